From an optimization exercise on the open Yosys and OpenROAD flow, aimed at small area; shortcuts taken in it are not production practice. Where RTL was checked, it was by simulation tests only, not by an equivalence proof against the original. Runs are listed by start time; runs that overlapped did not see each other's results, and the first one shown may already differ from the original design. The series may have gaps, and a smaller design here may also do less where the tests do not look. No functional check of the RTL was part of run 10. Power and IR drop assume default switching activity.

--- flow/design.v ---
module fifo(
    input rst, clk, clr, en,
    input push_in, pop_in,
    input [7:0] din,
    input [3:0] threshold,
    output [7:0] dout,
    output reg empty, full, overrun, underrun, threshold_trigger
);
    reg [7:0] mem [0:15];  
    reg [3:0] waddr;
    logic push, pop;  
    logic temp_full, temp_empty;
    assign temp_empty = ~|(waddr);  
    assign temp_full  = &(waddr);   
    assign push = push_in & ~temp_full  & ~pop_in & en;  
    assign pop  = pop_in  & ~temp_empty & ~push_in & en;  
    always@(posedge clk, posedge rst) begin
        if(rst) waddr <= 4'h0;
        else if(clr) waddr <= 4'h0;
        else begin
            case({push, pop})
                2'b10: waddr <= waddr + 1;
                2'b01: waddr <= waddr - 1;
                default: waddr <= waddr;
            endcase
        end
    end
    assign dout = mem[0];  
    always@(posedge clk, posedge rst) begin
        if(rst) for(int i=0; i<16; ++i) mem[i] <= 8'h00;
        else if(clr) for(int i=0; i<16; ++i) mem[i] <= 8'h00;
        else begin
            case({push, pop})
                2'b01: begin
                    for(int i=0; i<15; ++i) mem[i] <= mem[i+1];
                    mem[15] <= 8'h00;
                end
                2'b10: mem[waddr] <= din;
                default: ;
            endcase
        end
    end
    always@(posedge clk, posedge rst) begin
        if(rst) begin
            empty <= 1'b1;
            full <= 1'b0;
            underrun <= 1'b0;
            overrun <= 1'b0;
            threshold_trigger <= 1'b0;
        end
        else begin
            empty <= temp_empty;
            full <= temp_full;
            underrun <= pop_in & temp_empty;
            overrun <= push_in & temp_full;
            threshold_trigger <= (waddr >= threshold);
        end
    end
endmodule
module uart_tx_top(
    input clk, rst, baud_pulse, parity_enable, tx_hold_reg_empty, stop_bit, sticky_parity, even_parity_select, set_break,
    input [7:0] din,  
    input [1:0] wls,
    output reg pop, sreg_empty, tx
);
    typedef enum logic [1:0] { 
        idle,
        start,
        send,
        parity
    } state_type;
    state_type state;
    reg [7:0] shift_register;  
    reg tx_data;  
    reg d_parity;  
    reg [2:0] bit_count;  
    reg [4:0] count;  
    reg parity_out;  
    always@(posedge clk, posedge rst) begin
        if(rst) begin
            state <= idle;
            count <= 5'd15;
            bit_count <= 0;
            shift_register <= 8'h00;
            pop <= 1'b0;
            sreg_empty <= 1'b0;
            tx_data <= 1'b1;
            d_parity <= 1'b0;
            parity_out <= 1'b0;
        end
        else begin
            pop <= 1'b0;  
            if(baud_pulse) begin
            case(state)
                idle: begin
                    if(tx_hold_reg_empty == 1'b0) begin  
                        if(count != 0) begin  
                            count <= count - 1;
                            state <= idle;
                        end
                        else begin
                            count <= 5'd15;
                            state <= start;
                            bit_count <= {1'b1, wls};  
                            pop <= 1'b1;  
                            shift_register <= din;
                            sreg_empty <= 1'b0;
                            tx_data <= 1'b0;  
                        end
                    end
                end
                start: begin
                    case(wls)  
                        2'b00: d_parity <= ^shift_register[4:0];
                        2'b01: d_parity <= ^shift_register[5:0];
                        2'b10: d_parity <= ^shift_register[6:0];
                        2'b11: d_parity <= ^shift_register[7:0];
                    endcase
                    if(count !=0) begin  
                        count <= count -1;
                        state <= start;
                    end
                    else begin
                        count <= 5'd15;
                        state <= send;
                        tx_data <= shift_register[0];  
                        shift_register <= shift_register >> 1;  
                    end
                end
                send: begin
                    case({sticky_parity, even_parity_select})
                        2'b00: parity_out <= ~d_parity;  
                        2'b01: parity_out <= d_parity;  
                        2'b10: parity_out <= 1'b1;      
                        2'b11: parity_out <= 1'b0;      
                    endcase
                    if(bit_count != 0) begin
                        if(count != 0) begin
                            count <= count - 1;
                            state <= send;
                        end
                        else begin
                            count <= 5'd15;
                            bit_count <= bit_count - 1;
                            state <= send;
                            tx_data <= shift_register[0];  
                            shift_register <= shift_register >> 1;  
                        end
                    end
                    else begin
                        if(count != 0) begin 
                            count <= count -1;
                            state <= send;
                        end
                        else begin
                            count <= 5'd15;
                            sreg_empty <= 1'b1;
                            if(parity_enable == 1'b1) begin
                                state <= parity;
                                count <= 5'd15;
                                tx_data <= parity_out;
                            end
                            else begin
                                state <= idle;
                                tx_data <= 1'b1;
                                count <= (stop_bit == 1'b0) ? 5'd15 : (wls == 2'b00) ? 5'd23 : 5'd31;
                            end
                        end
                    end
                end
                parity: begin
                    if(count != 0) begin  
                        count <= count -1;
                        state <= parity;
                    end
                    else begin
                        state <= idle;
                        tx_data <= 1'b1;
                        count <= (stop_bit == 1'b0) ? 5'd15 : (wls == 2'b00) ? 5'd23 : 5'd31;
                    end
                end
                default: ;
            endcase
            end
        end
    end
    always@(posedge clk, posedge rst) begin 
        if(rst) tx <= 1'b1;
        else tx <= tx_data & ~set_break;
    end
endmodule
module uart_rx_top(
    input clk, rst, baud_pulse, rx, parity_enable, sticky_parity, even_parity_select,
    input [1:0] wls,
    output reg push, 
    output reg parity_error, frame_error, break_error,
    output reg [7:0] dout
);
    typedef enum logic [7:0] {
        idle,
        start,
        read,
        parity,
        stop
    } state_type;
    state_type state;
    reg rx_reg;  
    wire fall_edge;
    always@(posedge clk, posedge rst) begin
        if(rst) rx_reg <= 1'b1;
        else rx_reg <= rx;
    end
    assign fall_edge = rx_reg;
    reg [2:0] bit_count;  
    reg [3:0] count;  
    always@(posedge clk, posedge rst) begin
        if(rst) begin
            state <= idle;
            push <= 1'b0;
            parity_error <= 1'b0;
            frame_error <= 1'b0;
            break_error <= 1'b0;
            bit_count <= 3'h0;
            count <= 4'h0;
            dout <= 8'h00;
        end
        else begin
            push <= 1'b0;
            if (baud_pulse) begin
                case(state)
                    idle: begin
                        if(!fall_edge) begin
                            state <= start;
                            count <= 4'd15;
                        end
                        else state <= idle;
                    end
                    start: begin
                        count <= count -1;
                        if(count == 4'd7) begin  
                            if(rx==1'b1) begin  
                                state <= idle;
                                count <= 4'd15;
                            end
                            else state <= start;
                        end
                        else if(count == 0) begin
                            state <= read;
                            count <= 4'd15;
                            bit_count <= {1'b1, wls};  
                        end
                    end
                    read: begin
                        count <= count -1;
                        if(count == 4'd7) begin
                            case(wls)
                                2'b00: dout <= {3'b000, rx, dout[4:1]};  
                                2'b01: dout <= {2'b00 , rx, dout[5:1]};
                                2'b10: dout <= {1'b0  , rx, dout[6:1]};
                                2'b11: dout <= {        rx, dout[7:1]};
                            endcase
                            state <= read;
                        end
                        else if(count == 0) begin
                            if(bit_count == 0) begin
                                if(parity_enable == 1'b1) begin
                                    state <= parity;
                                    count <= 4'd15;
                                end
                                else begin
                                    state <= stop;
                                    count <= 4'd15;
                                end
                            end
                            else begin
                                bit_count <= bit_count -1;
                                state <= read;
                                count <= 4'd15;
                            end
                        end
                    end
                    parity: begin
                        count <= count -1;
                        if(count == 4'd7) begin
                            case({sticky_parity, even_parity_select})
                                2'b00: parity_error <= ~^{rx, dout};  
                                2'b01: parity_error <= ^{rx, dout};  
                                2'b10: parity_error <= ~rx;      
                                2'b11: parity_error <= rx;      
                            endcase
                            state <= parity;
                        end
                        else if(count == 0) begin
                            state <= stop;
                            count <= 4'd15;
                        end
                    end
                    stop: begin
                        count <= count -1;
                        if(count == 4'd7) begin
                            frame_error <= ~rx;  
                            push <= 1'b1;
                            state <= stop;
                        end
                        else if(count == 0) begin
                            state <= idle;
                            count <= 4'd15;
                        end
                    end
                    default: ;
                endcase
            end
        end
    end
endmodule
 module uart_registers(
    input clk, rst,
    input wr, rd,
    input rx_fifo_empty,
    input rx_output_error, rx_parity_error, rx_frame_error, rx_break_error,
    input [2:0] addr,   
    input [7:0] din,
    input [7:0] rx_fifo_in,
    output tx_push, rx_pop, tx_rst, rx_rst,
    output [3:0] rx_fifo_threshold,
    output reg [7:0] dout,
    output [7:0] fcr_out, lcr_out, lsr_out,
    output baud_out
 );
    reg [7:0] lcr;
    wire lcr_dlab = lcr[7];  
    reg [1:0] fcr_rx_trigger;  
    reg       fcr_dma_mode;    
    reg       fcr_tx_rst;      
    reg       fcr_rx_rst;      
    reg       fcr_fifo_ena;    
    reg [7:0] lsr;
    reg [7:0] scr;  
    wire [3:0] dlab_addr;
    assign dlab_addr = {lcr_dlab, addr};
    wire tx_fifo_wr;
    assign tx_fifo_wr = wr & (dlab_addr == 4'b0000);  
    assign tx_push = tx_fifo_wr;  
    wire rx_fifo_rd;
    assign rx_fifo_rd = rd & (dlab_addr == 4'b0000);
    assign rx_pop = rx_fifo_rd;
    reg [7:0] rx_data;  
    always@(posedge clk, posedge rst) begin
        if(rst) rx_data <= 8'h00;
        else if(rx_pop) rx_data <= rx_fifo_in;  
    end
    reg [7:0] dmsb;  
    reg [7:0] dlsb;  
    wire [15:0] divisor = {dmsb, dlsb};
    reg update_baud;
    reg baud_pulse;
    reg [15:0] baud_count;
    always@(posedge clk, posedge rst) begin
        if(rst) begin
            dlsb <= 8'h00;
            dmsb <= 8'h00;
            update_baud <= 1'b0;
        end
        else begin
            update_baud <= 1'b0;
            if(wr & (dlab_addr == 4'b1000)) begin
                dlsb <= din;  
                update_baud <= 1'b1;  
            end
            if(wr & (dlab_addr == 4'b1001)) begin
                dmsb <= din;  
                update_baud <= 1'b1;  
            end
        end
    end
    always @(posedge clk, posedge rst) begin
        if (rst) baud_count  <= 16'h0;
        else if (update_baud || baud_count == 16'h0000) baud_count <= divisor;  
        else baud_count <= baud_count -1;
    end
    always @(posedge clk, posedge rst) begin
        if(rst) baud_pulse <= 1'b0;
        else baud_pulse <= |divisor & ~|baud_count;  
    end
    assign baud_out = baud_pulse;  
    always @(posedge clk, posedge rst) begin
        if(rst) begin
            fcr_rx_trigger <= 2'b00;
            fcr_dma_mode   <= 1'b0;
            fcr_tx_rst     <= 1'b0;
            fcr_rx_rst     <= 1'b0;
            fcr_fifo_ena   <= 1'b0;
        end
        else if (wr == 1'b1 && addr == 3'b010) begin
            fcr_rx_trigger <= din[7:6];
            fcr_dma_mode   <= din[3];
            fcr_tx_rst     <= din[2];
            fcr_rx_rst     <= din[1];
            fcr_fifo_ena   <= din[0];
        end
        else begin
            fcr_tx_rst     <= 1'b0;
            fcr_rx_rst     <= 1'b0;
        end
    end
    assign tx_rst = fcr_tx_rst;   
    assign rx_rst = fcr_rx_rst;
    assign fcr_out = {fcr_rx_trigger, 2'b00, fcr_dma_mode, fcr_tx_rst, fcr_rx_rst, fcr_fifo_ena};
    reg [3:0] rx_fifo_th_count;
    always@(*) begin
        if(fcr_fifo_ena == 1'b0) rx_fifo_th_count = 0;
        else begin
            case(fcr_rx_trigger)
                2'b00: rx_fifo_th_count = 4'd1;
                2'b01: rx_fifo_th_count = 4'd4;
                2'b10: rx_fifo_th_count = 4'd8;
                2'b11: rx_fifo_th_count = 4'd14;
            endcase
        end
    end
    assign rx_fifo_threshold = rx_fifo_th_count;    
    reg [7:0] lcr_temp;
    always @(posedge clk, posedge rst) begin
        if(rst) lcr <= 8'h00;
        else if (wr == 1'b1 && addr == 3'b011) lcr <= din;
    end
    assign lcr_out = lcr;
    wire read_lcr;
    assign read_lcr = (rd == 1) & (addr == 3'b011);
    always@(posedge clk, posedge rst) begin
        if(rst) lcr_temp <= 8'h00;
        else if(read_lcr) lcr_temp <= lcr;
    end
    always@(posedge clk, posedge rst) begin
        if(rst) lsr <= 8'b01100000;  
        else begin
            lsr[0] <=  ~rx_fifo_empty;
            lsr[1] <=   rx_output_error;
            lsr[2] <=   rx_parity_error;
            lsr[3] <=   rx_frame_error;
            lsr[4] <=   rx_break_error;
        end
    end
    assign lsr_out = lsr;
    reg [7:0] lsr_temp; 
    wire read_lsr;
    assign read_lsr = (rd == 1) & (addr == 3'b101);
    always@(posedge clk, posedge rst) begin
        if(rst) lsr_temp <= 8'h00;
        else if(read_lsr) lsr_temp <= lsr;
    end
    always@(posedge clk, posedge rst) begin
        if(rst) scr <= 8'h00;
        else if(wr == 1'b1 && addr == 3'b111) scr <= din;
    end 
    reg [7:0] scr_temp; 
    wire read_scr;
    assign read_scr = (rd == 1) & (addr == 3'b111);
    always@(posedge clk, posedge rst) begin
        if(rst) scr_temp <= 8'h00;
        else if(read_scr) scr_temp <= scr;
    end
    always@(posedge clk, posedge rst) begin
        if(rst) dout <= 8'h00;
        else begin
            case(addr)
                0: dout <= lcr_dlab ? dlsb : rx_data;
                1: dout <= lcr_dlab ? dmsb : 8'h00;  
                2: dout <= 8'h00;  
                3: dout <= lcr_temp;
                4: dout <= 8'h00;  
                5: dout <= lsr_temp;
                6: dout <= 8'h00;  
                7: dout <= scr_temp;
                default: ;
            endcase
        end
    end
    endmodule
module uart16550(
    input clk, rst,
    input wr, rd,
    input [2:0] addr,
    input [7:0] din,
    input rx,
    output [7:0] dout,
    output tx
);
    wire tx_push, rx_pop, tx_rst, rx_rst, baud_pulse;
    wire [3:0] rx_fifo_threshold;
    wire [7:0] fcr, lcr, lsr;
    wire [7:0] tx_fifo_out, rx_fifo_out, rx_data;
    wire tx_fifo_empty, tx_pop, tx_sreg_empty;
    wire rx_push, rx_parity_error, rx_frame_error, rx_break_error;
    wire rx_fifo_empty, rx_fifo_overrun;
    wire tx_fifo_full, tx_fifo_overrun, tx_fifo_underrun, tx_fifo_trigger;
    wire rx_fifo_full, rx_fifo_underrun, rx_fifo_trigger;
    uart_registers regs (
        .clk(clk), .rst(rst), .wr(wr), .rd(rd),
        .rx_fifo_empty(rx_fifo_empty),
        .rx_output_error(rx_fifo_overrun),
        .rx_parity_error(rx_parity_error),
        .rx_frame_error(rx_frame_error),
        .rx_break_error(rx_break_error),
        .addr(addr), .din(din), .rx_fifo_in(rx_fifo_out),
        .tx_push(tx_push), .rx_pop(rx_pop), .tx_rst(tx_rst), .rx_rst(rx_rst),
        .rx_fifo_threshold(rx_fifo_threshold),
        .dout(dout), .fcr_out(fcr), .lcr_out(lcr), .lsr_out(lsr),
        .baud_out(baud_pulse)
    );
    fifo tx_fifo (
        .rst(rst), .clk(clk), .clr(tx_rst), .en(fcr[0]),
        .push_in(tx_push), .pop_in(tx_pop), .din(din), .threshold(4'd0),
        .dout(tx_fifo_out), .empty(tx_fifo_empty), .full(tx_fifo_full),
        .overrun(tx_fifo_overrun), .underrun(tx_fifo_underrun),
        .threshold_trigger(tx_fifo_trigger)
    );
    uart_tx_top utx (
        .clk(clk), .rst(rst), .baud_pulse(baud_pulse),
        .parity_enable(lcr[3]), .tx_hold_reg_empty(tx_fifo_empty),
        .stop_bit(lcr[2]), .sticky_parity(lcr[5]), .even_parity_select(lcr[4]),
        .set_break(lcr[6]), .din(tx_fifo_out), .wls(lcr[1:0]),
        .pop(tx_pop), .sreg_empty(tx_sreg_empty), .tx(tx)
    );
    uart_rx_top urx (
        .clk(clk), .rst(rst), .baud_pulse(baud_pulse), .rx(rx),
        .parity_enable(lcr[3]), .sticky_parity(lcr[5]), .even_parity_select(lcr[4]),
        .wls(lcr[1:0]),
        .push(rx_push), .parity_error(rx_parity_error), .frame_error(rx_frame_error),
        .break_error(rx_break_error), .dout(rx_data)
    );
    fifo rx_fifo (
        .rst(rst), .clk(clk), .clr(rx_rst), .en(fcr[0]),
        .push_in(rx_push), .pop_in(rx_pop), .din(rx_data), .threshold(rx_fifo_threshold),
        .dout(rx_fifo_out), .empty(rx_fifo_empty), .full(rx_fifo_full),
        .overrun(rx_fifo_overrun), .underrun(rx_fifo_underrun),
        .threshold_trigger(rx_fifo_trigger)
    );
endmodule
--- flow/run.sh ---
#!/bin/bash
# synth_recipe.tcl (not shown) runs the flow's synth.tcl, then flattens the netlist and writes it again
# the make line also repeats each setting of config.mk as NAME=value (left out here)
make -C /OpenROAD-flow-scripts/flow DESIGN_CONFIG=/design/flow/config.mk WORK_HOME=/design/flow/orfs CLKGATE_MAP_FILE= SYNTH_SCRIPT=/design/flow/synth_recipe.tcl finish
--- flow/constraint.sdc ---
create_clock -name core_clock -period 10.0 [get_ports {clk}]
set_input_delay 2.0000 -clock core_clock [delete_from_list [all_inputs] [get_ports {clk}]]
set_output_delay 2.0000 -clock core_clock [all_outputs]
set_load 0.01 [all_outputs]
--- flow/config.mk ---
export PLATFORM = sky130hd
export DESIGN_NAME = uart16550
export DESIGN_NICKNAME = uart16550
export VERILOG_FILES = /design/flow/design.v
export SDC_FILE = /design/flow/constraint.sdc
export NUM_CORES = 4
export LEC_CHECK = 0
export CAP_MARGIN = 20
export CORE_MARGIN = 2
export CORE_UTILIZATION = 40
export PLACE_DENSITY = 0.6
export SLEW_MARGIN = 20
==> summary.txt, run 1 <==
Leak Pwr=between 8 and 9 nW; Global Route Usage Sum=approximately 17%; RSZ-0062 raised after global routing=no; Synth Instances=1857; height of the die=220 um; worst setup path class=input pin to register; Max Clock Freq=around 210 MHz; Syn Nets=roughly 1900; compound-gate portion of the synthesized area=between 10% and 20%; dpl cell area=19300 um^2; synthesized flop and latch total=406; CP peak stage delay=800 ps; final worst path period need=4830 ps; Layout area overhead=11.7%; Die ar.=48300 um^2; DR vias=around 13000; Synth Area per Inst=10.0 um^2; Final Hold Violating Endpoints=0; crit path max-delay cell type=clkdlybuf4s50_1; # fillers=4372; Setup-failing EPs final=0; Worst-Skew Late Latency=about 560 ps; period utilization=48.3%; CTS H-tree lvls=2; layout cells sized above 1=approximately an eighth; DRT iter0 DRCs=roughly 970; top cells by area, synth=dfrtp_1, a21oi_1, nand2_1; Seq/Total Area, Yosys=54.6%; final instance area=around 21000 um^2; largest registers=rx_fifo.mem (128), tx_fifo.mem (128), regs.baud_count (16); Synth area leader=dfrtp_1; Synth Area in XOR/XNOR=1.60%; r2r startpoint=tx_fifo.waddr[1]$_DFFE_PP0P_; gpl congestion=0.856; Reg2Reg Depth=7; # IOs=25; pin slew with the least headroom to its limit=1070 ps; Root Driver=clkbuf_16; Initial Util=around two fifths; drt drc=0; Chip Width=220 um; post_cts resized=0; drt pass-1 iters=5; WP data required=10460 ps; hold path startpoint=rx_fifo.overrun$_DFF_PP0_; # Post-CTS Setup Buffers=0; post-synth top area share=approximately 53%; register area=10200 um^2; synthesized area=18600 um^2; clk_skew=roughly 19 ps; IO Port Bufs=24; Hold Buf Count CTS=0; number of max-cap violations=0; clk buf depth=3; mux cell area share after synthesis=between 5 and 6%; Final Max Slew Viols=0; post-synthesis cell type count=75; DP HPWL=26100 um; P per Cell Area=209 nW/um^2; Max IR drop VDD=~0.16 mV; WL final=40100 um; Cell Chain, Critical Path=clkdlybuf4s50_1 -> nor4_4 -> and4_1 -> nor2_4 -> buf_4 -> a21oi_1 -> o21ai_0; critical path arrival=5290 ps; total gr overflow=0; number of synthesized flops with an enable pin=0; core area=46300 um^2; setup ws final=just over 5000 ps; Worst slew margin=between 20% and 30%; Hold Crit Depth=0; first-pass GRT wire length=67200 um; vias in the first global route=12800; adder-cell share of the synthesized area=roughly 1.7%; commonest non-fill, non-tap cells in the layout=dfrtp_1, a21oi_1, nand2_1, o21ai_0, o21ai_1; TritonCTS clock tree=done; Worst Hold Class=register to register; CP Capture Type=register; Post-synth ARST share=100%; Worst Setup Start Kind=input pin; Non-Filler Instances=2476; Reg-to-Reg End=tx_fifo.mem[10][7]$_DFFE_PP0P_; # rows=79; TritonCTS buffer count=46; initial antenna violation count=1; largest family of logic cells by synthesized area=compound AO/OA/AOI/OAI gates; YS warnings=5; vias per cell=5.31; status=complete, no violations; Synth Flop Type=dfrtp_1; Post-Place Cells=2391; WHS Endpoint=regs.lsr[1]$_DFF_PP0_; simple-gate share of the synthesized area=between 10% and 20%; wire length per cell=16.2 um; antenna-violating nets left=0; Critical Path Start=addr[1]; largest net degree at the start of global routing=around 180; CP max FO=74; Clock transition at path regs=60 ps; setup tns final=0 ps; worst slack, placed=approximately 4600 ps; Reg2Reg Setup Slack=6580 ps; commonest non-fill, non-tap cell in the layout=dfrtp_1; Sink Count=406; multi-input logic area=around 7800 um^2; # nets final=around 1900
[per-layer routing]
layer	vias up	wire, um	global-route usage, %
met5	-	0	0
met4	0	835	5.08
met3	55	1400	2.50
met2	190	18800	27.5
met1	6424	19100	23.5
li1	6474	-	-
[synthesized netlist by cell type, types with 5 or more instances]
library cell and count:
dfrtp_1 397, a21oi_1 326, nand2_1 252, o21ai_0 124
o21ai_1 100, nor2_1 97, clkbuf_1 80, mux2_2 75
inv_1 35, buf_2 27, ha_1 25, xnor2_1 24
nor3_1 22, mux2i_1 21, and3_1 20, and2_1 13
nand3_1 13, nor4_1 12, o21ai_2 12, a211oi_2 11
buf_6 11, nor2b_1 11, xor2_1 10, a31oi_1 9
dfstp_2 9, nor3b_2 9, a221oi_1 8, a22o_1 6
nand2b_1 6, a21oi_4 5, nand3b_1 5, o211ai_1 5
o31ai_1 5
[worst max-delay path by stage]
stage | cells after the start | slack, ps | end
6_report | 7 | 5170 | tx_fifo.mem[10][7]$_DFFE_PP0P_
5_1_grt | 7 | 4910 | tx_fifo.mem[10][7]$_DFFE_PP0P_
4_1_cts | 7 | 5220 | tx_fifo.mem[10][6]$_DFFE_PP0P_
3_5_place_dp | 7 | 4620 | tx_fifo.mem[8][0]$_DFFE_PP0P_
3_3_place_gp | 7 | 4550 | rx_fifo.mem[12][1]$_DFFE_PP0P_
2_1_floorplan | 1 | 2540 | regs.baud_count[0]$_DFF_PP0_
[per-stage QoR]
| step | util, % | power (mW) | hold slack (ps) |
|---|---|---|---|
| 6_report | 45.0 | 4.35 | 354 |
| 5_1_grt | 45.0 | 4.57 | 363 |
| 3_5_place_dp | 41.7 | 2.73 | 340 |
| 2_1_floorplan | - | 2.54 | 331 |
| 4_1_cts | 44.9 | 4.39 | 356 |
| 3_3_place_gp | 41.7 | 2.70 | 338 |
[power breakdown]
part	switching, mW	internal (mW)
clock	0.679	0.974
sequential	0.199	1.87
combinational	0.336	0.287
total	1.21	3.13
[area by class of cell]
cell class	count	area share (%)
sequential	406	48.9
multi-input combinational	1294	37.4
timing repair buffer	49	2.27
clock inverter	17	0.812
inverter	35	0.650
antenna	1	0.0120
tap	607	3.65
clock buffer	67	6.35
[logic make-up after synthesis]
family	Yosys count
AO/OA/AOI/OAI	647
AND/OR/NAND/NOR	492
flip-flops	406
buffers and inverters	157
multiplexers	96
XOR/XNOR	34
adder cells (fa/ha/maj)	25
[critical path: cells and delay by family]
family / cells / cell delay, ps
AND/OR/NAND/NOR: 3 / 1310
buffers and inverters: 2 / 1560
AO/OA/AOI/OAI: 2 / 370
==> run 2, diff against run 1 <==
==> flow/design.v (replaced) <==
module fifo(
    input rst, clk, clr, en,
    input push_in, pop_in,
    input [7:0] din,
    output [7:0] dout,           
    output reg empty,            
    output reg overrun           
);
    reg [7:0] mem [0:14];
    reg [3:0] cnt, rp, wp;
    wire temp_empty = (cnt == 4'd0);
    wire temp_full  = (cnt == 4'd15);
    wire push = push_in & ~temp_full  & ~pop_in  & en;
    wire pop  = pop_in  & ~temp_empty & ~push_in & en;
    wire [3:0] rp_inc = (rp == 4'd14) ? 4'd0 : rp + 4'd1;
    wire [3:0] wp_inc = (wp == 4'd14) ? 4'd0 : wp + 4'd1;
    always @(posedge clk, posedge rst) begin
        if (rst) begin
            cnt <= 4'd0;
            rp  <= 4'd0;
            wp  <= 4'd0;
        end
        else if (clr) begin
            cnt <= 4'd0;
            rp  <= wp;
        end
        else begin
            if (push) begin
                cnt <= cnt + 4'd1;
                wp  <= wp_inc;
            end
            if (pop) begin
                cnt <= cnt - 4'd1;
                rp  <= rp_inc;
            end
        end
    end
    genvar i;
    generate
        for (i = 0; i < 15; i = i + 1) begin : g_mem
            always @(posedge clk)
                if (push && wp == i) mem[i] <= din;
        end
    endgenerate
    assign dout = temp_empty ? 8'h00 : mem[rp];
    always @(posedge clk, posedge rst) begin
        if (rst) begin
            empty   <= 1'b1;
            overrun <= 1'b0;
        end
        else begin
            empty   <= temp_empty;
            overrun <= push_in & temp_full;
        end
    end
endmodule
module uart_tx_top(
    input clk, rst, baud_pulse, parity_enable, tx_hold_reg_empty, stop_bit, sticky_parity, even_parity_select, set_break,
    input [7:0] din,  
    input [1:0] wls,
    output reg pop, tx
);
    localparam [1:0] IDLE = 2'd0, START = 2'd1, SEND = 2'd2, PARITY = 2'd3;
    reg [1:0] state;
    reg [7:0] shift_register;
    reg tx_data;
    reg d_parity;
    reg [2:0] bit_count;
    reg [4:0] count;
    reg parity_out;
    wire [4:0] stop_count = (stop_bit == 1'b0) ? 5'd15 : (wls == 2'b00) ? 5'd23 : 5'd31;
    wire count_zero = (count == 5'd0);
    always @(posedge clk) begin
        if (baud_pulse) begin
            case (state)
                IDLE: if (!tx_hold_reg_empty && count_zero) begin
                    bit_count <= {1'b1, wls};
                    shift_register <= din;
                end
                START: begin
                    case (wls)
                        2'b00: d_parity <= ^shift_register[4:0];
                        2'b01: d_parity <= ^shift_register[5:0];
                        2'b10: d_parity <= ^shift_register[6:0];
                        2'b11: d_parity <= ^shift_register[7:0];
                    endcase
                    if (count_zero) shift_register <= shift_register >> 1;
                end
                SEND: begin
                    case ({sticky_parity, even_parity_select})
                        2'b00: parity_out <= ~d_parity;
                        2'b01: parity_out <= d_parity;
                        2'b10: parity_out <= 1'b1;
                        2'b11: parity_out <= 1'b0;
                    endcase
                    if (bit_count != 3'd0 && count_zero) begin
                        bit_count <= bit_count - 3'd1;
                        shift_register <= shift_register >> 1;
                    end
                end
                default: ;
            endcase
        end
    end
    always @(posedge clk, posedge rst) begin
        if (rst) begin
            state <= IDLE;
            count <= 5'd15;
            pop <= 1'b0;
            tx_data <= 1'b1;
        end
        else begin
            pop <= 1'b0;
            if (baud_pulse) begin
                case (state)
                    IDLE: if (!tx_hold_reg_empty) begin
                        if (!count_zero) count <= count - 5'd1;
                        else begin
                            count <= 5'd15;
                            state <= START;
                            pop <= 1'b1;
                            tx_data <= 1'b0;
                        end
                    end
                    START: begin
                        if (!count_zero) count <= count - 5'd1;
                        else begin
                            count <= 5'd15;
                            state <= SEND;
                            tx_data <= shift_register[0];
                        end
                    end
                    SEND: begin
                        if (!count_zero) count <= count - 5'd1;
                        else if (bit_count != 3'd0) begin
                            count <= 5'd15;
                            tx_data <= shift_register[0];
                        end
                        else if (parity_enable) begin
                            count <= 5'd15;
                            state <= PARITY;
                            tx_data <= parity_out;
                        end
                        else begin
                            count <= stop_count;
                            state <= IDLE;
                            tx_data <= 1'b1;
                        end
                    end
                    PARITY: begin
                        if (!count_zero) count <= count - 5'd1;
                        else begin
                            count <= stop_count;
                            state <= IDLE;
                            tx_data <= 1'b1;
                        end
                    end
                endcase
            end
        end
    end
    always @(posedge clk, posedge rst) begin
        if (rst) tx <= 1'b1;
        else tx <= tx_data & ~set_break;
    end
endmodule
module uart_rx_top(
    input clk, rst, baud_pulse, rx, parity_enable, sticky_parity, even_parity_select,
    input [1:0] wls,
    output reg push,
    output reg parity_error, frame_error,
    output reg [7:0] dout
);
    localparam [2:0] IDLE = 3'd0, START = 3'd1, READ = 3'd2, PARITY = 3'd3, STOP = 3'd4;
    reg [2:0] state;
    reg rx_reg;
    reg [2:0] bit_count;
    reg [3:0] count;
    always @(posedge clk) rx_reg <= rx;
    always @(posedge clk) begin
        if (baud_pulse) begin
            if (state == IDLE) count <= 4'd15;
            else count <= count - 4'd1;
            if (state == START && count == 4'd0) bit_count <= {1'b1, wls};
            if (state == READ && count == 4'd0) bit_count <= bit_count - 3'd1;
        end
    end
    wire mid = (count == 4'd7);
    wire last = (count == 4'd0);
    always @(posedge clk, posedge rst) begin
        if (rst) begin
            state <= IDLE;
            push <= 1'b0;
            parity_error <= 1'b0;
            frame_error <= 1'b0;
            dout <= 8'h00;
        end
        else begin
            push <= 1'b0;
            if (baud_pulse) begin
                case (state)
                    IDLE: if (!rx_reg) state <= START;
                    START: begin
                        if (mid) begin
                            if (rx) state <= IDLE;
                        end
                        else if (last) state <= READ;
                    end
                    READ: begin
                        if (mid) begin
                            case (wls)
                                2'b00: dout <= {3'b000, rx, dout[4:1]};
                                2'b01: dout <= {2'b00 , rx, dout[5:1]};
                                2'b10: dout <= {1'b0  , rx, dout[6:1]};
                                2'b11: dout <= {        rx, dout[7:1]};
                            endcase
                        end
                        else if (last && bit_count == 3'd0)
                            state <= parity_enable ? PARITY : STOP;
                    end
                    PARITY: begin
                        if (mid) begin
                            case ({sticky_parity, even_parity_select})
                                2'b00: parity_error <= ~^{rx, dout};
                                2'b01: parity_error <= ^{rx, dout};
                                2'b10: parity_error <= ~rx;
                                2'b11: parity_error <= rx;
                            endcase
                        end
                        else if (last) state <= STOP;
                    end
                    STOP: begin
                        if (mid) begin
                            frame_error <= ~rx;
                            push <= 1'b1;
                        end
                        else if (last) state <= IDLE;
                    end
                    default: ;
                endcase
            end
        end
    end
endmodule
module uart_registers(
    input clk, rst,
    input wr, rd,
    input rx_fifo_empty,
    input rx_output_error, rx_parity_error, rx_frame_error,
    input [2:0] addr,
    input [7:0] din,
    input [7:0] rx_fifo_in,
    output tx_push, rx_pop,
    output reg tx_rst, rx_rst, fifo_ena,
    output reg [7:0] dout,
    output reg [7:0] lcr,
    output reg baud_out
);
    wire dlab = lcr[7];
    wire a0 = (addr == 3'd0);
    wire a1 = (addr == 3'd1);
    assign tx_push = wr & ~dlab & a0;
    assign rx_pop  = rd & ~dlab & a0;
    reg [7:0] rx_data;
    always @(posedge clk, posedge rst) begin
        if (rst) rx_data <= 8'h00;
        else if (rx_pop) rx_data <= rx_fifo_in;
    end
    reg [7:0] dmsb, dlsb;
    wire [15:0] divisor = {dmsb, dlsb};
    reg update_baud;
    reg [15:0] baud_count;
    always @(posedge clk, posedge rst) begin
        if (rst) begin
            dlsb <= 8'h00;
            dmsb <= 8'h00;
            update_baud <= 1'b0;
        end
        else begin
            update_baud <= wr & dlab & (a0 | a1);
            if (wr & dlab & a0) dlsb <= din;
            if (wr & dlab & a1) dmsb <= din;
        end
    end
    wire count_zero = (baud_count == 16'h0000);
    always @(posedge clk, posedge rst) begin
        if (rst) baud_count <= 16'h0;
        else if (update_baud || count_zero) baud_count <= divisor;
        else baud_count <= baud_count - 16'd1;
    end
    always @(posedge clk, posedge rst) begin
        if (rst) baud_out <= 1'b0;
        else baud_out <= (|divisor) & count_zero;
    end
    always @(posedge clk, posedge rst) begin
        if (rst) begin
            tx_rst <= 1'b0;
            rx_rst <= 1'b0;
            fifo_ena <= 1'b0;
        end
        else if (wr && addr == 3'b010) begin
            tx_rst <= din[2];
            rx_rst <= din[1];
            fifo_ena <= din[0];
        end
        else begin
            tx_rst <= 1'b0;
            rx_rst <= 1'b0;
        end
    end
    reg [7:0] lcr_temp;
    always @(posedge clk, posedge rst) begin
        if (rst) lcr <= 8'h00;
        else if (wr && addr == 3'b011) lcr <= din;
    end
    always @(posedge clk, posedge rst) begin
        if (rst) lcr_temp <= 8'h00;
        else if (rd && addr == 3'b011) lcr_temp <= lcr;
    end
    reg [3:0] lsr;
    always @(posedge clk, posedge rst) begin
        if (rst) lsr <= 4'h0;
        else lsr <= {rx_frame_error, rx_parity_error, rx_output_error, ~rx_fifo_empty};
    end
    reg [3:0] lsr_temp;
    reg lsr_read;
    always @(posedge clk, posedge rst) begin
        if (rst) begin
            lsr_temp <= 4'h0;
            lsr_read <= 1'b0;
        end
        else if (rd && addr == 3'b101) begin
            lsr_temp <= lsr;
            lsr_read <= 1'b1;
        end
    end
    reg [7:0] scr, scr_temp;
    always @(posedge clk, posedge rst) begin
        if (rst) scr <= 8'h00;
        else if (wr && addr == 3'b111) scr <= din;
    end
    always @(posedge clk, posedge rst) begin
        if (rst) scr_temp <= 8'h00;
        else if (rd && addr == 3'b111) scr_temp <= scr;
    end
    always @(posedge clk, posedge rst) begin
        if (rst) dout <= 8'h00;
        else begin
            case (addr)
                3'd0: dout <= dlab ? dlsb : rx_data;
                3'd1: dout <= dlab ? dmsb : 8'h00;
                3'd3: dout <= lcr_temp;
                3'd5: dout <= {1'b0, lsr_read, lsr_read, 1'b0, lsr_temp};
                3'd7: dout <= scr_temp;
                default: dout <= 8'h00;
            endcase
        end
    end
endmodule
module uart16550(
    input clk, rst,
    input wr, rd,
    input [2:0] addr,
    input [7:0] din,
    input rx,
    output [7:0] dout,
    output tx
);
    wire tx_push, rx_pop, tx_rst, rx_rst, fifo_ena, baud_pulse;
    wire [7:0] lcr;
    wire [7:0] tx_fifo_out, rx_fifo_out, rx_data;
    wire tx_fifo_empty, tx_pop;
    wire rx_push, rx_parity_error, rx_frame_error;
    wire rx_fifo_empty, rx_fifo_overrun;
    wire tx_fifo_overrun;
    uart_registers regs (
        .clk(clk), .rst(rst), .wr(wr), .rd(rd),
        .rx_fifo_empty(rx_fifo_empty),
        .rx_output_error(rx_fifo_overrun),
        .rx_parity_error(rx_parity_error),
        .rx_frame_error(rx_frame_error),
        .addr(addr), .din(din), .rx_fifo_in(rx_fifo_out),
        .tx_push(tx_push), .rx_pop(rx_pop), .tx_rst(tx_rst), .rx_rst(rx_rst),
        .fifo_ena(fifo_ena), .dout(dout), .lcr(lcr), .baud_out(baud_pulse)
    );
    fifo tx_fifo (
        .rst(rst), .clk(clk), .clr(tx_rst), .en(fifo_ena),
        .push_in(tx_push), .pop_in(tx_pop), .din(din),
        .dout(tx_fifo_out), .empty(tx_fifo_empty), .overrun(tx_fifo_overrun)
    );
    uart_tx_top utx (
        .clk(clk), .rst(rst), .baud_pulse(baud_pulse),
        .parity_enable(lcr[3]), .tx_hold_reg_empty(tx_fifo_empty),
        .stop_bit(lcr[2]), .sticky_parity(lcr[5]), .even_parity_select(lcr[4]),
        .set_break(lcr[6]), .din(tx_fifo_out), .wls(lcr[1:0]),
        .pop(tx_pop), .tx(tx)
    );
    uart_rx_top urx (
        .clk(clk), .rst(rst), .baud_pulse(baud_pulse), .rx(rx),
        .parity_enable(lcr[3]), .sticky_parity(lcr[5]), .even_parity_select(lcr[4]),
        .wls(lcr[1:0]),
        .push(rx_push), .parity_error(rx_parity_error), .frame_error(rx_frame_error),
        .dout(rx_data)
    );
    fifo rx_fifo (
        .rst(rst), .clk(clk), .clr(rx_rst), .en(fifo_ena),
        .push_in(rx_push), .pop_in(rx_pop), .din(rx_data),
        .dout(rx_fifo_out), .empty(rx_fifo_empty), .overrun(rx_fifo_overrun)
    );
endmodule
==> summary.txt, run 2 <==
status=complete, no violations; Synth Area per Inst=12.7 um^2 (+27%); Hold Buf Count CTS=0 (unchanged); CP max FO=13 (-82%); Worst Hold Class=register to register; WP data required=10430 ps (-30 ps); CTS H-tree lvls=2 (unchanged); number of synthesized flops with an enable pin=260 (+260); critical path arrival=5180 ps (-110 ps); largest registers=rx_fifo.mem (120), tx_fifo.mem (120), regs.baud_count (16); first-pass GRT wire length=71700 um (+6.8%); Layout area overhead=12.6%; Initial Util=40.4% (+0.21 points); setup ws final=5250 ps (+87.2 ps); pin slew with the least headroom to its limit=1180 ps (+107 ps); Leak Pwr=7.16 nW (-18%); adder-cell share of the synthesized area=1.42% (-0.26 points); Sink Count=406 (unchanged); initial antenna violation count=0 (-1); crit path max-delay cell type=nor4_4; clk buf depth=3 (unchanged); simple-gate share of the synthesized area=12.0% (-0.56 points); Seq/Total Area, Yosys=64.3% (+9.6 points); Worst-Skew Late Latency=600 ps (+40 ps); Synth area leader=edfxtp_1; post-synth top area share=43.7% (-9.6 points); commonest non-fill, non-tap cell in the layout=edfxtp_1; core area=44100 um^2 (-4.6%); vias per cell=5.79 (+9.2%); Max Clock Freq=211 MHz (+1.8%); most frequent cell after synthesis=edfxtp_1; post_cts resized=0 (unchanged); worst setup path class=input pin to register; Die ar.=46300 um^2 (-4.1%); DRT iter0 DRCs=1442 (+49%); Clock transition at path regs=60 ps (about the same); Root Driver=clkbuf_16; Final Hold Violating Endpoints=0 (unchanged); # IOs=25 (unchanged); clk_skew=50.9 ps (+31.9 ps); synthesized area=17800 um^2 (-4.1%); Cell Chain, Critical Path=clkdlybuf4s50_1 -> or3_1 -> nor4_4 -> ha_1 -> a21o_1 -> a21oi_1 -> mux2i_2 -> xor2_1 -> nor2_1; Worst Setup Start Kind=input pin; largest net degree at the start of global routing=78 (-56%); synthesized flop and latch total=406 (unchanged); dpl cell area=18600 um^2 (-3.5%); worst slack, placed=4690 ps (+64.5 ps); drt pass-1 iters=7 (+2); Max IR drop VDD=0.126 mV (-20%); Global Route Usage Sum=20.2% (+3.2 points); # Post-CTS Setup Buffers=0 (unchanged); TritonCTS clock tree=done; height of the die=215 um (-2.0%); DP HPWL=30000 um (+15%); Chip Width=215 um (-2.0%); CP Capture Type=register; Post-synth ARST share=35.7% (-64 points); WL final=46800 um (+17%); worst path bufs/invs=1 (-1); top cells by area, synth=edfxtp_1, dfrtp_1, mux2_2; Synth Area in XOR/XNOR=2.01% (+0.41 points); final instance area=20100 um^2 (-3.4%); cell family with most CP delay=simple AND/OR/NAND/NOR gates; # nets final=1441 (-23%); synth cell count leaders=edfxtp_1, dfrtp_1, nor2_1; wire length per cell=23.0 um (+42%); Final Util=45.5% (+0.57 points); drt drc=0 (unchanged); n_diodes=0 (-1); DR vias=11800 (-10%); Synth Instances=1401 (-25%); Syn Nets=1436 (-24%); period utilization=47.5% (-0.87 points); number of max-cap violations=0 (unchanged); CP peak stage delay=790 ps (about the same); Final Max Slew Viols=0 (unchanged); Worst slew margin=19.6% (-8.8 points); RSZ-0062 raised after global routing=no; Synth Flop Type=edfxtp_1; antenna-violating nets left=0 (unchanged); compound-gate portion of the synthesized area=11.3% (-8.7 points); P per Cell Area=223 nW/um^2 (+6.9%); final worst path period need=4750 ps (-87.2 ps); layout cells sized above 1=11.0% (-1.9 points); post-synthesis cell type count=80 (+6.7%); setup tns final=0 ps (unchanged); YS warnings=5 (unchanged); total gr overflow=0 (unchanged); TritonCTS buffer count=43 (-6.5%); IO Port Bufs=24 (unchanged); # rows=77 (-2.5%); vias in the first global route=11500 (-10%); mux cell area share after synthesis=6.60% (+0.94 points); Setup-failing EPs final=0 (unchanged); commonest non-fill, non-tap cells in the layout=edfxtp_1, dfrtp_1, nor2_1, nand2_1, a21oi_1; largest family of logic cells by synthesized area=simple AND/OR/NAND/NOR gates; gpl congestion=0.955 (+12%)
-- run 2: cell types whose count changed after synthesis, sizes merged, moves of 19 or more --
cell,previous run,this run
edfxtp,0,260
a21oi,332,63
nand3,13,35
dfrtp,397,137
nor2b,11,37
buf,42,17
nand2,252,100
clkbuf,80,61
o21ai,236,66
a22oi,2,25
nand2b,6,27
-- run 2: kinds of logic after synthesis --
logic type,Yosys count
AOI/OAI and AO/OA,298
xor gates and xnor gates,41
adders and majority gates,19
buffers and inverters,111
DFF,406
muxes,107
and+or+nand+nor,419
-- run 2: metrics by stage --
stage | power [mW] | hold slack, ps | std cells
5_1_grt | 4.67 | 358 | 2033
6_report | 4.49 | 345 | 2033
3_5_place_dp | 2.88 | 335 | 1952
2_1_floorplan | 2.61 | 331 | 1401
3_3_place_gp | 2.87 | 334 | 1952
4_1_cts | 4.50 | 345 | 2032
-- run 2: worst register-to-register path: stages, from the launching register on --
cell and delay, ps:
dfrtp_1 330, buf_4 480, nor2_1 210, and3_1 260
a311o_1 330, a2111oi_0 1030, o21ai_1 200
-- run 2: cell type report --
type | instances | area, um^2
Clock buffer | 66 | 1280
Clock inverter | 14 | 168
Fill cell | 3996 | 24000
Inverter | 33 | 129
Multi-Input combinational cell | 884 | 5960
Sequential cell | 406 | 11500
Tap cell | 592 | 741
Timing Repair Buffer | 38 | 343
-- run 2: per-layer routing --
layer	vias up	global-route usage, %	wire [um]
met5	-	0	0
met4	0	5.56	1170
met3	88	4.42	3820
met2	488	30.3	20900
met1	5939	29.5	21000
li1	5264	-	-
-- run 2: worst paths after layout --
path / from / end / slack (ps) / depth (start not counted)
worst max-delay path: addr[0] / rx_fifo.cnt[3]$_DFFE_PP0P_ / 5250 / 9
worst min-delay path: rx_fifo.overrun$_DFF_PP0_ / regs.lsr[1]$_DFF_PP0_ / 350 / 0
worst max register to register: tx_fifo.rp[2]$_DFFE_PP0P_ / utx.shift_register[1]$_DFFE_PP_ / 6860 / 6
worst min register to register: rx_fifo.overrun$_DFF_PP0_ / regs.lsr[1]$_DFF_PP0_ / 350 / 0
max in group asynchronous: rst / regs.lcr_temp[2]$_DFFE_PP0P_ / 6650 / 3
min in group asynchronous: rst / urx.state[0]$_DFFE_PP0P_ / 1920 / 2
-- run 2: report_power, final --
group | leakage, nW | switching [mW] | internal [mW]
registers | 4.11 | 0.149 | 1.93
logic | 2.33 | 0.488 | 0.306
clock network | 0.715 | 0.675 | 0.945
total | 7.16 | 1.31 | 3.18
==> run 3, diff against run 2 <==
--- a/flow/design.v
+++ b/flow/design.v
@@ -7,41 +7,30 @@
     output reg overrun           
 );
-    reg [7:0] mem [0:14];
-    reg [3:0] cnt, rp, wp;
+    reg [7:0] mem [1:15];
+    reg [3:0] cnt;
     wire temp_empty = (cnt == 4'd0);
     wire temp_full  = (cnt == 4'd15);
     wire push = push_in & ~temp_full  & ~pop_in  & en;
     wire pop  = pop_in  & ~temp_empty & ~push_in & en;
-    wire [3:0] rp_inc = (rp == 4'd14) ? 4'd0 : rp + 4'd1;
-    wire [3:0] wp_inc = (wp == 4'd14) ? 4'd0 : wp + 4'd1;
     always @(posedge clk, posedge rst) begin
-        if (rst) begin
-            cnt <= 4'd0;
-            rp  <= 4'd0;
-            wp  <= 4'd0;
-        end
-        else if (clr) begin
-            cnt <= 4'd0;
-            rp  <= wp;
-        end
-        else begin
-            if (push) begin
-                cnt <= cnt + 4'd1;
-                wp  <= wp_inc;
-            end
-            if (pop) begin
-                cnt <= cnt - 4'd1;
-                rp  <= rp_inc;
-            end
-        end
+        if (rst) cnt <= 4'd0;
+        else if (clr) cnt <= 4'd0;
+        else if (push) cnt <= cnt + 4'd1;
+        else if (pop) cnt <= cnt - 4'd1;
     end
-    genvar i;
-    generate
-        for (i = 0; i < 15; i = i + 1) begin : g_mem
-            always @(posedge clk)
-                if (push && wp == i) mem[i] <= din;
+    integer i;
+    always @(posedge clk) begin
+        if (push) begin
+            mem[1] <= din;
+            for (i = 2; i <= 15; i = i + 1) mem[i] <= mem[i-1];
         end
-    endgenerate
-    assign dout = temp_empty ? 8'h00 : mem[rp];
+    end
+    reg [7:0] head;
+    always @(*) begin
+        head = 8'h00;
+        for (i = 1; i <= 15; i = i + 1)
+            if (cnt == i) head = mem[i];
+    end
+    assign dout = head;
     always @(posedge clk, posedge rst) begin
         if (rst) begin
--- a/flow/config.mk
+++ b/flow/config.mk
@@ -6,7 +6,10 @@
 export NUM_CORES = 4
 export LEC_CHECK = 0
+export ABC_AREA = 1
 export CAP_MARGIN = 20
 export CORE_MARGIN = 2
 export CORE_UTILIZATION = 40
+export CTS_BUF_LIST = sky130_fd_sc_hd__clkbuf_4
+export CTS_CLUSTER_SIZE = 30
 export PLACE_DENSITY = 0.6
 export SLEW_MARGIN = 20
==> summary.txt, run 3 <==
Worst Hold Class=register to register; Sink Count=390 (-3.9%); WP data required=10690 ps (+260 ps); Comb pwr share=24.4% (+6.7 points); WL met2=16200 um (-22%); # rows=75 (-2.6%); Synth area leader=edfxtp_1; initial antenna violation count=1 (+1); gpl congestion=0.882 (-7.6%); height of the die=210 um (-2.6%); Synth Instances=1647 (+18%); worst setup path class=input pin to register; CP Capture Type=register; WL met1=18100 um (-14%); final worst path period need=4680 ps (-69.5 ps); simple-gate share of the synthesized area=21.3% (+9.4 points); Die ar.=43900 um^2 (-5.2%); adder-cell share of the synthesized area=1.56% (+0.14 points); vias in the first global route=11500 (+0.087%); Final Hold Violating Endpoints=0 (unchanged); Worst-Skew Late Latency=820 ps (+220 ps); Max Clock Freq=214 MHz (+1.5%); cell family with most CP delay=buffers and inverters; DR vias=11700 (-0.73%); Post-synth ARST share=33.1% (-2.6 points); post-synthesis cell type count=48 (-40%); setup ws final=5320 ps (+69.5 ps); Initial Util=40.4% (-0.073 points); Layout area overhead=13.2%; drt drc=0 (unchanged); compound-gate portion of the synthesized area=5.48% (-5.8 points); crit path max-delay cell type=buf_4; pin slew with the least headroom to its limit=1040 ps (-135 ps); register area=11100 um^2 (-3.5%); DP HPWL=24700 um (-18%); largest net degree at the start of global routing=87 (+12%); core area=41900 um^2 (-5.1%); Setup-failing EPs final=0 (unchanged); clock share of power=31.7% (-4.4 points); TritonCTS buffer count=104 (+140%); Root Driver=clkbuf_4; Synth Area per Inst=10.3 um^2 (-19%); post-synth top area share=46.2% (+2.5 points); # IOs=25 (unchanged); setup tns final=0 ps (unchanged); Leak Pwr=7.84 nW (+9.5%); Worst Setup Start Kind=input pin; Seq/Total Area, Yosys=65.5% (+1.2 points); clk buf depth=3 (unchanged); number of synthesized flops with an enable pin=260 (unchanged); Hold Buf Count CTS=0 (unchanged); Clock transition at path regs=60 ps (about the same); Net Sw Power=1.53 mW (+17%); total gr overflow=0 (unchanged); critical path arrival=5370 ps (+190 ps); # nets final=1786 (+24%); Final Max Slew Viols=0 (unchanged); mux cell area share after synthesis=0.526% (-6.1 points); # Post-CTS Setup Buffers=0 (unchanged); first-pass GRT wire length=61000 um (-15%); Max IR drop VDD=0.0866 mV (-31%); P per Cell Area=239 nW/um^2 (+6.9%); CP max FO=69 (+56); worst slack, placed=4260 ps (-429 ps); IO Port Bufs=24 (unchanged); commonest non-fill, non-tap cells in the layout=nand2_1, edfxtp_1, clkbuf_4, nor2_1, inv_1; status=complete, no violations; Cell Chain, Critical Path=clkdlybuf4s50_1 -> inv_1 -> nand2_1 -> inv_2 -> nand3_2 -> nand4_2 -> inv_4 -> buf_4 -> nor2_1 -> inv_1 -> o21ai_1 -> o21ai_1 -> a21oi_1; TritonCTS clock tree=done; final instance area=19100 um^2 (-4.8%); period utilization=46.8% (-0.69 points); dpl cell area=17700 um^2 (-4.9%); Syn Nets=1684 (+17%); Synth Flop Type=edfxtp_1; synth cell count leaders=nand2_1, edfxtp_1, nor2_1; vias per cell=4.93 (-15%); cell-internal power=3.04 mW (-4.4%); most frequent cell after synthesis=nand2_1; layout cells sized above 1=14.3% (+3.3 points); Chip Width=210 um (-2.6%); Top Metal Used=met4; Worst slew margin=30.4% (+11 points); # fillers=3943 (-1.3%); antenna-violating nets left=0 (unchanged); multi-input logic area=5150 um^2 (-14%); worst path bufs/invs=6 (+5); wire length per cell=15.8 um (-31%); Synth Area in XOR/XNOR=1.50% (-0.51 points); number of max-cap violations=0 (unchanged); synthesized flop and latch total=390 (-3.9%); post_cts resized=0 (unchanged); commonest non-fill, non-tap cell in the layout=nand2_1; RSZ-0062 raised after global routing=no; largest family of logic cells by synthesized area=simple AND/OR/NAND/NOR gates; clk_skew=66.6 ps (+15.7 ps); Global Route Usage Sum=17.6% (-2.5 points); WL final=37500 um (-20%); synthesized area=16900 um^2 (-5.3%); top cells by area, synth=edfxtp_1, dfrtp_1, nand2_1; DRT iter0 DRCs=912 (-37%); CTS H-tree lvls=3 (+1); Sw Share=33.5% (+4.3 points); met3 wire length=2300 um (-40%); largest registers=rx_fifo.mem (120), tx_fifo.mem (120), regs.baud_count (16); YS warnings=5 (unchanged); CP peak stage delay=780 ps (about the same); drt pass-1 iters=8 (+1); Seq pwr share=43.9% (-2.3 points)
-- run 3: power groups by stage --
stage          clock network (mW)  registers [mW]  logic (mW)
5_1_grt                      1.58            2.02        1.31
4_1_cts                      1.50            2.00        1.12
3_5_place_dp                    0            2.03        1.12
6_report                     1.45            2.00        1.12
2_1_floorplan                   0            1.99       0.828
3_3_place_gp                    0            2.03        1.10
-- run 3: cells by family after synthesis --
kind of cell	Yosys count
AND/OR/NAND/NOR	849
flip-flops	390
buffers and inverters	179
AO/OA/AOI/OAI	171
XOR/XNOR	29
adder cells (fa/ha/maj)	21
multiplexers	8
-- run 3: worst paths after layout --
| path | slack, ps | cells past startpoint | start | endpoint |
|---|---|---|---|---|
| setup / recovery | 5320 | 13 | addr[1] | rx_fifo.cnt[3]$_DFFE_PP0P_ |
| hold / removal | 350 | 0 | rx_fifo.overrun$_DFF_PP0_ | regs.lsr[1]$_DFF_PP0_ |
| setup reg to reg | 6510 | 10 | regs.lcr[7]$_DFFE_PP0P_ | rx_fifo.cnt[3]$_DFFE_PP0P_ |
| hold reg to reg | 350 | 0 | rx_fifo.overrun$_DFF_PP0_ | regs.lsr[1]$_DFF_PP0_ |
| max in group asynchronous | 6960 | 3 | rst | urx.dout[3]$_DFFE_PP0P_ |
| min in group asynchronous | 1740 | 2 | rst | tx_fifo.cnt[0]$_DFFE_PP0P_ |
-- run 3: layout make-up --
type | instances | area share (%)
Multi-Input combinational cell | 1078 | 26.9
Tap cell | 539 | 3.53
Inverter | 147 | 2.94
Clock buffer | 169 | 6.63
Antenna cell | 1 | 0.0131
Timing Repair Buffer | 28 | 1.52
Clock inverter | 22 | 0.608
Sequential cell | 390 | 57.8
-- run 3: metrics by stage --
step                      total power [mW]  hold WS (ps)  util [%]  cells
after floorplan                       2.82           331         -   1647
after CTS                             4.62           349      45.6   2372
after global placement                3.13           333      42.3   2181
after global routing                  4.90           368      45.7   2374
after detailed placement              3.15           335      42.3   2181
final                                 4.57           347      45.7   2374
-- run 3: per-layer routing --
layer / vias up / GRT usage [%]
met4: 0 / 6.46
li1: 5792 / -
met1: 5522 / 25.6
met3: 74 / 4.28
met5: - / 0
met2: 305 / 25.7
==> run 4, diff against run 3 <==
--- a/flow/config.mk
+++ b/flow/config.mk
@@ -9,7 +9,7 @@
 export CAP_MARGIN = 20
 export CORE_MARGIN = 2
-export CORE_UTILIZATION = 40
-export CTS_BUF_LIST = sky130_fd_sc_hd__clkbuf_4
-export CTS_CLUSTER_SIZE = 30
-export PLACE_DENSITY = 0.6
+export CORE_UTILIZATION = 60
+export CTS_BUF_LIST = sky130_fd_sc_hd__clkbuf_8
+export CTS_CLUSTER_SIZE = 40
+export PLACE_DENSITY = 0.7
 export SLEW_MARGIN = 20
==> summary.txt, run 4 <==
post-synthesis cell type count=48 (unchanged); # IOs=25 (unchanged); Leak Pwr=7.75 nW (-1.1%); worst setup path class=input pin to register; layout cells sized above 1=10.1% (-4.2 points); Synth Flop Type=edfxtp_1; core area=27800 um^2 (-34%); Chip Width=172 um (-18%); final worst path period need=4980 ps (+299 ps); total gr overflow=0 (unchanged); commonest non-fill, non-tap cells in the layout=nand2_1, edfxtp_1, nor2_1, inv_1, dfrtp_1; post_cts resized=0 (unchanged); Cell Chain, Critical Path=clkdlybuf4s50_1 -> nor2_1 -> nand2_1 -> nor3_1 -> nand4_1 -> inv_4 -> buf_4 -> nor4_1 -> o21ai_1 -> o21ai_1 -> a21oi_1; Global Route Usage Sum=24.7% (+7.1 points); largest registers=rx_fifo.mem (120), tx_fifo.mem (120), regs.baud_count (16); Root Driver=clkbuf_8; clk buf depth=3 (unchanged); number of synthesized flops with an enable pin=260 (unchanged); Hold Buf Count CTS=0 (unchanged); Seq/Total Area, Yosys=65.5% (unchanged); compound-gate portion of the synthesized area=5.48% (unchanged); Post-synth ARST share=33.1% (unchanged); Synth area leader=edfxtp_1; WL final=35700 um (-4.9%); largest family of logic cells by synthesized area=simple AND/OR/NAND/NOR gates; IO Port Bufs=24 (unchanged); height of the die=172 um (-18%); Layout area overhead=11.3%; CP max FO=72 (+4.3%); CP peak stage delay=810 ps (+30 ps); Max Clock Freq=201 MHz (-6.0%); most frequent cell after synthesis=nand2_1; WP data required=10500 ps (-190 ps); DR vias=11600 (-0.53%); setup tns final=0 ps (unchanged); antenna-violating nets left=0 (unchanged); P per Cell Area=240 nW/um^2 (+0.47%); Initial Util=60.8% (+20 points); simple-gate share of the synthesized area=21.3% (unchanged); # fillers=2124 (-46%); mux cell area share after synthesis=0.526% (unchanged); synthesized area=16900 um^2 (unchanged); Synth Area per Inst=10.3 um^2 (unchanged); CTS H-tree lvls=3 (unchanged); cell family with most CP delay=buffers and inverters; Clock transition at path regs=60 ps (about the same); gpl congestion=0.914 (+3.6%); wire length per cell=16.6 um (+5.3%); n_diodes=0 (-1); clk_skew=32.5 ps (-34.1 ps); Final Hold Violating Endpoints=0 (unchanged); Non-Filler Instances=2142 (-9.8%); TritonCTS clock tree=done; Worst Setup Start Kind=input pin; Setup-failing EPs final=0 (unchanged); DP HPWL=24300 um (-2.0%); RSZ-0062 raised after global routing=no; YS warnings=5 (unchanged); Post-Place Cells=2021 (-7.3%); DRT iter0 DRCs=1072 (+18%); drt drc=0 (unchanged); post-synth top area share=46.2% (unchanged); worst path bufs/invs=3 (-3); first-pass GRT wire length=56600 um (-7.2%); # rows=61 (-19%); Sink Count=390 (unchanged); Worst slew margin=26.3% (-4.1 points); vias per cell=5.43 (+10%); # Post-CTS Setup Buffers=0 (unchanged); period utilization=49.8% (+3.0 points); synth cell count leaders=nand2_1, edfxtp_1, nor2_1; # nets final=1748 (-2.1%); commonest non-fill, non-tap cell in the layout=nand2_1; Synth Instances=1647 (unchanged); initial antenna violation count=0 (-1); Final Max Slew Viols=0 (unchanged); synthesized flop and latch total=390 (unchanged); critical path arrival=5480 ps (+110 ps); vias in the first global route=11000 (-4.6%); Synth Area in XOR/XNOR=1.50% (unchanged); top cells by area, synth=edfxtp_1, dfrtp_1, nand2_1; Worst Hold Class=register to register; Max IR drop VDD=0.123 mV (+42%); Syn Nets=1684 (unchanged); Worst-Skew Late Latency=600 ps (-220 ps); pin slew with the least headroom to its limit=1100 ps (+61.2 ps); crit path max-delay cell type=buf_4; Die ar.=29500 um^2 (-33%); multi-input logic area=5140 um^2 (about the same); largest net degree at the start of global routing=73 (-16%); number of max-cap violations=0 (unchanged); status=complete, no violations; drt pass-1 iters=5 (-3); CP Capture Type=register; adder-cell share of the synthesized area=1.56% (unchanged); register area=11100 um^2 (unchanged); TritonCTS buffer count=66 (-37%); Top cell by count, worst path=o21ai_1
==> run 4: cell types whose count changed in the layout (fill, tap and decap cells not counted), sizes merged <==
cell / delta
clkbuf: -87
inv: +26
clkinv: -9
bufinv: -1
clkinvlp: +1
diode: -1
==> run 4: worst reg2reg max path, stage by stage, from the launching register on <==
cell and delay [ps]:
dfrtp_1 440, ha_1 220, inv_1 230, nor2_4 130, inv_2 200, nand4_1 270
inv_4 580, buf_4 810, nor4_1 90, o21ai_1 210, o21ai_1 80, a21oi_1 110
==> run 4: through the flow <==
step / total power, mW / util, % / instance area (um^2) / setup WS [ps] / hold WS [ps]
global placement: 3.13 / 63.0 / 17500 / 4500 / 333
CTS: 4.54 / 67.7 / 18800 / 5070 / 355
finish: 4.51 / 67.7 / 18800 / 5020 / 353
detailed placement: 3.15 / 63.0 / 17500 / 4450 / 335
global route: 4.78 / 67.7 / 18800 / 4610 / 357
floorplan: 2.82 / - / 16900 / 4570 / 331
==> run 4: worst paths after layout <==
kind,from,cells past startpoint,slack (ps),end
worst max register to register,tx_fifo.cnt[0]$_DFFE_PP0P_,11,6550,tx_fifo.cnt[3]$_DFFE_PP0P_
worst min register to register,rx_fifo.overrun$_DFF_PP0_,0,350,regs.lsr[1]$_DFF_PP0_
worst min-delay path,rx_fifo.overrun$_DFF_PP0_,0,350,regs.lsr[1]$_DFF_PP0_
min in group asynchronous,rst,2,1910,urx.state[2]$_DFFE_PP0P_
max in group asynchronous,rst,3,6720,regs.rx_data[1]$_DFFE_PP0P_
worst max-delay path,addr[2],11,5020,tx_fifo.cnt[3]$_DFFE_PP0P_
==> run 4: cells by family (layout without fill, tap and decap cells) <==
logic type                 after synthesis  in the layout
and+or+nand+nor                        849            849
AOI/OAI and AO/OA                      171            171
muxes                                    8              8
DFF                                    390            390
buffers and inverters                  179            296
adders and majority gates               21             21
xor gates and xnor gates                29             29
==> run 4: layout make-up <==
type	count	share of cell area, %
sequential	390	58.8
multi-input combinational	1078	27.3
clock buffer	82	6.00
inverter	147	2.97
tap	378	2.51
timing repair buffer	28	1.44
clock inverter	39	0.918
==> run 4: layer usage <==
metal | global-route usage, % | vias to the layer above | wire length, um
li1 | - | 5655 | -
met1 | 36.6 | 5527 | 16500
met2 | 37.7 | 371 | 16100
met3 | 3.84 | 78 | 2050
met4 | 8.59 | 0 | 952
met5 | 0 | - | 0
==> run 4: where the power goes <==
group,switching (mW),internal [mW],leakage [nW]
clock network,0.638,0.743,0.750
logic,0.744,0.378,3.05
registers,0.136,1.88,3.94
total,1.52,3.00,7.75
==> run 5, diff against run 4 <==
--- a/flow/config.mk
+++ b/flow/config.mk
@@ -10,6 +10,7 @@
 export CORE_MARGIN = 2
 export CORE_UTILIZATION = 60
-export CTS_BUF_LIST = sky130_fd_sc_hd__clkbuf_8
-export CTS_CLUSTER_SIZE = 40
+export CTS_BUF_LIST = sky130_fd_sc_hd__clkbuf_8 sky130_fd_sc_hd__clkbuf_16
+export CTS_CLUSTER_DIAMETER = 100
+export CTS_CLUSTER_SIZE = 30
 export PLACE_DENSITY = 0.7
 export SLEW_MARGIN = 20
==> summary.txt, run 5 <==
Initial Util=60.8% (unchanged); Worst Setup Start Kind=input pin; # fillers=2172 (+2.3%); WL final=34600 um (-3.0%); TritonCTS clock tree=done; Final Max Slew Viols=0 (unchanged); CTS H-tree lvls=1 (-2); antenna-violating nets left=0 (unchanged); n_diodes=0 (unchanged); Global Route Usage Sum=23.7% (-1.1 points); Leak Pwr=7.29 nW (-6.0%); gpl congestion=0.914 (unchanged); # Post-CTS Setup Buffers=0 (unchanged); P per Cell Area=219 nW/um^2 (-8.6%); synthesized flop and latch total=390 (unchanged); compound-gate portion of the synthesized area=5.48% (unchanged); first-pass GRT wire length=54800 um (-3.2%); largest registers=rx_fifo.mem (120), tx_fifo.mem (120), regs.baud_count (16); Worst-Skew Late Latency=530 ps (-70 ps); adder-cell share of the synthesized area=1.56% (unchanged); pin slew with the least headroom to its limit=1090 ps (-8.48 ps); total gr overflow=0 (unchanged); Comb pwr share=28.4% (+3.5 points); Syn Nets=1684 (unchanged); synth cell count leaders=nand2_1, edfxtp_1, nor2_1; Synth Area in XOR/XNOR=1.50% (unchanged); Synth Area per Inst=10.3 um^2 (unchanged); Post-Place Cells=2021 (unchanged); worst slack, placed=4450 ps (unchanged); Chip Width=172 um (unchanged); Layout area overhead=6.66%; commonest non-fill, non-tap cells in the layout=nand2_1, edfxtp_1, nor2_1, inv_1, dfrtp_1; initial antenna violation count=0 (unchanged); drt drc=0 (unchanged); multi-input logic area=5140 um^2 (unchanged); IO Port Bufs=24 (unchanged); CP max FO=72 (unchanged); vias in the first global route=10500 (-4.4%); top cells by area, synth=edfxtp_1, dfrtp_1, nand2_1; commonest non-fill, non-tap cell in the layout=nand2_1; core area=27800 um^2 (unchanged); Final Hold Violating Endpoints=0 (unchanged); drt pass-1 iters=5 (unchanged); RSZ-0062 raised after global routing=no; number of max-cap violations=0 (unchanged); Non-Filler Instances=2050 (-4.3%); final worst path period need=5010 ps (+33.4 ps); CP Capture Type=register; simple-gate share of the synthesized area=21.3% (unchanged); worst setup path class=input pin to register; Sw Share=34.6% (+1.0 points); YS warnings=5 (unchanged); most frequent cell after synthesis=nand2_1; post-synth top area share=46.2% (unchanged); # rows=61 (unchanged); wire length per cell=16.9 um (+1.3%); status=complete, no violations; Synth Flop Type=edfxtp_1; clk buf depth=3 (unchanged); Post-synth ARST share=33.1% (unchanged); Worst slew margin=26.9% (+0.57 points); Max IR drop VDD=0.158 mV (+29%); setup tns final=0 ps (unchanged); largest net degree at the start of global routing=73 (unchanged); Net Sw Power=1.37 mW (-9.8%); register area=11100 um^2 (unchanged); layout cells sized above 1=6.40% (-3.7 points); clk_skew=43.6 ps (+11.1 ps); Hold Buf Count CTS=0 (unchanged); Synth Instances=1647 (unchanged); cell-internal power=2.58 mW (-14%); Seq/Total Area, Yosys=65.5% (unchanged); post_cts resized=0 (unchanged); # nets final=1699 (-2.8%); # IOs=25 (unchanged); Setup-failing EPs final=0 (unchanged); setup ws final=4990 ps (-33.4 ps); mux cell area share after synthesis=0.526% (unchanged); Synth area leader=edfxtp_1; TritonCTS buffer count=17 (-74%); WP data required=10470 ps (-30 ps); Worst Hold Class=register to register; Max Clock Freq=200 MHz (-0.67%); number of synthesized flops with an enable pin=260 (unchanged); Die ar.=29500 um^2 (unchanged); post-synthesis cell type count=48 (unchanged); DR vias=11300 (-3.1%); Seq pwr share=50.7% (+6.1 points); Sink Count=390 (unchanged); Final Util=64.9% (-2.8 points); clock share of power=20.9% (-9.7 points); Clock transition at path regs=120 ps (+60 ps); period utilization=50.1% (+0.33 points); DP HPWL=24300 um (unchanged); hold_ws=343 ps (-10.7 ps); synthesized area=16900 um^2 (unchanged); critical path arrival=5480 ps (about the same); vias per cell=5.50 (+1.2%); largest family of logic cells by synthesized area=simple AND/OR/NAND/NOR gates; DRT iter0 DRCs=1003 (-6.4%); Root Driver=clkbuf_16; height of the die=172 um (unchanged)
[run 5: cell types whose count changed in the layout (fill, tap and decap cells not counted), moves of 2 or more]
| cell | before | now |
|---|---|---|
| clkinvlp_4 | 2 | 0 |
| clkbuf_8 | 82 | 0 |
| clkinv_1 | 9 | 1 |
| clkinv_2 | 3 | 0 |
| clkbuf_16 | 0 | 17 |
| inv_1 | 149 | 136 |
| inv_6 | 3 | 0 |
[run 5: final timing paths]
| kind | startpoint | endpoint | slack, ps | cells after the start |
|---|---|---|---|---|
| worst max register to register | tx_fifo.cnt[0]$_DFFE_PP0P_ | tx_fifo.cnt[3]$_DFFE_PP0P_ | 6560 | 11 |
| worst min register to register | rx_fifo.overrun$_DFF_PP0_ | regs.lsr[1]$_DFF_PP0_ | 340 | 0 |
| worst max-delay path | addr[2] | tx_fifo.cnt[3]$_DFFE_PP0P_ | 4990 | 11 |
| max in group asynchronous | rst | regs.dmsb[6]$_DFFE_PP0P_ | 6710 | 3 |
| min in group asynchronous | rst | urx.state[2]$_DFFE_PP0P_ | 1960 | 2 |
| worst min-delay path | rx_fifo.overrun$_DFF_PP0_ | regs.lsr[1]$_DFF_PP0_ | 340 | 0 |
[run 5: layout make-up]
cell class / instances / share of cell area, %
Sequential cell: 390 / 61.4
Multi-Input combinational cell: 1078 / 28.5
Inverter: 147 / 3.10
Tap cell: 378 / 2.62
Clock buffer: 17 / 2.36
Timing Repair Buffer: 28 / 1.50
Clock inverter: 12 / 0.472
[run 5: logic make-up (layout without fill, tap and decap cells)]
| kind of cell | count (synthesis) | in the layout |
|---|---|---|
| AOI/OAI and AO/OA | 171 | 171 |
| xor gates and xnor gates | 29 | 29 |
| adders and majority gates | 21 | 21 |
| buffers and inverters | 179 | 204 |
| DFF | 390 | 390 |
| muxes | 8 | 8 |
| and+or+nand+nor | 849 | 849 |
[run 5: through the flow]
stage / total power [mW] / cell area [um^2]
finish: 3.95 / 18000
detailed placement: 3.15 / 17500
global placement: 3.13 / 17500
global route: 4.19 / 18000
floorplan: 2.82 / 16900
CTS: 3.97 / 18000
[run 5: metal layers]
metal / up-vias / track usage [%] / part of all wire, %
met5: - / 0 / 0
met3: 53 / 2.44 / 4.8
met4: 0 / 5.66 / 2.3
met1: 5417 / 36.0 / 47
li1: 5513 / - / -
met2: 285 / 37.2 / 46
[run 5: power groups by stage]
| stage | sequential (mW) | clock, mW | combinational (mW) |
|---|---|---|---|
| global route | 2.02 | 0.889 | 1.28 |
| floorplan | 1.99 | 0 | 0.828 |
| detailed placement | 2.03 | 0 | 1.12 |
| CTS | 2.00 | 0.841 | 1.13 |
| global placement | 2.03 | 0 | 1.10 |
| finish | 2.00 | 0.825 | 1.12 |
[run 5: critical path, cell delays in order]
cell	delay [ps]
clkdlybuf4s50_1	470
nor2_1	170
nand2_1	100
nor3_1	490
nand4_1	390
inv_4	570
buf_4	780
nor4_1	90
o21ai_1	210
o21ai_1	80
a21oi_1	110
==> run 6, diff against run 5 <==
--- a/flow/design.v
+++ b/flow/design.v
@@ -26,9 +26,27 @@
         end
     end
+    wire [7:0] m [0:15];
+    assign m[0] = 8'h00;
+    genvar g;
+    generate for (g = 1; g < 16; g = g + 1) begin : gm
+        assign m[g] = mem[g];
+    end endgenerate
+    reg [7:0] q [0:3];
     reg [7:0] head;
+    integer k;
     always @(*) begin
-        head = 8'h00;
-        for (i = 1; i <= 15; i = i + 1)
-            if (cnt == i) head = mem[i];
+        for (k = 0; k < 4; k = k + 1)
+            case (cnt[1:0])
+                2'd0: q[k] = m[4*k];
+                2'd1: q[k] = m[4*k+1];
+                2'd2: q[k] = m[4*k+2];
+                default: q[k] = m[4*k+3];
+            endcase
+        case (cnt[3:2])
+            2'd0: head = q[0];
+            2'd1: head = q[1];
+            2'd2: head = q[2];
+            default: head = q[3];
+        endcase
     end
     assign dout = head;
==> summary.txt, run 6 <==
height of the die=169 um (-1.7%); post-synth top area share=47.9% (+1.7 points); P per Cell Area=195 nW/um^2 (-11%); top cells by area, synth=edfxtp_1, dfrtp_1, nand2_1; Setup-failing EPs final=0 (unchanged); WHS Endpoint=regs.lsr[1]$_DFF_PP0_; WP data required=10150 ps (-320 ps); Max IR drop VDD=0.170 mV (+7.2%); Final Hold Violating Endpoints=0 (unchanged); Comb pwr share=19.5% (-8.9 points); synth cell count leaders=nand2_1, edfxtp_1, dfrtp_1; Clock transition at path regs=110 ps (about the same); antenna-violating nets left=0 (unchanged); Worst Setup Start Kind=input pin; Sink Count=390 (unchanged); drt drc=0 (unchanged); cell-internal power=2.38 mW (-7.8%); Die ar.=28500 um^2 (-3.4%); synthesized area=16300 um^2 (-3.5%); Layout area overhead=6.38%; post_cts resized=0 (unchanged); Worst Hold Class=register to register; core area=26800 um^2 (-3.5%); IO Port Bufs=24 (unchanged); YS warnings=6 (+1); commonest non-fill, non-tap cells in the layout=nand2_1, edfxtp_1, dfrtp_1, inv_1, o21ai_0; Seq/Total Area, Yosys=67.9% (+2.4 points); wire length per cell=17.3 um (+2.6%); synthesized flop and latch total=390 (unchanged); Reg2Reg Depth=6 (-5); CP Capture Type=register; Global Route Usage Sum=23.3% (-0.34 points); Syn Nets=1541 (-8.5%); # Post-CTS Setup Buffers=0 (unchanged); Final Max Slew Viols=0 (unchanged); post-synthesis cell type count=47 (-2.1%); hold path startpoint=rx_fifo.overrun$_DFF_PP0_; DP HPWL=21600 um (-11%); # nets final=1557 (-8.4%); Root Driver=clkbuf_16; Max Clock Freq=218 MHz (+9.4%); largest net degree at the start of global routing=86 (+18%); # fillers=2083 (-4.1%); worst setup path class=input pin to register; Synth area leader=edfxtp_1; gpl congestion=0.900 (-1.6%); number of max-cap violations=0 (unchanged); layout cells sized above 1=4.50% (-1.9 points); clock share of power=23.1% (+2.2 points); Leak Pwr=6.76 nW (-7.2%); setup ws final=5420 ps (+432 ps); largest registers=rx_fifo.mem (120), tx_fifo.mem (120), regs.baud_count (16); r2r startpoint=tx_fifo.cnt[0]$_DFFE_PP0P_; critical path arrival=4730 ps (-750 ps); Worst-Skew Late Latency=520 ps (about the same); TritonCTS buffer count=16 (-1); most frequent cell after synthesis=nand2_1; period utilization=45.8% (-4.3 points); Chip Width=169 um (-1.7%); Synth Area per Inst=10.8 um^2 (+5.6%); drt pass-1 iters=5 (unchanged); number of synthesized flops with an enable pin=260 (unchanged); clk_skew=14.5 ps (-29.1 ps); pin slew with the least headroom to its limit=1070 ps (-22.4 ps); Initial Util=60.8% (about the same); Hold Crit Depth=0 (unchanged); Seq pwr share=57.4% (+6.7 points); Synth Flop Type=edfxtp_1; worst slack, placed=4880 ps (+431 ps); RSZ-0062 raised after global routing=no; Post-synth ARST share=33.1% (unchanged); total gr overflow=0 (unchanged); Hold Buf Count CTS=0 (unchanged); commonest non-fill, non-tap cell in the layout=nand2_1; Sw Share=29.5% (-5.1 points); WL final=32400 um (-6.3%); # IOs=25 (unchanged); Worst slew margin=28.6% (+1.7 points); # rows=60 (-1.6%); Reg2Reg Setup Slack=6770 ps (+210 ps); status=complete, no violations; setup tns final=0 ps (unchanged); vias per cell=5.69 (+3.6%); vias in the first global route=10300 (-1.6%); Reg-to-Reg End=tx_fifo.mem[8][5]$_DFFE_PP_; CP max FO=71 (-1.4%); clk buf depth=3 (unchanged); TritonCTS clock tree=done; n_diodes=0 (unchanged); Synth Instances=1506 (-8.6%); CTS H-tree lvls=1 (unchanged); final worst path period need=4580 ps (-432 ps); DRT iter0 DRCs=960 (-4.3%); DR vias=10700 (-5.4%); initial antenna violation count=0 (unchanged); Net Sw Power=998 uW (-27%); first-pass GRT wire length=53300 um (-2.8%)
-- run 6: changes by cell type after synthesis, moves of 8 or more --
cell | before | now
buf_2 | 10 | 22
nor3_1 | 11 | 3
or2_2 | 27 | 3
o211ai_1 | 2 | 11
clkbuf_1 | 19 | 9
inv_2 | 19 | 2
inv_1 | 127 | 106
a21oi_1 | 39 | 27
nor2_1 | 167 | 87
nand2_1 | 485 | 508
-- run 6: how the worst max path moves through the flow --
stage	slack [ps]	to	start	depth (start not counted)
detailed placement	4880	tx_fifo.mem[11][5]$_DFFE_PP_	addr[2]	7
global placement	4960	tx_fifo.mem[8][5]$_DFFE_PP_	addr[2]	7
finish	5420	tx_fifo.mem[8][5]$_DFFE_PP_	addr[2]	7
floorplan	3920	tx_fifo.cnt[1]$_DFFE_PP0P_	addr[2]	9
global route	5280	tx_fifo.mem[11][4]$_DFFE_PP_	addr[2]	7
CTS	5460	tx_fifo.mem[11][2]$_DFFE_PP_	addr[2]	7
-- run 6: stage by stage --
| stage | instances | hold WS [ps] | total power, mW | area (um^2) | util (%) |
|---|---|---|---|---|---|
| final | 1873 | 365 | 3.38 | 17300 | 64.7 |
| after CTS | 1873 | 362 | 3.41 | 17300 | 64.7 |
| after floorplan | 1506 | 331 | 2.42 | 16300 | - |
| after global routing | 1873 | 369 | 3.56 | 17300 | 64.7 |
| after global placement | 1845 | 336 | 2.62 | 16900 | 63.0 |
| after detailed placement | 1845 | 346 | 2.64 | 16900 | 63.0 |
-- run 6: power by group through the flow --
stage / combinational, mW / clock [mW] / sequential [mW]
finish: 0.660 / 0.780 / 1.94
global route: 0.761 / 0.842 / 1.95
CTS: 0.668 / 0.802 / 1.94
detailed placement: 0.664 / 0 / 1.97
global placement: 0.647 / 0 / 1.97
floorplan: 0.484 / 0 / 1.94
-- run 6: cell type report --
class | instances | area [um^2] | area share (%)
repair buffers | 33 | 308 | 1.77
well taps | 341 | 427 | 2.46
flip-flops and latches | 390 | 11100 | 63.8
multi-input cells | 972 | 4670 | 26.9
inverters | 109 | 417 | 2.40
clock buffers | 17 | 425 | 2.45
clock inverters | 11 | 41.3 | 0.238
-- run 6: critical path, cell delays in order --
cell	delay (ps)
clkdlybuf4s50_1	440
inv_1	180
nand2_1	140
nor2_4	210
nand4_2	310
inv_4	590
buf_4	810
-- run 6: logic make-up (layout without fill, tap and decap cells) --
group | after synthesis | in the layout | share of synthesized area, %
simple gates | 750 | 750 | 19.1
flops | 390 | 390 | 67.9
compound gates | 167 | 167 | 5.73
buf+inv | 144 | 170 | 3.60
xor+xnor | 22 | 22 | 1.18
fa+ha+maj | 19 | 19 | 1.55
mux | 14 | 14 | 0.951
-- run 6: metal layers --
metal / share of wire [%] / GRT usage [%]
met1: 46 / 34.4
met2: 47 / 37.6
met3: 4.5 / 2.50
met4: 2.5 / 6.37
met5: 0 / 0
==> run 7, diff against run 6 <==
==> flow/flow/run.sh (new file) <==
#!/bin/bash
# Own layout flow: the standard ORFS flow with two changes:
#  - the port buffers are buf_1 cells instead of the default choice
#  - clock tree synthesis clusters the register clock pins into larger
#    groups driven by clkbuf_16 and inserts no dummy loads
# Every step's full output is in the ORFS logs under orfs/logs; make's own
# output is in flow_make.log.
set -euo pipefail
bash standard.sh \
  BUFFER_PORTS_ARGS="-buffer_cell sky130_fd_sc_hd__buf_1" \
  CTS_ARGS="-sink_clustering_enable -repair_clock_nets -sink_clustering_size 30 -sink_clustering_max_diameter 100 -buf_list {sky130_fd_sc_hd__clkbuf_8 sky130_fd_sc_hd__clkbuf_16} -dont_use_dummy_load" \
  finish > flow_make.log 2>&1
==> flow/standard.sh (new file) <==
#!/bin/bash
# synth_recipe.tcl (not shown) runs the flow's synth.tcl, then flattens the netlist and writes it again
# the make line also repeats each setting of config.mk as NAME=value (left out here)
make -C /OpenROAD-flow-scripts/flow DESIGN_CONFIG=/design/flow/config.mk WORK_HOME=/design/flow/orfs CLKGATE_MAP_FILE= SYNTH_SCRIPT=/design/flow/synth_recipe.tcl "${@:-finish}"
removed: flow/run.sh
==> summary.txt, run 7 <==
status=complete, no violations; Critical Path Start=addr[2]; setup ws final=5760 ps (+338 ps); Sink Count=390 (unchanged); commonest non-fill, non-tap cell in the layout=nand2_1; Setup-failing EPs final=0 (unchanged); DR vias=10500 (-1.4%); commonest non-fill, non-tap cells in the layout=nand2_1, edfxtp_1, dfrtp_1, inv_1, o21ai_0; Cell Chain, Critical Path=buf_1 -> inv_1 -> nand2_1 -> nor2_4 -> nand4_2 -> inv_4 -> buf_4; CP peak stage delay=720 ps (-90 ps); wire length per cell=17.7 um (+2.4%); Post-synth ARST share=33.1% (unchanged); dpl cell area=16700 um^2 (-0.93%); antenna-violating nets left=0 (unchanged); Syn Nets=1541 (unchanged); Max IR drop VDD=0.179 mV (+5.3%); setup tns final=0 ps (unchanged); top cells by area, synth=edfxtp_1, dfrtp_1, nand2_1; Chip Width=169 um (unchanged); r2r startpoint=tx_fifo.cnt[3]$_DFFE_PP0P_; # fillers=2108 (+1.2%); Reg2Reg Setup Slack=6800 ps (+30 ps); Synth Flop Type=edfxtp_1; DP HPWL=21900 um (+1.4%); WL final=33000 um (+1.7%); vias in the first global route=10300 (-0.64%); Hold Crit Depth=0 (unchanged); critical path arrival=4390 ps (-340 ps); Final Util=63.9% (-0.79 points); Hold Buf Count CTS=0 (unchanged); gpl congestion=0.874 (-2.9%); Worst Setup Start Kind=input pin; Clock transition at path regs=110 ps (about the same); CP max FO=62 (-13%); Seq/Total Area, Yosys=67.9% (unchanged); # IOs=25 (unchanged); n_diodes=0 (unchanged); Synth area leader=edfxtp_1; final worst path period need=4240 ps (-338 ps); Final Max Slew Viols=0 (unchanged); height of the die=169 um (unchanged); Final Hold Violating Endpoints=0 (unchanged); most frequent cell after synthesis=nand2_1; # rows=60 (unchanged); total gr overflow=0 (unchanged); vias per cell=5.66 (-0.66%); TritonCTS buffer count=16 (unchanged); worst setup path class=input pin to register; Worst slew margin=27.1% (-1.5 points); period utilization=42.4% (-3.4 points); Synth Area per Inst=10.8 um^2 (unchanged); number of synthesized flops with an enable pin=260 (unchanged); P per Cell Area=195 nW/um^2 (+0.21%); post-synth top area share=47.9% (unchanged); hold path startpoint=rx_fifo.overrun$_DFF_PP0_; layout cells sized above 1=4.48% (-0.027 points); Synth Instances=1506 (unchanged); Initial Util=60.8% (unchanged); post_cts resized=0 (unchanged); CP Capture Type=register; Worst Hold Class=register to register; Root Driver=clkbuf_16; worst slack, placed=5230 ps (+343 ps); Reg-to-Reg End=tx_fifo.mem[1][5]$_DFFE_PP_; clk buf depth=3 (unchanged); YS warnings=6 (unchanged); synthesized area=16300 um^2 (unchanged); CTS H-tree lvls=1 (unchanged); largest registers=rx_fifo.mem (120), tx_fifo.mem (120), regs.baud_count (16); Layout area overhead=5.09%; RSZ-0062 raised after global routing=no; WP data required=10150 ps (about the same); TritonCTS clock tree=done; WHS Endpoint=regs.lsr[1]$_DFF_PP0_; drt pass-1 iters=5 (unchanged); synthesized flop and latch total=390 (unchanged); Global Route Usage Sum=23.6% (+0.30 points); final instance area=17100 um^2 (-1.2%); pin slew with the least headroom to its limit=1090 ps (+22.3 ps); Worst-Skew Late Latency=520 ps (about the same); clk_skew=20.1 ps (+5.60 ps); Die ar.=28500 um^2 (unchanged); crit path max-delay cell type=buf_4; first-pass GRT wire length=53500 um (+0.38%); number of max-cap violations=0 (unchanged); Reg2Reg Depth=6 (unchanged); Leak Pwr=6.63 nW (-2.0%); initial antenna violation count=0 (unchanged); drt drc=0 (unchanged); # Post-CTS Setup Buffers=0 (unchanged); IO Port Bufs=24 (unchanged); PnR Total Power=3.34 mW (-1.0%); synth cell count leaders=nand2_1, edfxtp_1, dfrtp_1; core area=26800 um^2 (unchanged); largest net degree at the start of global routing=91 (+5.8%); # nets final=1556 (-0.064%); Max Clock Freq=236 MHz (+8.0%); post-synthesis cell type count=47 (unchanged); DRT iter0 DRCs=1164 (+21%)
## run 7: metrics by stage
stage          hold slack, ps  cells
2_1_floorplan             331   1506
3_3_place_gp              335   1844
3_5_place_dp              338   1844
4_1_cts                   363   1860
5_1_grt                   380   1860
6_report                  362   1860
## run 7: worst max path at each step
| stage | to | slack (ps) | cells after the start |
|---|---|---|---|
| 5_1_grt | tx_fifo.mem[5][2]$_DFFE_PP_ | 5570 | 7 |
| 4_1_cts | tx_fifo.mem[8][3]$_DFFE_PP_ | 5790 | 7 |
| 3_5_place_dp | tx_fifo.mem[1][5]$_DFFE_PP_ | 5230 | 7 |
| 3_3_place_gp | tx_fifo.mem[1][3]$_DFFE_PP_ | 5320 | 7 |
| 6_report | tx_fifo.mem[1][5]$_DFFE_PP_ | 5760 | 7 |
| 2_1_floorplan | tx_fifo.cnt[1]$_DFFE_PP0P_ | 3920 | 9 |
## run 7: critical path: cells and delay by family
family	cells	cell delay [ps]
AND/OR/NAND/NOR	3	680
buffers and inverters	4	1650
## run 7: routing by layer
layer  up-vias  part of all wire (%)  global-route usage [%]
met1      5129                    47                    34.6
li1       5124                     -                       -
met4         0                   2.1                    6.03
met2       221                    47                    38.4
met3        46                   3.9                    2.78
met5         -                     0                       0
## run 7: power by group
part	leakage, nW	internal [mW]	switching [mW]	total (mW)
Sequential	3.88	1.84	0.104	1.94
Combinational	2.55	0.220	0.436	0.656
Clock	0.197	0.292	0.455	0.747
## run 7: layout make-up
| cell class | count | area [um^2] | share of cell area (%) |
|---|---|---|---|
| Clock buffer | 16 | 400 | 2.34 |
| Inverter | 109 | 417 | 2.43 |
| Multi-Input combinational cell | 972 | 4670 | 27.3 |
| Sequential cell | 390 | 11100 | 64.6 |
| Tap cell | 341 | 427 | 2.49 |
| Timing Repair Buffer | 32 | 158 | 0.920 |
## run 7: logic make-up after synthesis
| group | count (synthesis) | synth area share, % |
|---|---|---|
| XOR/XNOR | 22 | 1.18 |
| flip-flops | 390 | 67.9 |
| multiplexers | 14 | 0.951 |
| AO/OA/AOI/OAI | 167 | 5.73 |
| AND/OR/NAND/NOR | 750 | 19.1 |
| buffers and inverters | 144 | 3.60 |
| adder cells (fa/ha/maj) | 19 | 1.55 |
==> run 8, diff against run 7 <==
--- a/flow/flow/run.sh
+++ b/flow/flow/run.sh
@@ -9,4 +9,4 @@
 bash standard.sh \
   BUFFER_PORTS_ARGS="-buffer_cell sky130_fd_sc_hd__buf_1" \
-  CTS_ARGS="-sink_clustering_enable -repair_clock_nets -sink_clustering_size 30 -sink_clustering_max_diameter 100 -buf_list {sky130_fd_sc_hd__clkbuf_8 sky130_fd_sc_hd__clkbuf_16} -dont_use_dummy_load" \
+  CTS_ARGS="-sink_clustering_enable -repair_clock_nets -sink_clustering_size 20 -sink_clustering_max_diameter 80 -buf_list {sky130_fd_sc_hd__clkbuf_8} -dont_use_dummy_load" \
   finish > flow_make.log 2>&1
==> summary.txt, run 8 <==
drt pass-1 iters=6 (+1); Final Max Slew Viols=0 (unchanged); # nets final=1563 (+0.45%); compound-gate portion of the synthesized area=5.73% (unchanged); simple-gate share of the synthesized area=19.1% (unchanged); CP Capture Type=register; YS warnings=6 (unchanged); Sw Share=30.5% (+0.76 points); TritonCTS clock tree=done; WP data required=10170 ps (+20 ps); most frequent cell after synthesis=nand2_1; Post-synth ARST share=33.1% (unchanged); Global Route Usage Sum=23.8% (+0.18 points); Max Clock Freq=238 MHz (+1.0%); synth cell count leaders=nand2_1, edfxtp_1, dfrtp_1; number of synthesized flops with an enable pin=260 (unchanged); post_cts resized=0 (unchanged); clk_skew=43.6 ps (+23.5 ps); critical path arrival=4370 ps (-20 ps); initial antenna violation count=0 (unchanged); CTS H-tree lvls=1 (unchanged); IO Port Bufs=24 (unchanged); largest registers=rx_fifo.mem (120), tx_fifo.mem (120), regs.baud_count (16); Seq pwr share=59.5% (+1.4 points); vias in the first global route=10400 (+0.96%); pin slew with the least headroom to its limit=1060 ps (-35.2 ps); vias per cell=5.66 (about the same); status=complete, no violations; clock share of power=20.2% (-2.1 points); total gr overflow=0 (unchanged); met2 Usage GRT=38.8% (+0.41 points); Synth Flop Type=edfxtp_1; synthesized flop and latch total=390 (unchanged); Worst-Skew Late Latency=580 ps (+60 ps); met3 GRT Util=2.92% (+0.14 points); synthesized area=16300 um^2 (unchanged); Post-Place Cells=1844 (unchanged); Hold Buf Count CTS=0 (unchanged); hold_ws=362 ps (-0.443 ps); Worst slew margin=29.4% (+2.3 points); post-synth top area share=47.9% (unchanged); DRT iter0 DRCs=1168 (+0.34%); number of max-cap violations=0 (unchanged); clk buf depth=3 (unchanged); worst setup path class=input pin to register; largest net degree at the start of global routing=91 (unchanged); Leak Pwr=6.59 nW (-0.48%); P per Cell Area=191 nW/um^2 (-2.0%); Synth area leader=edfxtp_1; Non-Filler Instances=1867 (+0.38%); final worst path period need=4200 ps (-42.4 ps); TritonCTS buffer count=23 (+7); first-pass GRT wire length=53800 um (+0.58%); commonest non-fill, non-tap cells in the layout=nand2_1, edfxtp_1, dfrtp_1, inv_1, o21ai_0; drt drc=0 (unchanged); DP HPWL=21900 um (unchanged); n_diodes=0 (unchanged); Clock transition at path regs=120 ps (about the same); # rows=60 (unchanged); Final Hold Violating Endpoints=0 (unchanged); # fillers=2125 (+0.81%); Seq/Total Area, Yosys=67.9% (unchanged); height of the die=169 um (unchanged); setup tns final=0 ps (unchanged); PnR Total Power=3.26 mW (-2.5%); antenna-violating nets left=0 (unchanged); post-synthesis cell type count=47 (unchanged); largest family of logic cells by synthesized area=simple AND/OR/NAND/NOR gates; Initial Util=60.8% (unchanged); RSZ-0062 raised after global routing=no; Net Sw Power=995 uW (about the same); CP max FO=62 (unchanged); Synth Area per Inst=10.8 um^2 (unchanged); wire length per cell=17.7 um (about the same); # Post-CTS Setup Buffers=0 (unchanged); cell-internal power=2.27 mW (-3.5%); DR vias=10600 (+0.43%); Worst Hold Class=register to register; gpl congestion=0.874 (unchanged); mux cell area share after synthesis=0.951% (unchanged); Sink Count=390 (unchanged); layout cells sized above 1=4.91% (+0.44 points); Synth Area in XOR/XNOR=1.18% (unchanged); Max IR drop VDD=0.140 mV (-22%); WL final=33100 um (+0.30%); Worst Setup Start Kind=input pin; Synth Instances=1506 (unchanged); period utilization=42.0% (-0.42 points); Die ar.=28500 um^2 (unchanged); commonest non-fill, non-tap cell in the layout=nand2_1; Comb pwr share=20.2% (+0.6 points); adder-cell share of the synthesized area=1.55% (unchanged); Global Route met1 Usage=34.2% (-0.34 points); # IOs=25 (unchanged); Chip Width=169 um (unchanged); GRT busiest layer=met2; core area=26800 um^2 (unchanged); Setup-failing EPs final=0 (unchanged); Syn Nets=1541 (unchanged); Root Driver=clkbuf_8; Layout area overhead=4.57%; top cells by area, synth=edfxtp_1, dfrtp_1, nand2_1
==> run 8: cell counts after synthesis <==
No cell type changed its count.
==> run 8: worst paths after layout <==
kind	start	end	slack, ps	cells past startpoint
max in group asynchronous	rst	regs.baud_count[3]$_DFF_PP0_	7380	3
setup reg to reg	tx_fifo.cnt[3]$_DFFE_PP0P_	tx_fifo.mem[10][5]$_DFFE_PP_	6750	6
hold / removal	rx_fifo.overrun$_DFF_PP0_	regs.lsr[1]$_DFF_PP0_	360	0
min in group asynchronous	rst	utx.count[4]$_DFFE_PP0P_	1480	2
setup / recovery	addr[2]	tx_fifo.mem[10][5]$_DFFE_PP_	5800	7
hold reg to reg	rx_fifo.overrun$_DFF_PP0_	regs.lsr[1]$_DFF_PP0_	360	0
==> run 8: cell type report <==
class / count / area (um^2) / area share [%]
well taps: 341 / 427 / 2.50
clock buffers: 23 / 317 / 1.86
repair buffers: 32 / 158 / 0.924
flip-flops and latches: 390 / 11100 / 64.9
inverters: 109 / 417 / 2.44
multi-input cells: 972 / 4670 / 27.4
==> run 8: through the flow <==
stage	instance area, um^2	util [%]	setup slack, ps
after floorplan	16300	-	3920
after global placement	16700	62.4	5320
after detailed placement	16700	62.4	5230
after CTS	17000	63.6	5820
after global routing	17100	63.6	5600
final	17100	63.6	5800
==> run 8: cells by family (layout without fill, tap and decap cells) <==
kind of cell	count (synthesis)	after routing
XOR/XNOR	22	22
buffers and inverters	144	164
multiplexers	14	14
flip-flops	390	390
AO/OA/AOI/OAI	167	167
adder cells (fa/ha/maj)	19	19
AND/OR/NAND/NOR	750	750
==> run 8: power groups by stage <==
stage	clock, mW	sequential (mW)	combinational (mW)
after CTS	0.689	1.94	0.660
after global placement	0	1.97	0.636
after detailed placement	0	1.97	0.655
after global routing	0.731	1.96	0.754
final	0.660	1.94	0.660
after floorplan	0	1.94	0.484
==> run 8: critical path, stage by stage <==
cell	delay, ps
buf_1	90
inv_1	160
nand2_1	150
nor2_4	220
nand4_2	310
inv_4	670
buf_4	730
==> run 8: metal layers <==
layer  vias up  part of all wire (%)
li1       5135                     -
met1      5150                    46
met2       232                    47
met3        48                   4.1
met4         0                   2.4
met5         -                     0
==> run 9, diff against run 8 <==
--- a/flow/flow/run.sh
+++ b/flow/flow/run.sh
@@ -9,4 +9,4 @@
 bash standard.sh \
   BUFFER_PORTS_ARGS="-buffer_cell sky130_fd_sc_hd__buf_1" \
-  CTS_ARGS="-sink_clustering_enable -repair_clock_nets -sink_clustering_size 20 -sink_clustering_max_diameter 80 -buf_list {sky130_fd_sc_hd__clkbuf_8} -dont_use_dummy_load" \
+  CTS_ARGS="-sink_clustering_enable -repair_clock_nets -sink_clustering_size 20 -sink_clustering_max_diameter 50 -buf_list {sky130_fd_sc_hd__clkbuf_8} -dont_use_dummy_load" \
   finish > flow_make.log 2>&1
==> summary.txt, run 9 <==
status=complete, no violations; register area=11100 um^2 (unchanged); synthesized area=16300 um^2 (unchanged); setup ws final=5790 ps (-11.5 ps); largest net degree at the start of global routing=91 (unchanged); initial antenna violation count=0 (unchanged); Syn Nets=1541 (unchanged); r2r startpoint=tx_fifo.cnt[0]$_DFFE_PP0P_; CTS H-tree lvls=2 (+1); clk buf depth=3 (unchanged); Reg2Reg Setup Slack=6830 ps (+80 ps); first-pass GRT wire length=54100 um (+0.55%); clk_skew=50.7 ps (+7.07 ps); Final Max Slew Viols=0 (unchanged); Post-synth ARST share=33.1% (unchanged); RSZ-0062 raised after global routing=no; synth cell count leaders=nand2_1, edfxtp_1, dfrtp_1; pin slew with the least headroom to its limit=1060 ps (+5.05 ps); Clock transition at path regs=90 ps (-30 ps); number of synthesized flops with an enable pin=260 (unchanged); post-synth top area share=47.9% (unchanged); total gr overflow=0 (unchanged); Layout area overhead=5.75%; setup tns final=0 ps (unchanged); Global Route Usage Sum=24.1% (+0.27 points); TritonCTS clock tree=done; WP data required=10160 ps (about the same); drt pass-1 iters=5 (-1); IO Port Bufs=24 (unchanged); Initial Util=60.8% (unchanged); antenna-violating nets left=0 (unchanged); Hold Buf Count CTS=0 (unchanged); multi-input logic area=4670 um^2 (unchanged); Sw Share=30.2% (-0.31 points); Root Driver=clkbuf_8; Sink Count=390 (unchanged); commonest non-fill, non-tap cell in the layout=nand2_1; synthesized flop and latch total=390 (unchanged); # rows=60 (unchanged); worst slack, placed=5230 ps (unchanged); Seq pwr share=56.7% (-2.8 points); clock share of power=24.1% (+3.9 points); DRT iter0 DRCs=1159 (-0.77%); Cell Chain, Critical Path=buf_1 -> inv_1 -> nand2_1 -> nor2_4 -> nand4_2 -> inv_4 -> buf_4; wire length per cell=17.7 um (about the same); DR vias=10600 (+0.48%); # fillers=2100 (-1.2%); TritonCTS buffer count=37 (+61%); post_cts resized=0 (unchanged); height of the die=169 um (unchanged); Die ar.=28500 um^2 (unchanged); Chip Width=169 um (unchanged); # Post-CTS Setup Buffers=0 (unchanged); YS warnings=6 (unchanged); layout cells sized above 1=5.78% (+0.86 points); # nets final=1577 (+0.90%); period utilization=42.1% (+0.11 points); WL final=33300 um (+0.77%); post-synthesis cell type count=47 (unchanged); Leak Pwr=6.69 nW (+1.5%); vias in the first global route=10400 (+0.63%); # IOs=25 (unchanged); Synth area leader=edfxtp_1; Max IR drop VDD=0.116 mV (-17%); Worst Hold Class=register to register; P per Cell Area=199 nW/um^2 (+3.8%); Worst Setup EP=tx_fifo.mem[3][7]$_DFFE_PP_; critical path arrival=4370 ps (about the same); n_diodes=0 (unchanged); CP Capture Type=register; core area=26800 um^2 (unchanged); Setup-failing EPs final=0 (unchanged); Critical Path Start=addr[2]; Seq/Total Area, Yosys=67.9% (unchanged); CP max FO=62 (unchanged); Worst-Skew Late Latency=550 ps (-30 ps); Synth Area per Inst=10.8 um^2 (unchanged); most frequent cell after synthesis=nand2_1; Worst Setup Start Kind=input pin; Net Sw Power=1.03 mW (+3.9%); CP peak stage delay=720 ps (about the same); Max Clock Freq=238 MHz (-0.27%); Reg-to-Reg End=tx_fifo.mem[3][7]$_DFFE_PP_; worst setup path class=input pin to register; Reg2Reg Depth=6 (unchanged); largest registers=rx_fifo.mem (120), tx_fifo.mem (120), regs.baud_count (16); Worst slew margin=29.1% (-0.34 points); Final Hold Violating Endpoints=0 (unchanged); crit path max-delay cell type=buf_4; vias per cell=5.64 (-0.27%); final worst path period need=4210 ps (+11.5 ps); number of max-cap violations=0 (unchanged); drt drc=0 (unchanged); Comb pwr share=19.2% (-1.0 points); cell-internal power=2.39 mW (+5.5%); DP HPWL=21900 um (unchanged); commonest non-fill, non-tap cells in the layout=nand2_1, edfxtp_1, dfrtp_1, inv_1, o21ai_0; Synth Instances=1506 (unchanged); Synth Flop Type=edfxtp_1; gpl congestion=0.874 (unchanged); top cells by area, synth=edfxtp_1, dfrtp_1, nand2_1
==> run 9: changes by cell type in the layout (fill, tap and decap cells not counted) <==
cell | previous run | this run
clkbuf_8 | 23 | 37
==> run 9: worst min-delay path by stage <==
stage	startpoint	to	slack, ps	cells past startpoint
2_1_floorplan	rx_fifo.overrun$_DFF_PP0_	regs.lsr[1]$_DFF_PP0_	330	0
3_3_place_gp	rx_fifo.overrun$_DFF_PP0_	regs.lsr[1]$_DFF_PP0_	340	0
3_5_place_dp	rx_fifo.overrun$_DFF_PP0_	regs.lsr[1]$_DFF_PP0_	340	0
4_1_cts	rx_fifo.overrun$_DFF_PP0_	regs.lsr[1]$_DFF_PP0_	360	0
5_1_grt	rx_fifo.overrun$_DFF_PP0_	regs.lsr[1]$_DFF_PP0_	370	0
6_report	rx_fifo.overrun$_DFF_PP0_	regs.lsr[1]$_DFF_PP0_	360	0
==> run 9: power by group through the flow <==
stage | logic, mW | clock network, mW | registers [mW]
finish | 0.658 | 0.824 | 1.94
floorplan | 0.484 | 0 | 1.94
global route | 0.753 | 0.900 | 1.96
detailed placement | 0.655 | 0 | 1.97
global placement | 0.636 | 0 | 1.97
CTS | 0.660 | 0.843 | 1.94
==> run 9: worst max-delay path: cells and delay by family <==
family                 cells  cell delay [ps]
buffers and inverters      4             1640
AND/OR/NAND/NOR            3              680
==> run 9: final cells by class <==
| class | count | share of cell area (%) |
|---|---|---|
| flip-flops and latches | 390 | 64.2 |
| multi-input cells | 972 | 27.1 |
| clock buffers | 37 | 2.95 |
| well taps | 341 | 2.47 |
| inverters | 109 | 2.42 |
| repair buffers | 32 | 0.914 |
==> run 9: per-layer routing <==
| metal | part of all wire [%] | global-route usage (%) |
|---|---|---|
| met5 | 0 | 0 |
| met4 | 2.4 | 7.57 |
| met3 | 5.0 | 3.95 |
| met2 | 47 | 38.3 |
| met1 | 46 | 34.6 |
==> run 9: logic make-up after synthesis <==
group,count (synthesis),synth area share [%]
xor gates and xnor gates,22,1.18
and+or+nand+nor,750,19.1
DFF,390,67.9
adders and majority gates,19,1.55
buffers and inverters,144,3.60
muxes,14,0.951
AOI/OAI and AO/OA,167,5.73
==> run 9: stage by stage <==
stage | hold WS, ps | power [mW] | instance area [um^2] | utilization [%] | cells
after global placement | 335 | 2.61 | 16700 | 62.4 | 1844
after floorplan | 331 | 2.42 | 16300 | - | 1506
after CTS | 359 | 3.44 | 17200 | 64.3 | 1881
after detailed placement | 338 | 2.63 | 16700 | 62.4 | 1844
after global routing | 373 | 3.61 | 17200 | 64.4 | 1881
final | 358 | 3.42 | 17200 | 64.4 | 1881
==> run 10, diff against run 9 <==
--- a/flow/design.v
+++ b/flow/design.v
@@ -86,10 +86,6 @@
                 end
                 START: begin
-                    case (wls)
-                        2'b00: d_parity <= ^shift_register[4:0];
-                        2'b01: d_parity <= ^shift_register[5:0];
-                        2'b10: d_parity <= ^shift_register[6:0];
-                        2'b11: d_parity <= ^shift_register[7:0];
-                    endcase
+                    d_parity <= ^{shift_register[4:0], shift_register[5] & (wls != 2'b00),
+                                  shift_register[6] & wls[1], shift_register[7] & (wls == 2'b11)};
                     if (count_zero) shift_register <= shift_register >> 1;
                 end
--- a/flow/flow/run.sh
+++ b/flow/flow/run.sh
@@ -9,4 +9,4 @@
 bash standard.sh \
   BUFFER_PORTS_ARGS="-buffer_cell sky130_fd_sc_hd__buf_1" \
-  CTS_ARGS="-sink_clustering_enable -repair_clock_nets -sink_clustering_size 20 -sink_clustering_max_diameter 50 -buf_list {sky130_fd_sc_hd__clkbuf_8} -dont_use_dummy_load" \
+  CTS_ARGS="-sink_clustering_enable -repair_clock_nets -sink_clustering_size 18 -sink_clustering_max_diameter 80 -buf_list {sky130_fd_sc_hd__clkbuf_8} -dont_use_dummy_load" \
   finish > flow_make.log 2>&1
==> summary.txt, run 10 <==
status=complete, no violations; Max IR drop VDD=0.116 mV (about the same); Hold Buf Count CTS=0 (unchanged); Setup-failing EPs final=0 (unchanged); Worst Setup Start Kind=input pin; number of max-cap violations=0 (unchanged); WHS Endpoint=regs.lsr[1]$_DFF_PP0_; TritonCTS buffer count=25 (-32%); CTS H-tree lvls=1 (-1); Syn Nets=1526 (-0.97%); hold path startpoint=rx_fifo.overrun$_DFF_PP0_; met2 Usage GRT=35.6% (-2.7 points); DR vias=10600 (-0.20%); Layout area overhead=4.56%; top cells by area, synth=edfxtp_1, dfrtp_1, nand2_1; initial antenna violation count=0 (unchanged); met3 GRT Util=3.41% (-0.54 points); critical path arrival=4520 ps (+150 ps); Final Util=63.5% (-0.87 points); Sink Count=390 (unchanged); antenna-violating nets left=0 (unchanged); Reg2Reg Depth=6 (unchanged); Clock transition at path regs=110 ps (+20 ps); Final Hold Violating Endpoints=0 (unchanged); Synth Instances=1491 (-1.0%); Final Max Slew Viols=0 (unchanged); hold_ws=361 ps (+2.92 ps); core area=26800 um^2 (unchanged); r2r startpoint=tx_fifo.cnt[1]$_DFFE_PP0P_; Worst-Skew Late Latency=580 ps (+30 ps); largest registers=rx_fifo.mem (120), tx_fifo.mem (120), regs.baud_count (16); total gr overflow=0 (unchanged); Max Clock Freq=232 MHz (-2.3%); Root Driver=clkbuf_8; YS warnings=6 (unchanged); commonest non-fill, non-tap cells in the layout=nand2_1, edfxtp_1, dfrtp_1, o21ai_0, inv_1; layout cells sized above 1=5.56% (-0.22 points); Global Route Usage Sum=24.2% (+0.12 points); # rows=60 (unchanged); pin slew with the least headroom to its limit=951 ps (-111 ps); wire length per cell=18.2 um (+2.7%); DP HPWL=22100 um (+0.76%); period utilization=43.1% (+1.0 points); TritonCTS clock tree=done; post_cts resized=0 (unchanged); DRT iter0 DRCs=1272 (+9.7%); # Post-CTS Setup Buffers=0 (unchanged); Initial Util=60.7% (-0.14 points); Reg-to-Reg End=tx_fifo.mem[10][5]$_DFFE_PP_; Seq/Total Area, Yosys=68.0% (+0.15 points); number of synthesized flops with an enable pin=260 (unchanged); gpl congestion=0.915 (+4.7%); worst path bufs/invs=4 (unchanged); # fillers=2120 (+0.95%); IO Port Bufs=24 (unchanged); Synth area leader=edfxtp_1; synth cell count leaders=nand2_1, edfxtp_1, dfrtp_1; post-synth top area share=48.0% (+0.11 points); drt pass-1 iters=5 (unchanged); # IOs=25 (unchanged); Synth Area per Inst=10.9 um^2 (+0.78%); GRT busiest layer=met1; Reg2Reg Setup Slack=6610 ps (-220 ps); height of the die=169 um (-0.11%); Die ar.=28500 um^2 (-0.22%); Hold Crit Depth=0 (unchanged); Cell Chain, Critical Path=buf_1 -> inv_2 -> nand2_2 -> nor2_4 -> nand4_1 -> inv_4 -> buf_4; post-synthesis cell type count=45 (-4.3%); most frequent cell after synthesis=nand2_1; first-pass GRT wire length=54200 um (+0.19%); Global Route met1 Usage=37.4% (+2.9 points); clk_skew=22.2 ps (-28.4 ps); CP peak stage delay=830 ps (+110 ps); Post-synth ARST share=33.1% (unchanged); vias in the first global route=10000 (-4.0%); commonest non-fill, non-tap cell in the layout=nand2_1; CP Capture Type=register; n_diodes=0 (unchanged); WP data required=10210 ps (+50 ps); Chip Width=169 um (-0.11%); synthesized area=16300 um^2 (-0.22%); final worst path period need=4310 ps (+100 ps); setup tns final=0 ps (unchanged); P per Cell Area=196 nW/um^2 (-1.2%); synthesized flop and latch total=390 (unchanged); Crit. path cell count=7 (unchanged); worst setup path class=input pin to register; RSZ-0062 raised after global routing=no; cell family with most CP delay=buffers and inverters; vias per cell=5.72 (+1.4%); Worst Hold Class=register to register; # nets final=1548 (-1.8%); clk buf depth=3 (unchanged); Synth Flop Type=edfxtp_1; largest net degree at the start of global routing=91 (unchanged); Worst slew margin=36.6% (+7.5 points); crit path max-delay cell type=buf_4; drt drc=0 (unchanged); CP max FO=73 (+18%); Leak Pwr=6.45 nW (-3.6%); WL final=33700 um (+1.1%)
==> run 10: layer usage <==
layer,wire [um],up-vias
met3,2030,57
met1,15600,5124
met5,0,-
met4,1210,0
li1,-,5073
met2,14900,341
==> run 10: worst max-delay path by stage <==
stage | startpoint | end | slack, ps
3_3_place_gp | addr[2] | tx_fifo.mem[15][7]$_DFFE_PP_ | 5180
2_1_floorplan | addr[2] | tx_fifo.cnt[1]$_DFFE_PP0P_ | 4070
6_report | addr[2] | tx_fifo.mem[10][5]$_DFFE_PP_ | 5690
5_1_grt | addr[2] | tx_fifo.mem[4][1]$_DFFE_PP_ | 5520
4_1_cts | addr[2] | tx_fifo.mem[5][0]$_DFFE_PP_ | 5730
3_5_place_dp | addr[2] | tx_fifo.mem[7][0]$_DFFE_PP_ | 5070
==> run 10: stage by stage <==
step           area, um^2  setup WS (ps)  instances  total power, mW
2_1_floorplan       16300           4070       1491             2.47
3_3_place_gp        16700           5180       1827             2.66
3_5_place_dp        16700           5070       1827             2.68
4_1_cts             17000           5730       1852             3.36
5_1_grt             17000           5520       1852             3.53
6_report            17000           5690       1852             3.34
==> run 10: layout make-up <==
class | count | area [um^2] | share of cell area (%)
flip-flops and latches | 390 | 11100 | 65.0
multi-input cells | 970 | 4660 | 27.4
well taps | 341 | 427 | 2.51
inverters | 95 | 367 | 2.15
clock buffers | 25 | 344 | 2.02
repair buffers | 31 | 146 | 0.860
==> run 10: cell families after synthesis <==
group                    share of synthesized area (%)
flip-flops                                        68.0
AO/OA/AOI/OAI                                     5.14
adder cells (fa/ha/maj)                           1.55
AND/OR/NAND/NOR                                   19.5
buffers and inverters                             3.41
XOR/XNOR                                          1.40
multiplexers                                     0.969
==> run 10: report_power, final <==
group / switching, mW / total [mW] / internal (mW)
registers: 0.126 / 1.97 / 1.85
logic: 0.450 / 0.679 / 0.229
clock network: 0.461 / 0.687 / 0.225
==> run 11, diff against run 10 <==
--- a/flow/design.v
+++ b/flow/design.v
@@ -86,6 +86,10 @@
                 end
                 START: begin
-                    d_parity <= ^{shift_register[4:0], shift_register[5] & (wls != 2'b00),
-                                  shift_register[6] & wls[1], shift_register[7] & (wls == 2'b11)};
+                    case (wls)
+                        2'b00: d_parity <= ^shift_register[4:0];
+                        2'b01: d_parity <= ^shift_register[5:0];
+                        2'b10: d_parity <= ^shift_register[6:0];
+                        2'b11: d_parity <= ^shift_register[7:0];
+                    endcase
                     if (count_zero) shift_register <= shift_register >> 1;
                 end
==> summary.txt, run 11 <==
WP data required=10200 ps (about the same); Final Hold Violating Endpoints=0 (unchanged); # rows=60 (unchanged); # fillers=2123 (+0.14%); critical path arrival=4390 ps (-130 ps); # Post-CTS Setup Buffers=0 (unchanged); Reg2Reg Depth=6 (unchanged); top cells by area, synth=edfxtp_1, dfrtp_1, nand2_1; Syn Nets=1541 (+0.98%); period utilization=41.9% (-1.2 points); Synth Instances=1506 (+1.0%); height of the die=169 um (+0.11%); synthesized area=16300 um^2 (+0.22%); Setup-failing EPs final=0 (unchanged); final worst path period need=4190 ps (-119 ps); Synth Area per Inst=10.8 um^2 (-0.78%); vias per cell=5.68 (-0.65%); DR vias=10600 (+0.26%); CTS H-tree lvls=1 (unchanged); # IOs=25 (unchanged); worst setup path class=input pin to register; Non-Filler Instances=1869 (+0.92%); CP max FO=62 (-15%); Worst slew margin=29.3% (-7.2 points); CP peak stage delay=730 ps (-100 ps); Final Max Slew Viols=0 (unchanged); Layout area overhead=4.74%; # nets final=1565 (+1.1%); number of synthesized flops with an enable pin=260 (unchanged); first-pass GRT wire length=53800 um (-0.75%); initial antenna violation count=0 (unchanged); commonest non-fill, non-tap cells in the layout=nand2_1, edfxtp_1, dfrtp_1, inv_1, o21ai_0; largest net degree at the start of global routing=91 (unchanged); Die ar.=28500 um^2 (+0.22%); Global Route Usage Sum=23.8% (-0.41 points); Hold Crit Depth=0 (unchanged); Clock transition at path regs=110 ps (about the same); Post-Place Cells=1844 (+0.93%); hold path startpoint=rx_fifo.overrun$_DFF_PP0_; TritonCTS buffer count=25 (unchanged); Sink Count=390 (unchanged); Max IR drop VDD=0.121 mV (+4.0%); clk buf depth=3 (unchanged); Reg2Reg Setup Slack=6810 ps (+200 ps); crit path max-delay cell type=buf_4; Root Driver=clkbuf_8; post_cts resized=0 (unchanged); gpl congestion=0.874 (-4.5%); pin slew with the least headroom to its limit=1060 ps (+107 ps); Cell Chain, Critical Path=buf_1 -> inv_1 -> nand2_1 -> nor2_4 -> nand4_2 -> inv_4 -> buf_4; synthesized flop and latch total=390 (unchanged); clk_skew=30.0 ps (+7.77 ps); RSZ-0062 raised after global routing=no; DRT iter0 DRCs=1100 (-14%); Hold Buf Count CTS=0 (unchanged); Initial Util=60.8% (+0.14 points); Synth area leader=edfxtp_1; Chip Width=169 um (+0.11%); Worst Setup Start Kind=input pin; Worst Hold Class=register to register; n_diodes=0 (unchanged); IO Port Bufs=24 (unchanged); vias in the first global route=10400 (+3.4%); post-synth top area share=47.9% (-0.11 points); synth cell count leaders=nand2_1, edfxtp_1, dfrtp_1; antenna-violating nets left=0 (unchanged); post-synthesis cell type count=47 (+4.4%); hold_ws=363 ps (+1.20 ps); drt drc=0 (unchanged); Synth Flop Type=edfxtp_1; WHS Endpoint=regs.lsr[1]$_DFF_PP0_; Max Clock Freq=239 MHz (+2.8%); most frequent cell after synthesis=nand2_1; total gr overflow=0 (unchanged); P per Cell Area=192 nW/um^2 (-2.1%); r2r startpoint=tx_fifo.cnt[0]$_DFFE_PP0P_; Worst-Skew Late Latency=590 ps (about the same); YS warnings=6 (unchanged); largest registers=rx_fifo.mem (120), tx_fifo.mem (120), regs.baud_count (16); WL final=33000 um (-2.1%); PnR Total Power=3.28 mW (-1.7%); status=complete, no violations; TritonCTS clock tree=done; number of max-cap violations=0 (unchanged); commonest non-fill, non-tap cell in the layout=nand2_1; Reg-to-Reg End=tx_fifo.mem[10][5]$_DFFE_PP_; wire length per cell=17.6 um (-3.0%); Post-synth ARST share=33.1% (unchanged); layout cells sized above 1=5.04% (-0.52 points); CP Capture Type=register; drt pass-1 iters=6 (+1); setup tns final=0 ps (unchanged); Seq/Total Area, Yosys=67.9% (-0.15 points); core area=26800 um^2 (unchanged); DP HPWL=21900 um (-0.76%); cell family with most CP delay=buffers and inverters; worst path bufs/invs=4 (unchanged); Leak Pwr=6.61 nW (+2.4%)
run 11: cell count changes after synthesis, sizes merged, moves of 3 or more:
cell / previous run / this run
inv: 93 / 108
buf: 31 / 26
clkbuf: 5 / 9
nand2: 515 / 510
a31oi: 4 / 1
o2111ai: 0 / 5
o211ai: 8 / 11
o21ai: 102 / 105
run 11: kinds of logic after synthesis:
family          after synthesis  synth area share [%]
simple gates                750                  19.1
flops                       390                  67.9
compound gates              167                  5.73
buf+inv                     144                  3.60
xor+xnor                     22                  1.18
fa+ha+maj                    19                  1.55
mux                          14                 0.951
run 11: how the worst max path moves through the flow:
stage,startpoint,end,slack (ps),cells past startpoint
3_5_place_dp,addr[2],tx_fifo.mem[1][5]$_DFFE_PP_,5230,7
2_1_floorplan,addr[2],tx_fifo.cnt[1]$_DFFE_PP0P_,3920,9
6_report,addr[2],tx_fifo.mem[10][5]$_DFFE_PP_,5810,7
3_3_place_gp,addr[2],tx_fifo.mem[1][3]$_DFFE_PP_,5320,7
5_1_grt,addr[2],tx_fifo.mem[10][5]$_DFFE_PP_,5630,7
4_1_cts,addr[2],tx_fifo.mem[10][5]$_DFFE_PP_,5850,7
run 11: cell type report:
cell class | instances | area, um^2 | area share (%)
clock buffers | 25 | 344 | 2.01
inverters | 109 | 417 | 2.44
multi-input cells | 972 | 4670 | 27.3
flip-flops and latches | 390 | 11100 | 64.8
well taps | 341 | 427 | 2.50
repair buffers | 32 | 158 | 0.923
run 11: per-layer routing:
| layer | global-route usage (%) | part of all wire, % | up-vias |
|---|---|---|---|
| li1 | - | - | 5137 |
| met1 | 34.4 | 45 | 5133 |
| met2 | 38.8 | 48 | 296 |
| met3 | 2.76 | 4.7 | 57 |
| met4 | 6.86 | 2.5 | 0 |
| met5 | 0 | 0 | - |
run 11: through the flow:
| step | area, um^2 | utilization, % | setup WS (ps) |
|---|---|---|---|
| 6_report | 17100 | 63.7 | 5810 |
| 5_1_grt | 17100 | 63.7 | 5630 |
| 4_1_cts | 17100 | 63.7 | 5850 |
| 3_5_place_dp | 16700 | 62.4 | 5230 |
| 3_3_place_gp | 16700 | 62.4 | 5320 |
| 2_1_floorplan | 16300 | - | 3920 |
run 11: power by group:
group | switching (mW) | internal, mW
Combinational | 0.436 | 0.220
Clock | 0.460 | 0.225
Sequential | 0.103 | 1.84
Total | 0.999 | 2.28

separate check: timing with driven ports:
The results above use ideal ports. As a check the final layouts listed here were re-extracted and re-timed, cells and wires unchanged. Step 1 assumes that a clkbuf_16 drives the clock port and a buf_2 every other input. Step 2 adds t to the input delays and takes it off the output delays; t is the mean of the earliest and latest rising clock arrival at the registers after step 1. Input paths then give back, and output paths get back, about the clock's delay inside the block. Three values: ideal ports, drivers, drivers and shift; two values: the first two.
run | shift t [ns] | setup slack, ns | clock arrival spread, ns | worst slew at a driven data input, ns | pins driven straight from the clock port
run 1 | 0.611 | 5.166 / 5.187 / 4.576 | 0.022 / 0.023 | 0.07 | 1
run 2 | 0.630 | 5.253 / 5.279 / 4.649 | 0.058 / 0.058 | 0.04 | 1
run 3 | 0.839 | 5.322 / 5.349 / 4.511 | 0.066 / 0.067 | 0.06 | 1
run 4 | 0.629 | 5.023 / 5.050 / 4.421 | 0.034 / 0.034 | 0.05 | 1
run 5 | 0.562 | 4.990 / 5.019 / 4.456 | 0.045 / 0.045 | 0.05 | 1
run 6 | 0.564 | 5.422 / 5.449 / 4.885 | 0.016 / 0.017 | 0.03 | 1
run 7 | 0.557 | 5.760 / 5.791 / 5.233 | 0.021 / 0.021 | 0.03 | 1
run 8 | 0.605 | 5.803 / 5.828 / 5.223 | 0.045 / 0.045 | 0.03 | 1
run 9 | 0.583 | 5.791 / 5.818 / 5.235 | 0.064 / 0.064 | 0.04 | 1
run 10 | 0.614 | 5.691 / 5.718 / 5.104 | 0.024 / 0.024 | 0.03 | 1
run 11 | 0.625 | 5.810 / 5.835 / 5.210 | 0.033 / 0.033 | 0.03 | 1
After both steps every run listed still meets setup and hold. For run 3, which loses most, drivers alone change the setup slack by +0.027 ns; drivers and shift together by -0.811 ns.
